This is an optimization exercise on Yosys and OpenROAD, whose aim is small area, a short achievable clock period and few clock cycles, not a production implementation.
Where RTL was checked, it was by simulation tests only, not by an equivalence proof against the original.
The runs stand in the order in which they began. Some may have run side by side, so a run need not build on the results above it, and the first need not be the original design.
Some runs may be left out. An edit can pass the tests and still lose a function that they never use.
Function not checked in runs 2 and 3: the RTL went through the layout flow alone.
No activity file was given, so power comes from the tool's default toggle rates.

==> design/flow/design.v <==
module ALU(
	input [31:0] dataa,
	input [31:0] datab,
	input [3:0]  ALUctr,
	output reg less,
	output reg zero,
	output reg [31:0] aluresult
);
    reg [31:0] reverse;
    reg [31:0] temp;
    reg carry;
    reg of;
    wire [4:0] offset;
    assign offset = datab[4:0];
    always @(*)
    begin
        less = 1'b0;
        zero = 1'b0;
        aluresult = 32'b0;
        reverse = 32'b0;
        temp = 32'b0;
        carry = 1'b0;
        of = 1'b0;
        case(ALUctr[2:0])
        3'b000:
            begin
                if(ALUctr[3] == 1'b0)
                begin
                    {carry, aluresult} = dataa + datab;
                    zero = (!aluresult);
                end
                else 
                begin
                    {carry, aluresult} = dataa + ~datab + 1;
                    zero = (!aluresult);
                end
            end
        3'b001:
            begin
                aluresult = dataa << datab[4:0];
                zero = (!aluresult);
            end
        3'b010:
            begin
                if(ALUctr[3] == 1'b0)
                begin
                    reverse = ~datab;
                    {carry, aluresult} = dataa + reverse + 1;
                    of = (dataa[31] == reverse[31]) && (aluresult [31] != dataa[31]);
                    less = (aluresult[31] ^ of) ? 1'b1 : 1'b0;
                    aluresult = less;
                end
                else
                begin
                    reverse = ~datab;
                    {carry, aluresult} = dataa + reverse + 1;
                    less = (carry ^ 1) ? 1'b1 : 1'b0;
                    aluresult = less;
                end
                zero = (dataa == datab);
            end
        3'b011:
            begin 
                aluresult = datab;
                zero = (!aluresult);
            end
        3'b100:
            begin 
                aluresult = dataa ^ datab;
                zero = (!aluresult);
            end
        3'b101:
            begin 
                if(ALUctr[3] == 1'b0)
                begin
                    temp = offset[0] ? {32'b0, dataa[31:1]} : dataa;
                    temp = offset[1] ? {32'b0, temp[31:2]} : temp;
                    temp = offset[2] ? {32'b0, temp[31:4]} : temp;
                    temp = offset[3] ? {32'b0, temp[31:8]} : temp;
                    temp = offset[4] ? {32'b0, temp[31:16]} : temp;
                end
                else
                begin
                    temp = offset[0] ? {dataa[31], dataa[31:1]} : dataa;
                    temp = offset[1] ? {{2{temp[31]}}, temp[31:2]} : temp;
                    temp = offset[2] ? {{4{temp[31]}}, temp[31:4]} : temp;
                    temp = offset[3] ? {{8{temp[31]}}, temp[31:8]} : temp;
                    temp = offset[4] ? {{16{temp[31]}}, temp[31:16]} : temp;
                end
                aluresult = temp;
                zero = (!aluresult);
            end
        3'b110:
            begin 
                aluresult = dataa | datab;
                zero = (!aluresult);
            end
        3'b111:
            begin 
                aluresult = dataa & datab;
                zero = (!aluresult);
            end
        endcase 
    end
endmodule
module control_signal_generator (
    input  wire [31:0] instr,
    output wire [2:0]  ExtOp,
    output wire        RegWr,
    output wire        ALUAsrc,
    output wire [1:0]  ALUBsrc,
    output wire [3:0]  ALUctr,
    output wire [2:0]  Branch,
    output wire        MemtoReg,
    output wire        MemWr,
    output wire [2:0]  MemOp,
    output wire [(5)-1:0] rd,
    output wire [(5)-1:0] rs1,
    output wire [(5)-1:0] rs2
);
    wire [6:0] op    = instr[6:0];
    assign  rs1   = instr[19:15];
    assign  rs2   = instr[24:20];
    assign  rd    = instr[11:7];
    wire [2:0] func3 = instr[14:12];
    wire [6:0] func7 = instr[31:25];
    reg [18:0] control_signal;
    assign {ExtOp, RegWr, Branch, MemtoReg, MemWr, MemOp, ALUAsrc, ALUBsrc, ALUctr} = control_signal;
    always @(*) begin
        casex ({op[6:2], func3, func7[5]})
            9'b01101xxxx: control_signal = 19'b001_1_000_0_0_000_0_01_0011;
            9'b00101xxxx: control_signal = 19'b001_1_000_0_0_000_1_01_0000;
            9'b00100000x: control_signal = 19'b000_1_000_0_0_000_0_01_0000;
            9'b00100010x: control_signal = 19'b000_1_000_0_0_000_0_01_0010;
            9'b00100011x: control_signal = 19'b000_1_000_0_0_000_0_01_1010;
            9'b00100100x: control_signal = 19'b000_1_000_0_0_000_0_01_0100;
            9'b00100110x: control_signal = 19'b000_1_000_0_0_000_0_01_0110;
            9'b00100111x: control_signal = 19'b000_1_000_0_0_000_0_01_0111;
            9'b001000010: control_signal = 19'b000_1_000_0_0_000_0_01_0001;
            9'b001001010: control_signal = 19'b000_1_000_0_0_000_0_01_0101;
            9'b001001011: control_signal = 19'b000_1_000_0_0_000_0_01_1101;
            9'b011000000: control_signal = 19'b000_1_000_0_0_000_0_00_0000;
            9'b011000001: control_signal = 19'b000_1_000_0_0_000_0_00_1000;
            9'b011000010: control_signal = 19'b000_1_000_0_0_000_0_00_0001;
            9'b011000100: control_signal = 19'b000_1_000_0_0_000_0_00_0010;
            9'b011000110: control_signal = 19'b000_1_000_0_0_000_0_00_1010;
            9'b011001000: control_signal = 19'b000_1_000_0_0_000_0_00_0100;
            9'b011001010: control_signal = 19'b000_1_000_0_0_000_0_00_0101;
            9'b011001011: control_signal = 19'b000_1_000_0_0_000_0_00_1101;
            9'b011001100: control_signal = 19'b000_1_000_0_0_000_0_00_0110;
            9'b011001110: control_signal = 19'b000_1_000_0_0_000_0_00_0111;
            9'b11011xxxx: control_signal = 19'b100_1_001_0_0_000_1_10_0000;
            9'b11001000x: control_signal = 19'b000_1_010_0_0_000_1_10_0000;
            9'b11000000x: control_signal = 19'b011_0_100_0_0_000_0_00_0010;
            9'b11000001x: control_signal = 19'b011_0_101_0_0_000_0_00_0010;
            9'b11000100x: control_signal = 19'b011_0_110_0_0_000_0_00_0010;
            9'b11000101x: control_signal = 19'b011_0_111_0_0_000_0_00_0010;
            9'b11000110x: control_signal = 19'b011_0_110_0_0_000_0_00_1010;
            9'b11000111x: control_signal = 19'b011_0_111_0_0_000_0_00_1010;
            9'b00000000x: control_signal = 19'b000_1_000_1_0_000_0_01_0000;
            9'b00000001x: control_signal = 19'b000_1_000_1_0_001_0_01_0000;
            9'b00000010x: control_signal = 19'b000_1_000_1_0_010_0_01_0000;
            9'b00000100x: control_signal = 19'b000_1_000_1_0_100_0_01_0000;
            9'b00000101x: control_signal = 19'b000_1_000_1_0_101_0_01_0000;
            9'b01000000x: control_signal = 19'b010_0_000_0_1_000_0_01_0000;
            9'b01000001x: control_signal = 19'b010_0_000_0_1_001_0_01_0000;
            9'b01000010x: control_signal = 19'b010_0_000_0_1_010_0_01_0000;
            default: begin control_signal = 19'b010_0_000_0_1_010_0_01_0000; end
        endcase 
    end
endmodule
module imm_generator (
    input  wire [31:0] instr,
    input  wire [2:0]  ExtOp,
    output reg  [31:0] imm
);
    always @(*) 
    case (ExtOp)
        3'b000: imm = {{20{instr[31]}}, instr[31:20]};  
        3'b001: imm = {instr[31:12], 12'b0};  
        3'b010: imm = {{20{instr[31]}}, instr[31:25], instr[11:7]};  
        3'b011: imm = {{20{instr[31]}}, instr[7], instr[30:25], instr[11:8], 1'b0};  
        3'b100: imm = {{12{instr[31]}}, instr[19:12], instr[20], instr[30:21], 1'b0};  
        default: imm = 32'b0;
    endcase    
endmodule
module jump_control(
    input   wire    [2:0]   branch,
    input   wire            zero,
    input   wire            less, 
    output  wire            pc_source_sel,
    output  wire            pc_offset_sel
);
    reg [1:0] pc_sel;
    assign {pc_source_sel, pc_offset_sel} = pc_sel;
    always @(*)
        casex ({branch, zero, less})
            5'b000xx: pc_sel = 2'b00;
            5'b001xx: pc_sel = 2'b01;
            5'b010xx: pc_sel = 2'b11;
            5'b1000x: pc_sel = 2'b00;
            5'b1001x: pc_sel = 2'b01;
            5'b1010x: pc_sel = 2'b01;
            5'b1011x: pc_sel = 2'b00;
            5'b110x0: pc_sel = 2'b00;
            5'b110x1: pc_sel = 2'b01;
            5'b111x0: pc_sel = 2'b01;
            5'b111x1: pc_sel = 2'b00;
            default: pc_sel = 2'b00;
        endcase
endmodule
module pc_generator(
    input   wire    [(32)-1:0]    pc,              
    input   wire                    pc_source_sel,   
    input   wire                    pc_offset_sel,
    input   wire    [(32)-1:0]    jalr_reg,
    input   wire    [(32)-1:0]    offset,
    output  wire    [(32)-1:0]    next_pc
);
    wire [(32)-1:0] pc_source = pc_source_sel ? jalr_reg : pc;
    wire [(32)-1:0] pc_offset = pc_offset_sel ? offset : 4;
    assign next_pc = pc_source + pc_offset;
endmodule
module regheap (
    input  wire WrClk,
    input  wire [4:0] Ra,
    input  wire [4:0] Rb,
    input  wire [4:0] Rw,
    input  wire        RegWr,
    input  wire [31:0] busW,
    output wire [31:0] busA,
    output wire [31:0] busB
);
    integer i;
    reg [31:0] regs [31:0];
    assign busA = (Ra == 5'd0) ? 32'b0 : regs[Ra];
    assign busB = (Rb == 5'd0) ? 32'b0 : regs[Rb];
    always @(posedge WrClk) 
    begin
        if(RegWr && Rw)
            regs[Rw] <= busW;
    end
endmodule
module rv32is(
    input 	clock,
	input 	reset,
	output [31:0] imemaddr,
	input  [31:0] imemdataout,
	output [31:0] dmemaddr,
	input  [31:0] dmemdataout,
	output [31:0] dmemdatain,
	output [2:0] dmemop,
	output	dmemwe
);
    wire clk = clock;
    wire rst = reset;
    wire [31:0] inst_read_data = imemdataout, data_read_data = dmemdataout;
    wire [31:0] inst_read_addr, data_write_addr, data_write_data;
    reg [31:0] pc;
    wire data_write_en;
    wire [2:0] data_mode;
    wire [(32)-1:0] wire_next_pc, jalr_reg, offset;
    wire pc_offset_sel, pc_source_sel;
    wire [(32)-1:0] inst = inst_read_data;
    wire RegWr, ALUAsrc, MemtoReg, MemWr;
    wire [2:0] Branch, MemOp, ExtOp;
    wire [1:0] ALUBsrc;
    wire [3:0] ALUctr;
    wire [(5)-1:0] Ranum, Rbnum, Rwnum;
    wire [(32)-1:0] Ra, Rb;
    wire [(32)-1:0] imm;
    wire [(32)-1:0] next_pc;
    pc_generator PG (
        .next_pc(wire_next_pc),
        .pc_offset_sel(pc_offset_sel),
        .pc_source_sel(pc_source_sel),
        .pc(pc),
        .jalr_reg(Ra),
        .offset(imm)
    );
    assign next_pc = rst ? 0 : wire_next_pc; 
    always @(posedge clk, posedge rst)
        if (rst) pc <= 0;
        else pc <= next_pc;
    assign inst_read_addr = next_pc;
    control_signal_generator CSG(
        .instr(inst),
        .ALUAsrc(ALUAsrc),
        .ALUBsrc(ALUBsrc),
        .ALUctr(ALUctr),
        .Branch(Branch),
        .MemtoReg(MemtoReg),
        .MemWr(MemWr),
        .MemOp(MemOp),
        .ExtOp(ExtOp),
        .RegWr(RegWr),
        .rs1(Ranum),
        .rs2(Rbnum),
        .rd(Rwnum)
    );
    imm_generator IG(
        .instr(inst),
        .ExtOp(ExtOp),
        .imm(imm)
    );
    wire [(32)-1:0] aluresult;
    wire [(32)-1:0] dataa = ALUAsrc ? pc : Ra;
    reg [(32)-1:0] datab;
    regheap myregfile(
        .WrClk(clk),
        .RegWr(RegWr),
        .Ra(Ranum),
        .Rb(Rbnum),
        .Rw(Rwnum),
        .busW(MemtoReg ? data_read_data : aluresult),
        .busA(Ra),
        .busB(Rb)
    );
    always @(*)
        case (ALUBsrc)
            2'b01: datab = imm;
            2'b10: datab = 4;
            2'b00: datab = Rb;
            default: datab = 32'b0;
        endcase
    wire less, zero;
    ALU alu(
        .dataa(dataa),
        .datab(datab),
        .ALUctr(ALUctr),
        .less(less),
        .zero(zero),
        .aluresult(aluresult)
    );
    jump_control JC(
        .branch(Branch),
        .less(less),
        .zero(zero),
        .pc_offset_sel(pc_offset_sel),
        .pc_source_sel(pc_source_sel)
    );
    assign data_write_en = MemWr;
    assign data_mode = MemOp;
    assign data_write_addr = aluresult;
    assign data_write_data = Rb;
    assign dmemwe = data_write_en;
    assign dmemop = data_mode;
    assign imemaddr = inst_read_addr;
    assign dmemaddr = aluresult;
    assign dmemdatain = data_write_data;
endmodule
==> design/flow/run.sh <==
#!/bin/bash
# synth_recipe.tcl (not shown) runs the flow's synth.tcl, then flattens the netlist and writes it again
# the make line also repeats each setting of config.mk as NAME=value (left out here)
make -C /OpenROAD-flow-scripts/flow DESIGN_CONFIG=/design/flow/config.mk WORK_HOME=/design/flow/orfs CLKGATE_MAP_FILE= SYNTH_SCRIPT=/design/flow/synth_recipe.tcl finish
==> design/flow/config.mk <==
export PLATFORM = sky130hd
export DESIGN_NAME = rv32is
export DESIGN_NICKNAME = rv32is
export VERILOG_FILES = /design/flow/design.v
export SDC_FILE = /design/flow/constraint.sdc
export NUM_CORES = 4
export LEC_CHECK = 0
export CAP_MARGIN = 20
export CORE_MARGIN = 2
export CORE_UTILIZATION = 40
export SLEW_MARGIN = 20
==> design/flow/constraint.sdc <==
create_clock -name core_clock -period 22.0 [get_ports {clock}]
set_input_delay 4.4000 -clock core_clock [delete_from_list [all_inputs] [get_ports {clock}]]
set_output_delay 4.4000 -clock core_clock [all_outputs]
set_load 0.01 [all_outputs]
==> notes.md, run 1 <==
- DP Area: approximately 0.066 mm^2
- FF+latch count, synth: 1056
- Initial drt markers: 6933
- Area growth, synth to finish: 13.5%
- DP HPWL: 166000 um
- Final Hold Viols: 0
- Post_cts resized: 0
- Die width: around 400 um
- RSZ-0062 raised after global routing: no
- Period minus WS final: ~22 ns
- Setup crit start: imemdataout[4]
- CORE AREA: about 0.15 mm^2
- Fmax: approximately 46 MHz
- Vias in the first global route: about 44000
- Grt ovf: 0
- Distinct cells, synth: a little over 100
- Total wire length: ~250000 um
- P per Cell Area: around 86 mW/mm^2
- DIE AREA: 0.157 mm^2
- Placement Rows: ~140
- Clk_skew: between 0.05 and 0.06 ns
- Worst Hold Class: reg2reg
- First-pass GRT wire length: between 300000 and 400000 um
- Later-pin clock latency in the skew report: ~0.76 ns
- Seq/Total Area, Yosys: ~51%
- Synthesized area per cell: around 14 um^2
- Routed length per instance: around 38 um
- Post-CTS Setup Inserts: 0
- Pleak: approximately 23 nW
- DRC violations left: 0
- Total GRT Usage: approximately 31%
- Nets: ~4700
- Critical path class: in2out
- Clk pin slew, worst setup/hold paths: approximately 0.070 ns
- Final Cycle Share: between 90% and 100%
- Max_cap viols: 0
- PnR worst setup slack: 0.361 ns
- FF-to-FF path depth: 42
- Design Area, Final: 0.0696 mm^2
- Crit-path max FO: 16
- Cell depth of the worst hold path: 5
- Fraction of layout cells with a size suffix above 1: around a quarter
- Initial core utilization: about two fifths
- Setup tns final: 0 ns
- Max-slew violations: 0
- Largest net degree at the start of global routing: 87
- Routed vias: roughly 46000
- Finished Layout Cells: between 6000 and 7000
- CP startpoint kind: input port
- CP endpoint kind: output port
- Slowest stage delay, CP: between 0.8 and 0.9 ns
- Ys flop type: edfxtp_1
- Final total power: 5.98 mW
- DRT Pass-1 Iters: 6
- CP max stage cell: clkdlybuf4s50_1
- Initial antenna violation count: 25
- Drt via density: between 6 and 7
- Most used cell, CP: o21ai_0
- Max Root-Sink Buffers: 3
- TritonCTS clock tree: built
- Clock Tree Root: clkbuf_16
- Port Buffers: approximately 160
- CTS buffer count: about 110
- Num Clock Sinks: ~1100
- Ys Warns: 6
- Reg2reg start: myregfile.regs[13][2]
- Syn Std Cell Area: around 0.06 mm^2
- Inst Count DP: between 6000 and 7000
- Slew at the pin closest to its max-slew limit: between 1 and 1.5 ns
- Slew margin rel.: 11.0%
- Peak VDD IR: around 0.07 mV
- IO Count: approximately 170
- Final Wtd Congestion: roughly 1.1
- Post-synth EDFFs: a little over 1000
- Cell count after synthesis: around 4300
- H-tree Lvls: 3
- Endpoints failing setup: 0
- Post-DRT Antenna Nets: 0
- WP data arrival: ~17 ns
- Hold_sp: pc[1]
- Pre-CTS setup slack: 0.589 ns
- Outcome: finished clean
- Required @ worst endpoint: about 18 ns
- Cts hold-fix bufs: 0
- Post-synth ARST share: 3.03%
- Die Y: 396 um
-- final cells by class --
| cell class | instances | area (um^2) |
|---|---|---|
| fillers | 13400 | 82400 |
| clock buffers | 127 | 2800 |
| flip-flops and latches | 1056 | 31600 |
| repair buffers | 365 | 3320 |
| multi-input cells | 2861 | 28200 |
| clock inverters | 71 | 803 |
| diodes | 10 | 25.0 |
| well taps | 2030 | 2540 |
| inverters | 112 | 423 |
-- stage by stage --
stage / utilization [%] / hold slack (ns)
finish: 45.8 / 0.958
CTS: 45.8 / 0.960
detailed placement: 43.4 / 0.947
floorplan: - / 0.848
global route: 45.8 / 0.991
global placement: 43.4 / 0.952
-- final timing paths --
| kind | endpoint | slack (ns) |
|---|---|---|
| max | imemaddr[30] | 0.36 |
| min | pc[1] | 0.96 |
| max reg2reg | pc[30] | 10.30 |
| min reg2reg | pc[1] | 0.96 |
| max in group asynchronous | pc[16] | 17.32 |
| min in group asynchronous | pc[3] | 4.27 |
-- power breakdown --
group | switching, mW | total (mW) | leakage (nW) | internal [mW]
clock | 0.805 | 1.88 | 1.74 | 1.07
combinational | 1.10 | 1.58 | 11.9 | 0.484
sequential | 0.0131 | 2.51 | 9.70 | 2.50
-- synth_stat cells, drive strengths merged (97+ instances only) --
cell type / number / area (um^2)
clkbuf: 182 / 683
a21oi: 256 / 1380
ha: 131 / 1640
nor4: 97 / 644
nor2: 274 / 1030
mux2: 118 / 1330
nand2: 175 / 657
buf: 169 / 1030
mux4: 498 / 11200
mux2i: 212 / 2130
inv: 111 / 417
o21ai: 150 / 751
nor3: 112 / 572
edfxtp: 1024 / 30700
-- registers in the layout, summed over array words and instances (netlist names) --
signal / flops
pc: 32
myregfile.regs: 1024
-- routing by layer --
metal  GRT usage (%)  vias to the layer above  wire length [um]
li1                -                    18200                 -
met1            41.4                    23600             93500
met2            47.6                     3207            112000
met3            8.70                      663             30700
met4            14.6                       14             13800
met5               0                        -                88
-- worst max-delay path: cells and delay by family --
kind                     cells  cell delay [ns]
AO/OA/AOI/OAI               25             6.46
AND/OR/NAND/NOR             10             2.83
adder cells (fa/ha/maj)      4             1.26
buffers and inverters        6             1.95
XOR/XNOR                     2             0.28
-- cells by family after synthesis --
kind of cell	share of synthesized area, %
flip-flops	51.4
XOR/XNOR	0.771
other	0.00611
adder cells (fa/ha/maj)	2.77
AO/OA/AOI/OAI	10.9
multiplexers	23.9
AND/OR/NAND/NOR	6.74
buffers and inverters	3.48
-- layout by cell type (no fill, tap or decap), drive strengths merged, types with 19 or more instances in the layout --
cell	netlist	layout
inv	111	111
o21ai	150	150
clkdlybuf4s50	0	153
mux2	118	118
clkinv	1	53
a211oi	54	54
o22ai	62	62
mux2i	212	212
ha	131	131
buf	169	212
nand2	175	175
edfxtp	1024	1024
xor2	19	19
a21o	27	27
o211ai	23	23
nand3	39	39
nor2b	23	23
dfrtp	32	32
mux4	498	498
a22o	45	45
nor3	112	112
a31oi	50	50
clkbuf	182	127
a2111oi	34	34
nand4	32	32
a21oi	256	256
nor4	97	97
xnor2	35	35
nor2	274	274
conb	1	32
o221ai	54	54
a221oi	50	50
a22oi	25	25
Testbench counts, summed over its fixed seeds: cycles 158,921.
==> run 2, diff against run 1 <==
==> design/flow/design.v (replaced) <==
module rv32is(
    input 	clock,
	input 	reset,
	output [31:0] imemaddr,
	input  [31:0] imemdataout,
	output [31:0] dmemaddr,
	input  [31:0] dmemdataout,
	output [31:0] dmemdatain,
	output [2:0] dmemop,
	output	dmemwe
);
    reg  [31:0] pcF;
    reg         vI;
    reg  [31:0] pcI;
    reg         ptI;
    localparam NB = 2;
    reg  [NB-1:0] bv;
    reg  [9:0]    btag [0:NB-1];
    reg  [9:0]    btgt [0:NB-1];
    reg           bptr;
    reg  [31:0] ir;
    reg  [31:0] pcX;
    reg         vX;
    reg         ptX;
    reg  [31:1] s1;    
    reg  [31:1] s2;
    reg  isLUI, isAUIPC, isJAL, isJALR, isBR, isLD, isST, isOPI, isOP;
    reg  uses1, uses2, wrd, bimm, sub, scmp;
    reg  [31:0] m_res;
    reg  [31:0] m_sd;
    reg  [2:0]  m_op;
    reg         m_st;
    reg         m_we;
    reg         m_ld;
    reg  [4:0]  m_rd;
    reg  [31:0] regs [1:31];
    wire [6:0] op  = ir[6:0];
    wire [4:0] rd  = ir[11:7];
    wire [2:0] f3  = ir[14:12];
    wire [4:0] rs1 = ir[19:15];
    wire [4:0] rs2 = ir[24:20];
    wire       f7b = ir[30];
    wire [6:0] iop = imemdataout[6:0];
    wire [2:0] if3 = imemdataout[14:12];
    wire iLUI   = (iop[6:2] == 5'b01101);
    wire iAUIPC = (iop[6:2] == 5'b00101);
    wire iJAL   = (iop[6:2] == 5'b11011);
    wire iJALR  = (iop[6:2] == 5'b11001);
    wire iBR    = (iop[6:2] == 5'b11000);
    wire iLD    = (iop[6:2] == 5'b00000);
    wire iST    = (iop[6:2] == 5'b01000);
    wire iOPI   = (iop[6:2] == 5'b00100);
    wire iOP    = (iop[6:2] == 5'b01100);
    wire [31:0] immI = {{20{ir[31]}}, ir[31:20]};
    wire [31:0] immS = {{20{ir[31]}}, ir[31:25], ir[11:7]};
    wire [31:0] immB = {{20{ir[31]}}, ir[7], ir[30:25], ir[11:8], 1'b0};
    wire [31:0] immU = {ir[31:12], 12'b0};
    wire [31:0] immJ = {{12{ir[31]}}, ir[19:12], ir[20], ir[30:21], 1'b0};
    reg  [31:0] rf1, rf2;
    integer k;
    always @(*) begin
        rf1 = 32'b0;
        rf2 = 32'b0;
        for (k = 1; k < 32; k = k + 1) begin
            rf1 = rf1 | ({32{s1[k]}} & regs[k]);
            rf2 = rf2 | ({32{s2[k]}} & regs[k]);
        end
    end
    wire fw1 = m_we && (m_rd == rs1);
    wire fw2 = m_we && (m_rd == rs2);
    wire [31:0] a  = fw1 ? m_res : rf1;
    wire [31:0] r2 = fw2 ? m_res : rf2;
    wire hz = m_ld && ((uses1 && (rs1 == m_rd)) || (uses2 && (rs2 == m_rd)));
    wire [31:0] b = bimm ? (isST ? immS : immI) : r2;
    wire [31:0] bx = sub ? ~b : b;
    wire [31:0] sum = a + bx + {31'b0, sub};
    wire lt  = ({a[31] ^ scmp, a[30:0]} < {b[31] ^ scmp, b[30:0]});
    wire eq  = (a == b);
    wire        shl = !f3[2];
    wire [4:0]  sh  = b[4:0];
    wire [31:0] arev;
    wire [31:0] srev;
    genvar gi;
    generate for (gi = 0; gi < 32; gi = gi + 1) begin : g_rev
        assign arev[gi] = a[31 - gi];
    end endgenerate
    wire [31:0] sin  = shl ? arev : a;
    wire        fill = f7b & a[31] & !shl;
    wire [31:0] sout = $signed({fill, sin}) >>> sh;
    generate for (gi = 0; gi < 32; gi = gi + 1) begin : g_rev2
        assign srev[gi] = sout[31 - gi];
    end endgenerate
    wire [31:0] shres = shl ? srev : sout;
    reg [31:0] alu;
    always @(*) begin
        case (f3)
            3'b000: alu = sum;
            3'b001: alu = shres;
            3'b010: alu = {31'b0, lt};
            3'b011: alu = {31'b0, lt};
            3'b100: alu = a ^ b;
            3'b101: alu = shres;
            3'b110: alu = a | b;
            default: alu = a & b;
        endcase
    end
    wire [31:0] pcoff = isBR ? immB : (isJAL ? immJ : immU);
    wire [31:0] pcadd = pcX + pcoff;
    wire [31:0] link  = pcX + 32'd4;
    reg [31:0] res;
    always @(*) begin
        if (isOP | isOPI)      res = alu;
        else if (isLUI)        res = immU;
        else if (isAUIPC)      res = pcadd;
        else if (isJAL|isJALR) res = link;
        else                   res = sum;
    end
    reg cond;
    always @(*) begin
        case (f3)
            3'b000: cond = eq;
            3'b001: cond = !eq;
            3'b100: cond = lt;
            3'b101: cond = !lt;
            3'b110: cond = lt;
            3'b111: cond = !lt;
            default: cond = 1'b0;
        endcase
    end
    wire take = isJAL | isJALR | (isBR & cond);
    wire pok  = ptX & (pcadd == pcI);
    wire miss = isJALR | (take ? !pok : ptX);
    wire redirect = vX & (hz | miss);
    wire [31:0] target = hz ? pcX : (isJALR ? sum : (take ? pcadd : link));
    wire go = vX & !hz;
    wire binst = go & !ptX & (isJAL | (isBR & ir[31]));
    reg        pred;
    reg [9:0]  ptgt;
    integer e;
    always @(*) begin
        pred = 1'b0;
        ptgt = 10'b0;
        for (e = 0; e < NB; e = e + 1)
            if (bv[e] && btag[e] == pcF[11:2]) begin
                pred = 1'b1;
                ptgt = btgt[e];
            end
    end
    wire [31:0] fnext = pred ? {pcF[31:12], ptgt, 2'b00} : pcF + 32'd4;
    always @(posedge clock or posedge reset) begin
        if (reset) begin
            pcF  <= 32'b0;
            vI   <= 1'b0;
            vX   <= 1'b0;
            m_st <= 1'b0;
            m_we <= 1'b0;
            m_ld <= 1'b0;
            bv   <= {NB{1'b0}};
            bptr <= 1'b0;
        end else begin
            if (binst) begin
                bv[bptr] <= 1'b1;
                bptr <= bptr + 1'b1;
            end
            pcF  <= redirect ? target : fnext;
            vI   <= !redirect;
            vX   <= vI & !redirect;
            m_st <= go & isST;
            m_we <= go & wrd;
            m_ld <= go & isLD & wrd;
        end
    end
    always @(posedge clock) begin
        pcI   <= pcF;
        ptI   <= pred;
        ptX   <= ptI;
        if (binst) begin
            btag[bptr] <= pcX[11:2];
            btgt[bptr] <= pcadd[11:2];
        end
        ir    <= imemdataout;
        isLUI  <= iLUI;
        isAUIPC<= iAUIPC;
        isJAL  <= iJAL;
        isJALR <= iJALR;
        isBR   <= iBR;
        isLD   <= iLD;
        isST   <= iST;
        isOPI  <= iOPI;
        isOP   <= iOP;
        uses1  <= !(iLUI | iAUIPC | iJAL);
        uses2  <= iOP | iST | iBR;
        wrd    <= !(iBR | iST) && (imemdataout[11:7] != 5'd0);
        bimm   <= !(iOP | iBR);
        sub    <= iOP & imemdataout[30] & (if3 == 3'b000);
        scmp   <= iBR ? !if3[1] : !if3[0];
        for (k = 1; k < 32; k = k + 1) begin
            s1[k] <= (imemdataout[19:15] == k[4:0]);
            s2[k] <= (imemdataout[24:20] == k[4:0]);
        end
        pcX   <= pcI;
        m_res <= res;
        m_sd  <= r2;
        m_op  <= f3;
        m_rd  <= rd;
    end
    wire [31:0] wd = m_ld ? dmemdataout : m_res;
    integer i;
    always @(posedge clock) begin
        for (i = 1; i < 32; i = i + 1)
            if (m_we && m_rd == i[4:0]) regs[i] <= wd;
    end
    assign imemaddr   = pcF;
    assign dmemaddr   = m_res;
    assign dmemdatain = m_sd;
    assign dmemop     = m_op;
    assign dmemwe     = m_st;
endmodule
==> design/flow/flow/run.sh (new file) <==
#!/bin/bash
set -euo pipefail
bash standard.sh SETUP_SLACK_MARGIN=16 finish > standard.log 2>&1
==> design/flow/standard.sh (new file) <==
#!/bin/bash
# synth_recipe.tcl (not shown) runs the flow's synth.tcl, then flattens the netlist and writes it again
# the make line also repeats each setting of config.mk as NAME=value (left out here)
make -C /OpenROAD-flow-scripts/flow DESIGN_CONFIG=/design/flow/config.mk WORK_HOME=/design/flow/orfs CLKGATE_MAP_FILE= SYNTH_SCRIPT=/design/flow/synth_recipe.tcl "${@:-finish}"
removed: design/flow/run.sh
==> notes.md, run 2 <==
- Worst path depth: 21 (-55%)
- Total GRT Usage: 39.0% (+7.8 points)
- P per Cell Area: 105 mW/mm^2 (+22%)
- First-pass GRT wire length: 437000 um (+27%)
- Post-DRT Antenna Nets: 0 (unchanged)
- Count leader, synth: edfxtp_1
- DRT Pass-1 Iters: 13 (+7)
- Initial antenna violation count: 21 (-16%)
- Critical path class: reg2reg
- Crit-path max FO: 18 (+2)
- Reg2reg start: s2[19]
- Fraction of layout cells with a size suffix above 1: 16.7% (-7.5 points)
- Family with the most delay on the worst path: simple AND/OR/NAND/NOR gates
- Area of the multi-input gates: 0.0263 mm^2 (-6.7%)
- CORE AREA: 0.158 mm^2 (+3.8%)
- Placement Rows: 146 (+2.1%)
- Endpoints failing setup: 0 (unchanged)
- Initial core utilization: 40.2% (-0.20 points)
- DIE AREA: 0.162 mm^2 (+3.2%)
- Clk pin slew, worst setup/hold paths: 0.06 ns (about the same)
- H-tree Lvls: 4 (+1)
- Final Cycle Share: 27.8% (-71 points)
- Net Sw Frac: 35.0% (+2.9 points)
- Num Clock Sinks: 1312 (+24%)
- Wire length on met3: 56700 um (+85%)
- CTS buffer count: 143 (+32%)
- M1 WL: 110000 um (+18%)
- Initial drt markers: 13500 (+95%)
- CP max stage cell: or4_4
- Fmax: 164 MHz (+250%)
- DP HPWL: 191000 um (+15%)
- Ordered list of cells on the worst path: buf_6 > a22o_1 > a221oi_1 > nand3_1 > nor3_4 > a21oi_4 > a21oi_4 > ha_4 > nand2_1 > or4_4 > or3_4 > a41o_1 > xnor2_2 > a21oi_4 > a2111oi_4 > nand4_1 > nor3_2 > nor2_4 > buf_12 > inv_12 > mux2_1
- Area growth, synth to finish: 19.6%
- Most frequent cells in the layout: edfxtp_1, a22oi_1, nor2_1, buf_4, nand2_1
- Max Root-Sink Buffers: 3 (unchanged)
- Routed length per instance: 42.5 um (+13%)
- Commonest cells post-synth: edfxtp_1, a22oi_1, nor2_1
- Cts hold-fix bufs: 0 (unchanged)
- Later-pin clock latency in the skew report: 0.82 ns (+0.06 ns)
- FF+latch count, synth: 1312 (+24%)
- Slew at the pin closest to its max-slew limit: 1.37 ns (+0.0400 ns)
- Switching pwr: 2.78 mW (+45%)
- Syn Std Cell Area: 0.0634 mm^2 (+3.3%)
- Worst Hold Class: reg2reg
- Seq pwr share: 43.2% (+1.1 points)
- IO Count: 166 (unchanged)
- Required @ worst endpoint: 22.69 ns (+5.09 ns)
- Max-slew violations: 0 (unchanged)
- Yosys top cell area share: 48.9% (-1.2 points)
- Ys Warns: 2 (-4)
- Die width: 402 um (+1.6%)
- Ys flop type: edfxtp_1
- Pleak: 26.1 nW (+12%)
- Final Wtd Congestion: 1.02 (-10%)
- Distinct cells, synth: 102 (unchanged)
- Final Hold Viols: 0 (unchanged)
- Max reg flops: 992 (-3.1%)
- Seq/Total Area, Yosys: 58.1% (+6.7 points)
- Peak VDD IR: 0.0863 mV (+27%)
- Max_cap viols: 0 (unchanged)
- Register area: 0.0371 mm^2 (+18%)
- Period minus WS final: 6.11 ns (-15.53 ns)
- Total wire length: 330000 um (+32%)
- Slew margin rel.: 7.73% (-3.3 points)
- Post-synth ARST share: 3.05% (+0.018 points)
- Area leader, netlist: edfxtp_1
- Largest net degree at the start of global routing: 50 (-43%)
- Cell count after synthesis: 5292 (+22%)
- Clk_skew: 0.0645 ns (+0.0131 ns)
- Clock Tree Root: clkbuf_16
- Int Pwr: 5.16 mW (+27%)
- DRC violations left: 0 (unchanged)
- CP startpoint kind: flop
- WP data arrival: 6.80 ns (-10.44 ns)
- Design Area, Final: 0.0758 mm^2 (+8.8%)
- Post-synth EDFFs: 1032 (+0.78%)
- RSZ-0062 raised after global routing: yes
- Combinational Power Share: 26.5% (about the same)
- WL met2: 133000 um (+18%)
- FF-to-FF path depth: 21 (-50%)
- Clock power share: 30.3% (-1.1 points)
- Leading cell type in the layout, fill and taps excluded: edfxtp_1
- Slowest stage delay, CP: 0.55 ns (-0.29 ns)
- Drt via density: 7.36 (+6.9%)
- Synthesized area per cell: 12.0 um^2 (-15%)
- Grt ovf: 0 (unchanged)
- Outcome: finished clean
- Die Y: 402 um (+1.6%)
- RR Endpoint: pcF[29]
- Biggest register: regs
- DP Area: 0.0681 mm^2 (+3.2%)
- CP endpoint kind: flop
- Fill cells: 14200 (+5.7%)
- TritonCTS clock tree: built
- Routed vias: 57300 (+25%)
- Port Buffers: 163 (unchanged)
- Buf/Inv on CP: 3 (-3)
- Most used cell, CP: a21oi_4
- Nets: 5808 (+23%)
- Top Metal Used: met5
- Setup crit start: s2[19]
- Top cells by area, synth: edfxtp_1, a22oi_1, dfxtp_1
- CP endpoint: pcF[29]
- R2R setup slack: 15.89 ns (+5.59 ns)
- Setup tns final: 0 ns (unchanged)
- Vias in the first global route: 52900 (+21%)
run 2: cell count changes in the layout (fill, tap and decap cells not counted), moves of 90 or more:
cell,before,now
nand4_1,32,186
a22oi_1,25,642
xnor2_1,35,138
nand3_1,38,128
mux4_2,498,2
dfxtp_1,0,133
clkdlybuf4s50_1,153,63
a221oi_1,49,139
a22o_1,45,143
dlygate4sd2_1,0,99
run 2: timing repair:
item,CTS,global route
endpoints found under the setup margin,158,52
pin swaps,32,67
setup buffers,48,73
gates resized for setup,413,139
cloned,4,8
run 2: worst min path at each step:
stage                     from  endpoint  slack (ns)  depth (start not counted)
final                      ptI       ptX        0.33                          0
after global routing       ptI       ptX        0.34                          0
after CTS                  ptI       ptX        0.33                          0
after detailed placement   ptI       ptX        0.33                          0
after global placement     ptI       ptX        0.31                          0
after floorplan            ptI       ptX        0.31                          0
run 2: through the flow:
step	setup slack (ns)	util, %	instances	hold WS (ns)	total power [mW]
2_1_floorplan	16.68	-	5292	0.310	4.35
3_3_place_gp	13.98	43.2	7375	0.313	5.32
3_5_place_dp	14.04	43.2	7375	0.326	5.33
4_1_cts	15.84	47.0	7690	0.335	7.75
5_1_grt	15.84	48.0	7773	0.339	8.11
6_report	15.89	48.0	7780	0.332	7.95
run 2: final cells by class:
| class | instances | share of cell area, % |
|---|---|---|
| diodes | 8 | 0.0264 |
| clock buffers | 184 | 5.15 |
| clock inverters | 79 | 1.00 |
| inverters | 112 | 0.571 |
| multi-input cells | 3520 | 34.7 |
| flip-flops and latches | 1312 | 48.9 |
| well taps | 2072 | 3.42 |
| repair buffers | 493 | 6.23 |
run 2: logic make-up (layout without fill, tap and decap cells):
kind of cell               after synthesis  in the layout  share of synthesized area (%)
AOI/OAI and AO/OA                     1722           1722                           19.9
DFF                                   1312           1312                           58.1
and+or+nand+nor                       1205           1209                           9.32
buffers and inverters                  464            868                           2.87
muxes                                  227            227                           3.75
xor gates and xnor gates               202            202                           2.89
adders and majority gates              160            160                           3.18
other                                    0              8                              0
run 2: layer usage:
layer | vias to the layer above | GRT usage (%)
met4 | 18 | 27.2
li1 | 21800 | -
met3 | 1767 | 17.2
met5 | - | 0
met2 | 6015 | 55.1
met1 | 27700 | 47.5
run 2: power by group through the flow:
stage | Combinational, mW | Sequential (mW) | Clock, mW
2_1_floorplan | 1.03 | 3.32 | 0
3_3_place_gp | 1.85 | 3.47 | 0
3_5_place_dp | 1.87 | 3.47 | 0
4_1_cts | 1.95 | 3.40 | 2.40
5_1_grt | 2.18 | 3.43 | 2.50
6_report | 2.11 | 3.43 | 2.41
==> run 3, diff against run 2 <==
--- a/design/flow/design.v
+++ b/design/flow/design.v
@@ -27,3 +27,5 @@
     reg  isLUI, isAUIPC, isJAL, isJALR, isBR, isLD, isST, isOPI, isOP;
-    reg  uses1, uses2, wrd, bimm, sub, scmp;
+    reg  wrd, bimm, sub, scmp, sk1;
+    reg  fw1, fw2;     
+    reg  hz;           
     reg  [31:0] m_res;
@@ -68,7 +70,4 @@
     end
-    wire fw1 = m_we && (m_rd == rs1);
-    wire fw2 = m_we && (m_rd == rs2);
-    wire [31:0] a  = fw1 ? m_res : rf1;
-    wire [31:0] r2 = fw2 ? m_res : rf2;
-    wire hz = m_ld && ((uses1 && (rs1 == m_rd)) || (uses2 && (rs2 == m_rd)));
+    wire [31:0] a  = rf1 | ({32{fw1}} & m_res);
+    wire [31:0] r2 = rf2 | ({32{fw2}} & m_res);
     wire [31:0] b = bimm ? (isST ? immS : immI) : r2;
@@ -88,3 +87,7 @@
     wire        fill = f7b & a[31] & !shl;
-    wire [31:0] sout = $signed({fill, sin}) >>> sh;
+    wire [31:0] t0 = sh[0] ? {fill, sin[31:1]} : sin;
+    wire [31:0] t1 = sh[1] ? {{2{fill}}, t0[31:2]} : t0;
+    wire [31:0] t2 = sh[2] ? {{4{fill}}, t1[31:4]} : t1;
+    wire [31:0] t3 = sh[3] ? {{8{fill}}, t2[31:8]} : t2;
+    wire [31:0] sout = sh[4] ? {{16{fill}}, t3[31:16]} : t3;
     generate for (gi = 0; gi < 32; gi = gi + 1) begin : g_rev2
@@ -131,6 +134,15 @@
     wire pok  = ptX & (pcadd == pcI);
-    wire miss = isJALR | (take ? !pok : ptX);
-    wire redirect = vX & (hz | miss);
-    wire [31:0] target = hz ? pcX : (isJALR ? sum : (take ? pcadd : link));
+    wire skip = sk1 & !ptX & !ptI;
+    wire redT = vX & (hz | isJALR | !(pok | skip));
+    wire redN = vX & (hz | ptX);
+    wire [31:0] nextT = redT ? (hz ? pcX : (isJALR ? sum : pcadd)) : fnext;
+    wire [31:0] nextN = redN ? (hz ? pcX : link) : fnext;
+    wire vXT = vI & !redT & !(vX & !hz & skip);
+    wire vXN = vI & !redN;
     wire go = vX & !hz;
+    wire xw = go & wrd;      
+    wire iuses1 = !(iLUI | iAUIPC | iJAL);
+    wire iuses2 = iOP | iST | iBR;
+    wire f1n = xw & (rd == imemdataout[19:15]);
+    wire f2n = xw & (rd == imemdataout[24:20]);
     wire binst = go & !ptX & (isJAL | (isBR & ir[31]));
@@ -164,5 +176,5 @@
             end
-            pcF  <= redirect ? target : fnext;
-            vI   <= !redirect;
-            vX   <= vI & !redirect;
+            pcF  <= take ? nextT : nextN;
+            vI   <= !(take ? redT : redN);
+            vX   <= take ? vXT : vXN;
             m_st <= go & isST;
@@ -190,4 +202,2 @@
         isOP   <= iOP;
-        uses1  <= !(iLUI | iAUIPC | iJAL);
-        uses2  <= iOP | iST | iBR;
         wrd    <= !(iBR | iST) && (imemdataout[11:7] != 5'd0);
@@ -196,5 +206,10 @@
         scmp   <= iBR ? !if3[1] : !if3[0];
+        sk1    <= (iBR & ({imemdataout[31:25], imemdataout[11:7]} == 12'b0000000_01000))
+                | (iJAL & (imemdataout[31:12] == 20'b0_0000000100_0_00000000));
+        fw1   <= f1n;
+        fw2   <= f2n;
+        hz    <= xw & isLD & ((iuses1 & (rd == imemdataout[19:15])) | (iuses2 & (rd == imemdataout[24:20])));
         for (k = 1; k < 32; k = k + 1) begin
-            s1[k] <= (imemdataout[19:15] == k[4:0]);
-            s2[k] <= (imemdataout[24:20] == k[4:0]);
+            s1[k] <= (imemdataout[19:15] == k[4:0]) & !f1n;
+            s2[k] <= (imemdataout[24:20] == k[4:0]) & !f2n;
         end
==> design/flow/flow/run.sh (replaced) <==
#!/bin/bash
# Standard ORFS layout with two changes to how it is made (the constraints
# are unchanged):
#  - repair_timing aims for 16 ns of setup slack at the 22 ns clock;
#  - ports are buffered with buf_4 rather than the default delay buffer.
set -euo pipefail
bash standard.sh SETUP_SLACK_MARGIN=16 \
  "BUFFER_PORTS_ARGS=-buffer_cell sky130_fd_sc_hd__buf_4" finish > standard.log 2>&1
==> notes.md, run 3 <==
- Outcome: finished clean
- Clk_skew: 0.0938 ns (+0.0293 ns)
- Min Hold Slack: 0.361 ns (+0.0297 ns)
- Total GRT Usage: 38.8% (-0.19 points)
- DIE AREA: 0.165 mm^2 (+2.2%)
- Met1 Usage GRT: 47.8% (+0.30 points)
- Crit-path max FO: 20 (+2)
- Initial antenna violation count: 21 (unchanged)
- CP startpoint kind: flop
- H-tree Lvls: 4 (unchanged)
- Die Y: 406 um (+1.1%)
- Worst Hold Class: reg2reg
- Post-synthesis compound-gate area fraction: 20.1% (+0.13 points)
- First-pass GRT wire length: 442000 um (+1.1%)
- CP endpoint kind: flop
- Largest family of logic cells by synthesized area: compound AO/OA/AOI/OAI gates
- Biggest register: regs
- Max_cap viols: 0 (unchanged)
- Synthesized area per cell: 11.8 um^2 (-1.2%)
- Total wire length: 330000 um (-0.15%)
- Post-synth ARST share: 3.04% (-0.0046 points)
- Nets: 5850 (+0.72%)
- DRT Pass-1 Iters: 9 (-4)
- Pleak: 25.7 nW (-1.5%)
- Routed length per instance: 41.7 um (-1.9%)
- Max-slew violations: 0 (unchanged)
- Distinct cells, synth: 96 (-5.9%)
- Period minus WS final: 6.21 ns (+0.0997 ns)
- Commonest cells post-synth: edfxtp_1, a22oi_1, nor2_1
- Port Buffers: 163 (unchanged)
- Grt ovf: 0 (unchanged)
- Simple-gate area share of the yosys netlist: 9.95% (+0.63 points)
- Max Root-Sink Buffers: 3 (unchanged)
- Peak VDD IR: 0.0871 mV (+0.94%)
- Top cells by area, synth: edfxtp_1, a22oi_1, dfxtp_1
- R2R setup slack: 15.79 ns (-0.10 ns)
- Leading cell type in the layout, fill and taps excluded: edfxtp_1
- TritonCTS clock tree: built
- Xor and xnor area share after synthesis: 3.04% (+0.15 points)
- Slew margin rel.: 12.1% (+4.4 points)
- FF+latch count, synth: 1314 (+0.15%)
- Final Wtd Congestion: 1.03 (+1.7%)
- Placement Rows: 147 (+0.68%)
- Ys Warns: 2 (unchanged)
- DRC violations left: 0 (unchanged)
- CTS buffer count: 143 (unchanged)
- Setup tns final: 0 ns (unchanged)
- Drt via density: 7.31 (-0.72%)
- Critical path class: reg2reg
- Max reg flops: 992 (unchanged)
- Vias in the first global route: 53500 (+1.1%)
- WP data arrival: 6.81 ns (about the same)
- Count leader, synth: edfxtp_1
- Area leader, netlist: edfxtp_1
- Met2 Usage GRT: 54.8% (-0.27 points)
- Post-synth EDFFs: 1032 (unchanged)
- Clock Tree Root: clkbuf_16
- Cell count after synthesis: 5473 (+3.4%)
- Clk pin slew, worst setup/hold paths: 0.06 ns (about the same)
- Final Cycle Share: 28.2% (+0.45 points)
- Largest net degree at the start of global routing: 69 (+38%)
- Post-DRT Antenna Nets: 0 (unchanged)
- Multiplexer area fraction after synthesis: 3.63% (-0.11 points)
- Required @ worst endpoint: 22.60 ns (-0.09 ns)
- Num Clock Sinks: 1314 (+0.15%)
- Layer with the highest usage: met2
- Seq/Total Area, Yosys: 56.9% (-1.2 points)
- Later-pin clock latency in the skew report: 0.83 ns (about the same)
- Syn Std Cell Area: 0.0648 mm^2 (+2.2%)
- DP HPWL: 193000 um (+1.0%)
- CORE AREA: 0.161 mm^2 (+1.9%)
- Initial core utilization: 40.3% (+0.14 points)
- Routed vias: 57900 (+1.0%)
- Fmax: 161 MHz (-1.6%)
- Die width: 406 um (+1.1%)
- Final Hold Viols: 0 (unchanged)
- Post-synthesis adder-cell area fraction: 3.11% (-0.069 points)
- Slew at the pin closest to its max-slew limit: 1.32 ns (-0.0560 ns)
- Initial drt markers: 12700 (-6.1%)
- Ys flop type: edfxtp_1
- Most frequent cells in the layout: edfxtp_1, a22oi_1, buf_4, nor2_1, nand2_1
- Cts hold-fix bufs: 0 (unchanged)
- Yosys top cell area share: 47.8% (-1.1 points)
- Endpoints failing setup: 0 (unchanged)
- Met3 Use GR: 17.5% (+0.26 points)
- Area growth, synth to finish: 15.7%
- RSZ-0062 raised after global routing: no
- P per Cell Area: 113 mW/mm^2 (+8.0%)
- Fraction of layout cells with a size suffix above 1: 16.3% (-0.37 points)
- IO Count: 166 (unchanged)
==> run 3: changes by cell type after synthesis, moves of 58 or more <==
cell	change
a222oi_1	-63
a22o_1	-74
a22oi_1	+279
a221oi_1	-78
clkbuf_1	-77
mux2i_1	-58
buf_2	+59
==> run 3: repair_timing <==
action | 4_1_cts | 5_1_grt
pin swaps | 4 | 10
gates cloned | 1 | 1
gates resized for setup | 108 | 92
endpoints found under the hold margin | 0 | 0
endpoints found under the setup margin | 84 | 56
buffers inserted | 5 | 12
==> run 3: cells by family after synthesis <==
| group | after synthesis |
|---|---|
| AO/OA/AOI/OAI | 1811 |
| XOR/XNOR | 222 |
| adder cells (fa/ha/maj) | 160 |
| buffers and inverters | 491 |
| flip-flops | 1314 |
| multiplexers | 191 |
| AND/OR/NAND/NOR | 1284 |
==> run 3: area by class of cell <==
class | count | area, um^2
Fill cell | 14600 | 85800
Sequential cell | 1314 | 37000
Multi-Input combinational cell | 3669 | 26600
Clock buffer | 180 | 3800
Timing Repair Buffer | 371 | 3030
Tap cell | 2160 | 2700
Clock inverter | 85 | 1280
Inverter | 125 | 479
Antenna cell | 13 | 32.5
==> run 3: stage by stage <==
step / cells / setup slack, ns / instance area [um^2] / util, % / power [mW]
finish: 7917 / 15.79 / 75000 / 46.6 / 8.49
global route: 7908 / 16.00 / 74900 / 46.6 / 8.69
CTS: 7891 / 16.00 / 74400 / 46.3 / 8.32
detailed placement: 7620 / 14.62 / 68900 / 42.9 / 5.72
global placement: 7620 / 14.60 / 68900 / 42.9 / 5.71
floorplan: 5473 / 16.37 / 64800 / - / 4.63
==> run 3: metal layers <==
layer / part of all wire, % / vias to the layer above
met3: 17 / 1582
met4: 8.4 / 22
met2: 40 / 6057
li1: - / 22200
met5: 0.054 / -
met1: 34 / 28100
==> run 3: where the power goes <==
| part | total [mW] | internal [mW] | switching (mW) |
|---|---|---|---|
| clock network | 2.60 | 1.50 | 1.10 |
| logic | 2.38 | 0.787 | 1.59 |
| registers | 3.51 | 3.15 | 0.358 |
==> run 3: path summary, 6_finish.rpt <==
kind,cells after the start,startpoint,endpoint
min,0,ptI,ptX
max reg2reg,13,s1[27],m_res[5]
max in group asynchronous,2,reset,m_ld
min reg2reg,0,ptI,ptX
min in group asynchronous,2,reset,pcF[10]
max,13,s1[27],m_res[5]
==> run 3: critical path: stages (launching register included) <==
cell,delay [ns]
dfxtp_2,0.88
buf_4,0.62
a22oi_1,0.14
nand4_1,0.15
or4_1,0.66
inv_1,0.41
mux4_2,0.59
mux2i_1,0.73
o22ai_1,0.22
a211oi_2,0.48
nand2_1,0.14
o211ai_1,0.18
a222oi_1,0.22
o21ai_2,0.49
==> run 4, diff against run 3 <==
--- a/design/flow/design.v
+++ b/design/flow/design.v
@@ -28,2 +28,3 @@
     reg  wrd, bimm, sub, scmp, sk1;
+    reg  rsSum, rsSh, rsSlt, rsXor, rsOr, rsAnd, rsLink;
     reg  fw1, fw2;     
@@ -96,15 +97,2 @@
     wire [31:0] shres = shl ? srev : sout;
-    reg [31:0] alu;
-    always @(*) begin
-        case (f3)
-            3'b000: alu = sum;
-            3'b001: alu = shres;
-            3'b010: alu = {31'b0, lt};
-            3'b011: alu = {31'b0, lt};
-            3'b100: alu = a ^ b;
-            3'b101: alu = shres;
-            3'b110: alu = a | b;
-            default: alu = a & b;
-        endcase
-    end
     wire [31:0] pcoff = isBR ? immB : (isJAL ? immJ : immU);
@@ -112,10 +100,11 @@
     wire [31:0] link  = pcX + 32'd4;
-    reg [31:0] res;
-    always @(*) begin
-        if (isOP | isOPI)      res = alu;
-        else if (isLUI)        res = immU;
-        else if (isAUIPC)      res = pcadd;
-        else if (isJAL|isJALR) res = link;
-        else                   res = sum;
-    end
+    wire [31:0] res = ({32{rsSum}}  & sum)
+                    | ({32{rsSh}}   & shres)
+                    | ({32{rsSlt}}  & {31'b0, lt})
+                    | ({32{rsXor}}  & (a ^ b))
+                    | ({32{rsOr}}   & (a | b))
+                    | ({32{rsAnd}}  & (a & b))
+                    | ({32{isLUI}}  & immU)
+                    | ({32{isAUIPC}} & pcadd)
+                    | ({32{rsLink}} & link);
     reg cond;
@@ -206,2 +195,9 @@
         scmp   <= iBR ? !if3[1] : !if3[0];
+        rsSh   <= (iOP | iOPI) & (if3[1:0] == 2'b01);
+        rsSlt  <= (iOP | iOPI) & (if3[2:1] == 2'b01);
+        rsXor  <= (iOP | iOPI) & (if3 == 3'b100);
+        rsOr   <= (iOP | iOPI) & (if3 == 3'b110);
+        rsAnd  <= (iOP | iOPI) & (if3 == 3'b111);
+        rsLink <= iJAL | iJALR;
+        rsSum  <= !(iLUI | iAUIPC | iJAL | iJALR | ((iOP | iOPI) & (if3 != 3'b000)));
         sk1    <= (iBR & ({imemdataout[31:25], imemdataout[11:7]} == 12'b0000000_01000))
==> design/flow/flow/run.sh (replaced) <==
#!/bin/bash
# Standard ORFS layout (standard.sh, its synthesis unchanged) with
# these changes to how the layout is made; the constraints are unchanged:
#  - repair_timing aims for 16 ns of setup slack at the 22 ns clock;
#  - ports are buffered with buf_4 rather than the default delay buffer;
#  - clock tree sinks are clustered 20 to a leaf buffer.
# If a step after global routing fails (for example the final extraction
# refuses a detailed-routing connection), detailed routing is run again
# with another seed.
set -uo pipefail
ARGS=(SETUP_SLACK_MARGIN=16
      "BUFFER_PORTS_ARGS=-buffer_cell sky130_fd_sc_hd__buf_4"
      CTS_CLUSTER_SIZE=20 CTS_CLUSTER_DIAMETER=100)
if [ -f flow/extra.args ]; then
  while read -r a; do [ -n "$a" ] && ARGS+=("$a"); done < flow/extra.args
fi
B=orfs/results/sky130hd/rv32is/base
L=orfs/logs/sky130hd/rv32is/base
bash standard.sh "${ARGS[@]}" finish > standard.log 2>&1 && exit 0
for seed in 11 23; do
  [ -f $B/5_1_grt.odb ] || exit 1
  rm -f $B/5_2_route.odb $B/5_3_fillcell.odb $B/5_route.odb $B/5_route.sdc \
        $B/6_* $L/5_2_route* $L/5_3_fillcell* $L/6_*
  bash standard.sh "${ARGS[@]}" OR_SEED=$seed finish > standard_retry_$seed.log 2>&1 && exit 0
done
exit 1
==> notes.md, run 4 <==
- Outcome: finished clean
- Max-slew violations: 0 (unchanged)
- Initial antenna violation count: 13 (-38%)
- Critical path class: reg2out
- FF+latch count, synth: 1319 (+0.38%)
- Count leader, synth: edfxtp_1
- Commonest cells post-synth: edfxtp_1, a22oi_1, clkbuf_1
- Final Hold Viols: 0 (unchanged)
- Period minus WS final: 6.00 ns (-0.206 ns)
- Inst Count DP: 7235 (-5.1%)
- DRC violations left: 0 (unchanged)
- Synthesized area per cell: 12.2 um^2 (+3.3%)
- Worst Hold Class: reg2reg
- Final total power: 7.18 mW (-15%)
- CP startpoint kind: flop
- Die width: 402 um (-1.1%)
- Finished Layout Cells: 7390 (-6.7%)
- DP Area: 0.0677 mm^2 (-1.8%)
- Family with the most delay on the worst path: flip-flops
- First-pass GRT wire length: 417000 um (-5.8%)
- Largest net degree at the start of global routing: 67 (-2.9%)
- Area leader, netlist: edfxtp_1
- Most frequent cells in the layout: edfxtp_1, a22oi_1, buf_4, nor2_1, nand4_1
- Fmax: 167 MHz (+3.4%)
- Pleak: 23.9 nW (-7.2%)
- H-tree Lvls: 3 (-1)
- Slew at the pin closest to its max-slew limit: 1.19 ns (-0.133 ns)
- Die Y: 402 um (-1.1%)
- Final Wtd Congestion: 1.00 (-2.8%)
- CP endpoint kind: output port
- RSZ-0062 raised after global routing: yes
- Distinct cells, synth: 100 (+4.2%)
- Design Area, Final: 0.0705 mm^2 (-5.9%)
- Ordered list of cells on the worst path: buf_4
- Min Hold Slack: 0.379 ns (+0.0172 ns)
- Slew margin rel.: 21.0% (+8.9 points)
- Biggest register: regs
- P per Cell Area: 102 mW/mm^2 (-10%)
- DP HPWL: 185000 um (-4.2%)
- R2R setup slack: 16.04 ns (+0.25 ns)
- TritonCTS clock tree: built
- Ys flop type: edfxtp_1
- DIE AREA: 0.161 mm^2 (-2.2%)
- CTS buffer count: 79 (-45%)
- Initial drt markers: 11500 (-9.4%)
- Clk pin slew, worst setup/hold paths: 0.09 ns (+0.03 ns)
- Area growth, synth to finish: 11.4%
- Syn Std Cell Area: 0.0633 mm^2 (-2.3%)
- Vias in the first global route: 50800 (-5.0%)
- Cell count after synthesis: 5180 (-5.4%)
- Peak VDD IR: 0.108 mV (+24%)
- Max_cap viols: 0 (unchanged)
- Post-synth EDFFs: 1032 (unchanged)
- Num Clock Sinks: 1319 (+0.38%)
- Fill cells: 14200 (-2.7%)
- Routed vias: 54900 (-5.1%)
- Post-synth ARST share: 3.03% (-0.012 points)
- Max Root-Sink Buffers: 3 (unchanged)
- CP max stage cell: dfxtp_1
- Cts hold-fix bufs: 0 (unchanged)
- Post-DRT Antenna Nets: 0 (unchanged)
- DRT Pass-1 Iters: 8 (-1)
- Required @ worst endpoint: 17.60 ns (-5.00 ns)
- Clk_skew: 0.0737 ns (-0.0200 ns)
- Nets: 5494 (-6.1%)
- Fraction of layout cells with a size suffix above 1: 14.6% (-1.8 points)
- Ys Warns: 2 (unchanged)
- Slowest stage delay, CP: 0.65 ns (-0.23 ns)
- Port Buffers: 163 (unchanged)
- Initial core utilization: 40.4% (+0.092 points)
- Grt ovf: 0 (unchanged)
- CORE AREA: 0.157 mm^2 (-2.5%)
- Setup tns final: 0 ns (unchanged)
- Clock Tree Root: clkbuf_16
- Crit-path max FO: 4 (-80%)
- Total wire length: 310000 um (-5.9%)
- Top cells by area, synth: edfxtp_1, a22oi_1, dfxtp_1
- Placement Rows: 145 (-1.4%)
- WP data arrival: 1.60 ns (-5.21 ns)
- Final Cycle Share: 27.3% (-0.94 points)
- Leading cell type in the layout, fill and taps excluded: edfxtp_1
- Max reg flops: 992 (unchanged)
- Buf/Inv on CP: 1 (-1)
- IO Count: 166 (unchanged)
- Seq/Total Area, Yosys: 58.3% (+1.5 points)
- Total GRT Usage: 36.9% (-1.9 points)
- Routed length per instance: 42.0 um (+0.84%)
- Endpoints failing setup: 0 (unchanged)
- Yosys top cell area share: 48.9% (+1.1 points)
- Drt via density: 7.43 (+1.6%)
- Later-pin clock latency in the skew report: 0.76 ns (-0.07 ns)
[run 4: cell types whose count changed after synthesis, sizes merged, moves of 19 or more]
cell,change
xnor2,-29
clkbuf,+86
xor2,+30
o21ai,-47
nor3,-35
nor2,-75
nor4,+19
mux2i,-29
a21oi,-92
buf,-106
[run 4: layer usage]
layer / vias up / routed length, um / global-route usage [%]
li1: 20900 / - / -
met1: 26600 / 106000 / 45.6
met2: 5754 / 128000 / 53.7
met3: 1579 / 49900 / 15.2
met4: 14 / 25700 / 22.8
met5: - / 279 / 0.178
[run 4: final cells by class]
| type | count | area, um^2 | share of cell area (%) |
|---|---|---|---|
| diodes | 19 | 47.5 | 0.0674 |
| clock buffers | 112 | 2110 | 2.99 |
| clock inverters | 14 | 231 | 0.328 |
| inverters | 122 | 468 | 0.664 |
| multi-input cells | 3393 | 25300 | 35.8 |
| flip-flops and latches | 1319 | 37000 | 52.5 |
| well taps | 2058 | 2570 | 3.65 |
| repair buffers | 353 | 2780 | 3.95 |
[run 4: power breakdown]
group | internal, mW | switching [mW]
sequential | 3.15 | 0.352
combinational | 0.723 | 1.39
clock | 0.689 | 0.884
total | 4.56 | 2.62
[run 4: worst paths after layout]
check                           startpoint  depth (start not counted)      endpoint
min in group asynchronous            reset                          2          m_we
worst min-delay path                pcI[0]                          0        pcX[0]
worst min register to register      pcI[0]                          0        pcX[0]
worst max-delay path             m_res[23]                          1  dmemaddr[23]
worst max register to register       s2[4]                         20       pcF[17]
max in group asynchronous            reset                          2        pcF[4]
[run 4: metrics by stage]
stage	util, %	setup slack [ns]
3_3_place_gp	43.1	14.52
2_1_floorplan	-	16.29
6_report	45.0	16.00
4_1_cts	44.8	15.95
5_1_grt	45.0	15.94
3_5_place_dp	43.2	14.70
[run 4: cells by family after synthesis]
| kind of cell | synth area share [%] |
|---|---|
| DFF | 58.3 |
| adders and majority gates | 3.19 |
| and+or+nand+nor | 9.41 |
| buffers and inverters | 2.85 |
| muxes | 3.24 |
| xor gates and xnor gates | 3.39 |
| AOI/OAI and AO/OA | 19.6 |
[run 4: timing repair]
action | 4_1_cts | 5_1_grt
endpoints found under the hold margin | 0 | 0
setup endpoints to repair | 56 | 55
gates resized for setup | 29 | 64
pin swaps | 2 | 7
buffers inserted | 6 | 4
Testbench counts for the RTL of run 4, summed over its fixed seeds: cycles 182,386.
==> run 5, diff against run 4 <==
==> design/flow/flow/extra.args (new file) <==
CORE_UTILIZATION=35
==> notes.md, run 5 <==
- Initial drt markers: 11300 (-1.2%)
- Crit-path max FO: 4 (unchanged)
- CORE AREA: 0.180 mm^2 (+15%)
- Fin util: 39.3% (-5.7 points)
- Post-synth EDFFs: 1032 (unchanged)
- Peak VDD IR: 0.0819 mV (-24%)
- Slowest stage delay, CP: 0.67 ns (+0.02 ns)
- Later-pin clock latency in the skew report: 0.77 ns (about the same)
- Leading cell type in the layout, fill and taps excluded: edfxtp_1
- Count leader, synth: edfxtp_1
- CTS buffer count: 79 (unchanged)
- Clock power share: 22.0% (about the same)
- Required @ worst endpoint: 17.60 ns (about the same)
- Switching pwr: 2.65 mW (+1.1%)
- Final Wtd Congestion: 0.981 (-2.3%)
- TritonCTS clock tree: built
- Final total power: 7.22 mW (+0.47%)
- Cell count after synthesis: 5180 (unchanged)
- Buf/Inv on CP: 1 (unchanged)
- Die width: 429 um (+6.8%)
- Top cells by area, synth: edfxtp_1, a22oi_1, dfxtp_1
- Max reg flops: 992 (unchanged)
- FF+latch count, synth: 1319 (unchanged)
- CP endpoint kind: output port
- Routed length per instance: 40.8 um (-2.9%)
- Port Buffers: 163 (unchanged)
- Outcome: finished clean
- Grt ovf: 0 (unchanged)
- Vias in the first global route: 50600 (-0.33%)
- RSZ-0062 raised after global routing: yes
- Area growth, synth to finish: 11.7%
- Drt via density: 7.07 (-4.8%)
- Family with the most delay on the worst path: flip-flops
- Post-synth ARST share: 3.03% (unchanged)
- Final Cycle Share: 27.6% (+0.29 points)
- Combinational Power Share: 29.4% (about the same)
- DRT Pass-1 Iters: 9 (+1)
- Setup crit start: m_res[23]
- FF-to-FF path depth: 16 (-20%)
- Finished Layout Cells: 7678 (+3.9%)
- Initial core utilization: 35.1% (-5.2 points)
- Total GRT Usage: 32.5% (-4.4 points)
- Initial antenna violation count: 10 (-3)
- Nets: 5481 (-0.24%)
- Commonest cells post-synth: edfxtp_1, a22oi_1, clkbuf_1
- P per Cell Area: 102 mW/mm^2 (+0.19%)
- WP data arrival: 1.67 ns (+0.07 ns)
- Most frequent cells in the layout: edfxtp_1, a22oi_1, buf_4, nor2_1, nand4_1
- Die Y: 429 um (+6.8%)
- Routed vias: 54300 (-1.1%)
- Cts hold-fix bufs: 0 (unchanged)
- Biggest register: regs
- RR Endpoint: m_res[9]
- Int Pwr: 4.56 mW (about the same)
- Max-slew violations: 0 (unchanged)
- Worst Hold Class: reg2reg
- Fraction of layout cells with a size suffix above 1: 14.5% (-0.056 points)
- Inst Count DP: 7535 (+4.1%)
- Clk_skew: 0.0772 ns (+0.00349 ns)
- Final Hold Viols: 0 (unchanged)
- Area leader, netlist: edfxtp_1
- Seq/Total Area, Yosys: 58.3% (unchanged)
- First-pass GRT wire length: 419000 um (+0.60%)
- Max Root-Sink Buffers: 3 (unchanged)
- Ordered list of cells on the worst path: buf_4
- Pleak: 23.8 nW (-0.36%)
- Placement Rows: 156 (+7.6%)
- Synthesized area per cell: 12.2 um^2 (unchanged)
- Period minus WS final: 6.07 ns (+0.0642 ns)
- Total wire length: 313000 um (+0.86%)
- H-tree Lvls: 3 (unchanged)
- Setup tns final: 0 ns (unchanged)
- PnR worst setup slack: 15.93 ns (-0.0642 ns)
- CP endpoint: dmemaddr[23]
- DIE AREA: 0.184 mm^2 (+14%)
- Clk pin slew, worst setup/hold paths: 0.09 ns (about the same)
- Worst path depth: 1 (unchanged)
- Pre-CTS setup slack: 14.50 ns (-0.196 ns)
- IO Count: 166 (unchanged)
- CP max stage cell: dfxtp_1
- Yosys top cell area share: 48.9% (unchanged)
- R2R setup slack: 15.96 ns (-0.08 ns)
- Critical path class: reg2out
- Fmax: 165 MHz (-1.1%)
- Syn Std Cell Area: 0.0633 mm^2 (unchanged)
- Net Sw Frac: 36.8% (+0.24 points)
- Largest net degree at the start of global routing: 67 (unchanged)
- Ys Warns: 2 (unchanged)
- Seq pwr share: 48.6% (about the same)
- Ys flop type: edfxtp_1
- CP startpoint kind: flop
- Post-DRT Antenna Nets: 0 (unchanged)
- Num Clock Sinks: 1319 (unchanged)
- Reg2reg start: s2[9]
- Slew margin rel.: 12.6% (-8.4 points)
- Max_cap viols: 0 (unchanged)
- Slew at the pin closest to its max-slew limit: 1.30 ns (+0.113 ns)
- Distinct cells, synth: 100 (unchanged)
- Clock Tree Root: clkbuf_16
- DP HPWL: 182000 um (-1.5%)
- Endpoints failing setup: 0 (unchanged)
- DRC violations left: 0 (unchanged)
run 5: cells by family (layout without fill, tap and decap cells):
| family | count (synthesis) | count (layout) | synth area share (%) |
|---|---|---|---|
| buffers and inverters | 468 | 587 | 2.85 |
| other | 0 | 9 | 0 |
| AO/OA/AOI/OAI | 1676 | 1676 | 19.6 |
| XOR/XNOR | 230 | 230 | 3.39 |
| multiplexers | 163 | 163 | 3.24 |
| flip-flops | 1319 | 1319 | 58.3 |
| adder cells (fa/ha/maj) | 160 | 160 | 3.19 |
| AND/OR/NAND/NOR | 1164 | 1164 | 9.41 |
run 5: worst min path at each step:
stage	from	slack [ns]	cells after the start	end
after global routing	pcI[8]	0.38	0	pcX[8]
after floorplan	ptI	0.32	0	ptX
after CTS	pcI[8]	0.37	0	pcX[8]
final	pcI[0]	0.37	0	pcX[0]
after detailed placement	pcI[0]	0.36	0	pcX[0]
after global placement	pcI[1]	0.35	0	pcX[1]
run 5: cell type report:
class	count	area, um^2
Clock inverter	12	216
Clock buffer	113	2130
Multi-Input combinational cell	3393	25200
Timing Repair Buffer	340	2640
Tap cell	2370	2970
Sequential cell	1319	37100
Antenna cell	9	22.5
Inverter	122	468
Fill cell	17100	109000
run 5: per-stage QoR:
step / hold slack, ns / cell area [um^2]
3_5_place_dp: 0.357 / 67900
4_1_cts: 0.375 / 70500
2_1_floorplan: 0.323 / 63300
3_3_place_gp: 0.355 / 67900
6_report: 0.373 / 70700
5_1_grt: 0.380 / 70700
run 5: what timing repair did:
item,in CTS,in global routing
pin swaps,2,9
buffers inserted,5,3
cloned,0,1
gates resized for setup,57,48
endpoints found under the setup margin,77,42
run 5: power groups by stage:
stage	Combinational (mW)	Clock [mW]	Sequential [mW]
after floorplan	1.22	0	3.36
after global placement	1.99	0	3.53
after detailed placement	2.00	0	3.52
after CTS	2.03	1.59	3.48
after global routing	2.22	1.67	3.51
final	2.12	1.59	3.51
run 5: per-layer routing:
metal | up-vias | global-route usage, % | share of wire, %
met4 | 18 | 20.0 | 8.0
met2 | 5589 | 46.3 | 41
met5 | - | 0.651 | 0.072
met3 | 1531 | 14.2 | 17
li1 | 20900 | - | -
met1 | 26300 | 40.3 | 35
==> run 6, diff against run 5 <==
==> design/flow/flow/extra.args (replaced) <==
CORE_UTILIZATION=35
SETUP_SLACK_MARGIN=16.4
==> notes.md, run 6 <==
- RR Endpoint: pcF[23]
- Top cells by area, synth: edfxtp_1, a22oi_1, dfxtp_1
- DP HPWL: 189000 um (+4.1%)
- Family with the most delay on the worst path: flip-flops
- Leading cell type in the layout, fill and taps excluded: edfxtp_1
- Total wire length: 320000 um (+2.3%)
- Initial drt markers: 11900 (+4.9%)
- DRT Pass-1 Iters: 10 (+1)
- Cell count after synthesis: 5180 (unchanged)
- DRC violations left: 0 (unchanged)
- Clk pin slew, worst setup/hold paths: 0.09 ns (about the same)
- RSZ-0062 raised after global routing: yes
- Max_cap viols: 0 (unchanged)
- Commonest cells post-synth: edfxtp_1, a22oi_1, clkbuf_1
- Num Clock Sinks: 1319 (unchanged)
- WP data arrival: 1.42 ns (-0.25 ns)
- Slowest stage delay, CP: 0.48 ns (-0.19 ns)
- Total GRT Usage: 33.4% (+0.85 points)
- Syn Std Cell Area: 0.0633 mm^2 (unchanged)
- Final Cycle Share: 26.5% (-1.1 points)
- Hold_sp: pcI[27]
- Nets: 5633 (+2.8%)
- CP endpoint kind: output port
- TritonCTS clock tree: built
- DIE AREA: 0.184 mm^2 (unchanged)
- Max Root-Sink Buffers: 3 (unchanged)
- DP Area: 0.0681 mm^2 (+0.18%)
- Die Y: 429 um (unchanged)
- Final Hold Viols: 0 (unchanged)
- IO Count: 166 (unchanged)
- Vias in the first global route: 51700 (+2.0%)
- Placement Rows: 156 (unchanged)
- Routed length per instance: 40.9 um (+0.20%)
- Die width: 429 um (unchanged)
- Cts hold-fix bufs: 0 (unchanged)
- Period minus WS final: 5.82 ns (-0.246 ns)
- CORE AREA: 0.180 mm^2 (unchanged)
- FF+latch count, synth: 1319 (unchanged)
- Buf/Inv on CP: 1 (unchanged)
- Worst Hold Class: reg2reg
- Slew margin rel.: 17.8% (+5.2 points)
- Post-DRT Antenna Nets: 0 (unchanged)
- Fmax: 172 MHz (+4.2%)
- Fraction of layout cells with a size suffix above 1: 18.7% (+4.2 points)
- Crit-path max FO: 4 (unchanged)
- Setup tns final: 0 ns (unchanged)
- Hold EP: pcX[27]
- Clock Tree Root: clkbuf_16
- Ys flop type: edfxtp_1
- Most frequent cells in the layout: edfxtp_1, a22oi_1, buf_4, nor2_1, nand4_1
- Outcome: finished clean
- Distinct cells, synth: 100 (unchanged)
- Peak VDD IR: 0.0739 mV (-9.7%)
- Later-pin clock latency in the skew report: 0.80 ns (+0.03 ns)
- Area leader, netlist: edfxtp_1
- Ys Warns: 2 (unchanged)
- Initial core utilization: 35.1% (unchanged)
- Post-synth EDFFs: 1032 (unchanged)
- Seq/Total Area, Yosys: 58.3% (unchanged)
- Cell depth of the worst hold path: 0 (unchanged)
- Max reg flops: 992 (unchanged)
- R2R setup slack: 16.34 ns (+0.38 ns)
- Synthesized area per cell: 12.2 um^2 (unchanged)
- CP startpoint kind: flop
- H-tree Lvls: 3 (unchanged)
- Reg2reg start: s2[20]
- Port Buffers: 163 (unchanged)
- Final Wtd Congestion: 1.03 (+4.7%)
- CP max stage cell: dfxtp_4
- CTS buffer count: 80 (+1.3%)
- FF-to-FF path depth: 20 (+4)
- Grt ovf: 0 (unchanged)
- Largest net degree at the start of global routing: 67 (unchanged)
- Endpoints failing setup: 0 (unchanged)
- Pleak: 24.8 nW (+4.4%)
- Drt via density: 7.09 (+0.27%)
- Critical path class: reg2out
- Clk_skew: 0.0909 ns (+0.0137 ns)
- First-pass GRT wire length: 428000 um (+2.1%)
- Biggest register: regs
- Count leader, synth: edfxtp_1
- Ordered list of cells on the worst path: buf_6
- Area growth, synth to finish: 15.6%
- P per Cell Area: 103 mW/mm^2 (+0.48%)
- Initial antenna violation count: 18 (+8)
- Fill cells: 16900 (-1.3%)
- Routed vias: 55600 (+2.4%)
- Design Area, Final: 0.0732 mm^2 (+3.4%)
- Slew at the pin closest to its max-slew limit: 1.22 ns (-0.0773 ns)
- Max-slew violations: 0 (unchanged)
- Yosys top cell area share: 48.9% (unchanged)
- Required @ worst endpoint: 17.60 ns (about the same)
- Post-synth ARST share: 3.03% (unchanged)
[run 6: cell counts after synthesis]
No cell type changed its count.
[run 6: power breakdown]
part / leakage, nW / internal, mW / switching [mW]
Sequential: 11.9 / 3.17 / 0.307
Combinational: 11.8 / 0.885 / 1.53
Clock: 1.15 / 0.700 / 0.908
[run 6: how the worst max path moves through the flow]
stage / end / cells after the start / startpoint / slack, ns
2_1_floorplan: sk1 / 5 / imemdataout[24] / 16.41
3_3_place_gp: m_res[23] / 21 / fw2 / 14.75
3_5_place_dp: m_res[23] / 21 / fw2 / 14.75
4_1_cts: dmemaddr[3] / 1 / m_res[3] / 16.16
5_1_grt: dmemaddr[3] / 1 / m_res[3] / 16.14
6_report: dmemaddr[3] / 1 / m_res[3] / 16.18
[run 6: metal layers]
| metal | share of wire, % | global-route usage [%] |
|---|---|---|
| met1 | 34 | 40.6 |
| met2 | 40 | 47.0 |
| met5 | 0.075 | 0 |
| met4 | 9.0 | 22.8 |
| met3 | 17 | 15.0 |
[run 6: cell type report]
class | count | area, um^2 | share of cell area, %
Timing Repair Buffer | 491 | 4490 | 6.14
Antenna cell | 15 | 37.5 | 0.0513
Tap cell | 2370 | 2970 | 4.05
Multi-Input combinational cell | 3393 | 25500 | 34.9
Sequential cell | 1319 | 37300 | 50.9
Clock inverter | 15 | 268 | 0.366
Inverter | 122 | 482 | 0.658
Clock buffer | 116 | 2140 | 2.92
[run 6: per-stage QoR]
step                setup WS, ns  std cells  hold slack [ns]  utilization, %  total power, mW
floorplan                  16.41       5180            0.323               -             4.58
global placement           14.75       7550            0.340            37.8             5.52
detailed placement         14.75       7550            0.343            37.8             5.53
CTS                        16.16       7762            0.358            40.0             7.30
global route               16.14       7827            0.376            40.6             7.69
finish                     16.18       7841            0.357            40.6             7.50
[run 6: timing repair]
item,CTS,global route
gates resized for setup,313,115
gates cloned,1,3
pin swaps,8,32
buffers inserted,80,61
setup endpoints to repair,163,148
[run 6: logic make-up (layout without fill, tap and decap cells)]
| logic type | after synthesis | in the layout | share of synthesized area (%) |
|---|---|---|---|
| adder cells (fa/ha/maj) | 160 | 160 | 3.19 |
| buffers and inverters | 468 | 744 | 2.85 |
| other | 0 | 15 | 0 |
| XOR/XNOR | 230 | 230 | 3.39 |
| AND/OR/NAND/NOR | 1164 | 1164 | 9.41 |
| flip-flops | 1319 | 1319 | 58.3 |
| multiplexers | 163 | 163 | 3.24 |
| AO/OA/AOI/OAI | 1676 | 1676 | 19.6 |
==> run 7, diff against run 6 <==
==> design/flow/flow/extra.args (replaced) <==
SETUP_SLACK_MARGIN=16.4
==> notes.md, run 7 <==
- Final Hold Viols: 0 (unchanged)
- Cell depth of the worst hold path: 0 (unchanged)
- Top cells by area, synth: edfxtp_1, a22oi_1, dfxtp_1
- Post-synth EDFFs: 1032 (unchanged)
- Final Wtd Congestion: 1.02 (-1.1%)
- Pleak: 24.4 nW (-1.6%)
- Post-synth ARST share: 3.03% (unchanged)
- RSZ-0062 raised after global routing: yes
- Synthesized area per cell: 12.2 um^2 (unchanged)
- Die width: 402 um (-6.4%)
- Drt via density: 7.38 (+4.1%)
- Initial drt markers: 11700 (-1.8%)
- H-tree Lvls: 3 (unchanged)
- Final Cycle Share: 26.1% (-0.31 points)
- Met2 Usage GRT: 53.1% (+6.1 points)
- Fmax: 174 MHz (+1.2%)
- Count leader, synth: edfxtp_1
- DP HPWL: 182000 um (-4.1%)
- Critical path class: reg2out
- Cts hold-fix bufs: 0 (unchanged)
- Buf/Inv on CP: 1 (unchanged)
- Max reg flops: 992 (unchanged)
- Area leader, netlist: edfxtp_1
- Outcome: finished clean
- Period minus WS final: 5.75 ns (-0.0683 ns)
- Yosys top cell area share: 48.9% (unchanged)
- Fraction of layout cells with a size suffix above 1: 17.6% (-1.1 points)
- Routed vias: 55100 (-0.92%)
- Min Hold Slack: 0.358 ns (+0.00184 ns)
- Syn Std Cell Area: 0.0633 mm^2 (unchanged)
- Area growth, synth to finish: 13.8%
- FF-to-FF path depth: 19 (-5.0%)
- Nets: 5571 (-1.1%)
- Total GRT Usage: 37.2% (+3.8 points)
- Slowest stage delay, CP: 0.47 ns (about the same)
- Die Y: 402 um (-6.4%)
- Initial antenna violation count: 16 (-2)
- Ordered list of cells on the worst path: buf_6
- Met3 Use GR: 16.4% (+1.4 points)
- TritonCTS clock tree: built
- FF+latch count, synth: 1319 (unchanged)
- DIE AREA: 0.161 mm^2 (-12%)
- Pre-CTS setup slack: 14.68 ns (-0.0681 ns)
- Clock Tree Root: clkbuf_16
- Commonest cells post-synth: edfxtp_1, a22oi_1, clkbuf_1
- Endpoints failing setup: 0 (unchanged)
- Max Root-Sink Buffers: 3 (unchanged)
- CTS buffer count: 78 (-2.5%)
- Layer with the highest usage: met2
- Slew at the pin closest to its max-slew limit: 1.24 ns (+0.0236 ns)
- First-pass GRT wire length: 419000 um (-2.2%)
- WP data arrival: 1.35 ns (-0.07 ns)
- Leading cell type in the layout, fill and taps excluded: edfxtp_1
- Port Buffers: 163 (unchanged)
- CP startpoint kind: flop
- Max_cap viols: 0 (unchanged)
- Fin util: 46.0% (+5.4 points)
- Ys flop type: edfxtp_1
- Setup tns final: 0 ns (unchanged)
- Distinct cells, synth: 100 (unchanged)
- DRC violations left: 0 (unchanged)
- Total wire length: 312000 um (-2.5%)
- Post-DRT Antenna Nets: 0 (unchanged)
- Num Clock Sinks: 1319 (unchanged)
- CP max stage cell: dfxtp_4
- CP endpoint kind: output port
- Peak VDD IR: 0.0828 mV (+12%)
- Met1 Usage GRT: 45.6% (+5.0 points)
- IO Count: 166 (unchanged)
- DP Area: 0.0676 mm^2 (-0.75%)
- Family with the most delay on the worst path: flip-flops
- Seq/Total Area, Yosys: 58.3% (unchanged)
- DRT Pass-1 Iters: 12 (+2)
- Design Area, Final: 0.0721 mm^2 (-1.5%)
- PnR worst setup slack: 16.25 ns (+0.0683 ns)
- Max-slew violations: 0 (unchanged)
- Fill cells: 14100 (-16%)
- Worst path depth: 1 (unchanged)
- Initial core utilization: 40.4% (+5.2 points)
- Worst Hold Class: reg2reg
- Ys Warns: 2 (unchanged)
- Biggest register: regs
- Most frequent cells in the layout: edfxtp_1, a22oi_1, buf_4, nor2_1, nand4_1
- CORE AREA: 0.157 mm^2 (-13%)
- Routed length per instance: 41.9 um (+2.4%)
- Cell count after synthesis: 5180 (unchanged)
- P per Cell Area: 103 mW/mm^2 (+0.48%)
- Required @ worst endpoint: 17.60 ns (about the same)
- Clk_skew: 0.0794 ns (-0.0115 ns)
- Later-pin clock latency in the skew report: 0.77 ns (-0.03 ns)
- Placement Rows: 145 (-7.1%)
- Crit-path max FO: 4 (unchanged)
- Grt ovf: 0 (unchanged)
- Slew margin rel.: 17.1% (-0.71 points)
- Largest net degree at the start of global routing: 67 (unchanged)
- Clk pin slew, worst setup/hold paths: 0.09 ns (about the same)
- Vias in the first global route: 51500 (-0.36%)
run 7: report_power, final:
part           switching (mW)  internal (mW)
sequential              0.300           3.17
combinational            1.51          0.858
clock                   0.881          0.711
run 7: timing repair:
item                                    CTS  global route
endpoints found under the setup margin  145           139
pin swaps                                 8            23
cloned                                    1             3
setup buffers                            77            18
resized for setup                       269           130
run 7: layer usage:
metal	up-vias	wire, um
met3	1567	51500
met1	26700	106000
met5	-	395
met2	5718	128000
met4	22	26100
li1	21100	-
run 7: through the flow:
step	instances	total power, mW
after floorplan	5180	4.58
after global placement	7224	5.50
after detailed placement	7224	5.51
after CTS	7427	7.25
after global routing	7451	7.61
final	7461	7.42
run 7: kinds of logic (layout without fill, tap and decap cells):
kind of cell | count (synthesis) | count (layout) | share of synthesized area (%)
compound gates | 1676 | 1676 | 19.6
mux | 163 | 163 | 3.24
flops | 1319 | 1319 | 58.3
other cells | 0 | 13 | 0
xor+xnor | 230 | 230 | 3.39
buf+inv | 468 | 678 | 2.85
fa+ha+maj | 160 | 160 | 3.19
simple gates | 1164 | 1164 | 9.41
run 7: final timing paths:
path / from / to / slack [ns]
setup reg to reg: s2[8] / m_res[11] / 16.36
max in group asynchronous: reset / pcF[28] / 17.54
hold / removal: pcI[27] / pcX[27] / 0.36
min in group asynchronous: reset / pcF[2] / 3.83
setup / recovery: m_res[10] / dmemaddr[10] / 16.25
hold reg to reg: pcI[27] / pcX[27] / 0.36
run 7: area by class of cell:
cell class	instances	area, um^2	area share, %
sequential	1319	37200	51.7
multi-input combinational	3393	25500	35.3
timing repair buffer	431	3930	5.46
tap	2058	2570	3.57
clock buffer	113	2130	2.95
inverter	122	468	0.649
clock inverter	12	248	0.344
antenna	13	32.5	0.0451
==> run 8, diff against run 7 <==
==> design/flow/flow/extra.args (replaced) <==
SETUP_SLACK_MARGIN=16.4
CORE_UTILIZATION=45
==> notes.md, run 8 <==
- Outcome: finished clean
- Max_cap viols: 0 (unchanged)
- Worst Hold Class: reg2reg
- Slowest stage delay, CP: 0.47 ns (about the same)
- DRT Pass-1 Iters: 19 (+7)
- Peak VDD IR: 0.0860 mV (+3.8%)
- Count leader, synth: edfxtp_1
- Initial core utilization: 45.4% (+5.0 points)
- Leading cell type in the layout, fill and taps excluded: edfxtp_1
- Period minus WS final: 5.75 ns (-0.00340 ns)
- Fin util: 51.7% (+5.7 points)
- Initial antenna violation count: 7 (-9)
- CORE AREA: 0.140 mm^2 (-11%)
- First-pass GRT wire length: 416000 um (-0.59%)
- Top cells by area, synth: edfxtp_1, a22oi_1, dfxtp_1
- Max Root-Sink Buffers: 3 (unchanged)
- Biggest register: regs
- Area leader, netlist: edfxtp_1
- Max reg flops: 992 (unchanged)
- Nets: 5601 (+0.54%)
- Clock Tree Root: clkbuf_16
- CP max stage cell: dfxtp_4
- Final Cycle Share: 26.1% (about the same)
- Inst Count DP: 7069 (-2.1%)
- Area growth, synth to finish: 14.0%
- DIE AREA: 0.144 mm^2 (-11%)
- Min Hold Slack: 0.363 ns (+0.00482 ns)
- Finished Layout Cells: 7326 (-1.8%)
- DP HPWL: 185000 um (+1.9%)
- Slew margin rel.: 17.5% (+0.41 points)
- Placement Rows: 137 (-5.5%)
- Drt via density: 7.53 (+2.0%)
- Final Hold Viols: 0 (unchanged)
- H-tree Lvls: 3 (unchanged)
- DRC violations left: 0 (unchanged)
- Num Clock Sinks: 1319 (unchanged)
- Syn Std Cell Area: 0.0633 mm^2 (unchanged)
- Pre-CTS setup slack: 15.14 ns (+0.457 ns)
- Family with the most delay on the worst path: flip-flops
- Post-DRT Antenna Nets: 0 (unchanged)
- Pleak: 24.6 nW (+0.85%)
- Ys flop type: edfxtp_1
- Die width: 379 um (-5.7%)
- Clk pin slew, worst setup/hold paths: 0.09 ns (about the same)
- Routed length per instance: 42.5 um (+1.5%)
- Critical path class: reg2out
- CP startpoint kind: flop
- Fmax: 174 MHz (about the same)
- Design Area, Final: 0.0722 mm^2 (+0.13%)
- Die Y: 379 um (-5.7%)
- Port Buffers: 163 (unchanged)
- Crit-path max FO: 2 (-2)
- Ordered list of cells on the worst path: buf_6
- Setup tns final: 0 ns (unchanged)
- Required @ worst endpoint: 17.60 ns (about the same)
- RSZ-0062 raised after global routing: yes
- Seq/Total Area, Yosys: 58.3% (unchanged)
- Total GRT Usage: 42.1% (+4.9 points)
- Buf/Inv on CP: 1 (unchanged)
- WP data arrival: 1.35 ns (about the same)
- PnR worst setup slack: 16.25 ns (+0.00340 ns)
- Synthesized area per cell: 12.2 um^2 (unchanged)
- Grt ovf: 0 (unchanged)
- Slew at the pin closest to its max-slew limit: 1.22 ns (-0.0192 ns)
- Clk_skew: 0.0839 ns (+0.00451 ns)
- FF+latch count, synth: 1319 (unchanged)
- Cell count after synthesis: 5180 (unchanged)
- Final total power: 7.42 mW (about the same)
- Vias in the first global route: 51200 (-0.53%)
- Largest net degree at the start of global routing: 67 (unchanged)
- Post-synth ARST share: 3.03% (unchanged)
- Ys Warns: 2 (unchanged)
- P per Cell Area: 103 mW/mm^2 (-0.18%)
- TritonCTS clock tree: built
- Initial drt markers: 11800 (+0.53%)
- Cts hold-fix bufs: 0 (unchanged)
- Final Wtd Congestion: 1.01 (-0.33%)
- Later-pin clock latency in the skew report: 0.78 ns (about the same)
- IO Count: 166 (unchanged)
- Commonest cells post-synth: edfxtp_1, a22oi_1, clkbuf_1
- DP Area: 0.0676 mm^2 (unchanged)
- Fraction of layout cells with a size suffix above 1: 18.1% (+0.45 points)
- Most frequent cells in the layout: edfxtp_1, a22oi_1, buf_4, nor2_1, nand4_1
- Distinct cells, synth: 100 (unchanged)
- CP endpoint kind: output port
- Post-synth EDFFs: 1032 (unchanged)
- Max-slew violations: 0 (unchanged)
- Endpoints failing setup: 0 (unchanged)
- CTS buffer count: 80 (+2.6%)
- Total wire length: 311000 um (-0.36%)
- Routed vias: 55200 (+0.13%)
- Yosys top cell area share: 48.9% (unchanged)
==> run 8: cell count changes in the layout (fill, tap and decap cells not counted), moves of 4 or more <==
cell	delta
clkbuf_1	+17
or4_4	+4
buf_6	+6
buf_4	+21
buf_8	+4
o21ai_0	+4
or4_1	-4
==> run 8: logic make-up (layout without fill, tap and decap cells) <==
group,Yosys count,count (layout),synth area share [%]
other,0,11,0
AO/OA/AOI/OAI,1676,1676,19.6
buffers and inverters,468,727,2.85
multiplexers,163,163,3.24
AND/OR/NAND/NOR,1164,1164,9.41
flip-flops,1319,1319,58.3
XOR/XNOR,230,230,3.39
adder cells (fa/ha/maj),160,160,3.19
==> run 8: worst paths after layout <==
kind / start / end / slack (ns) / depth (start not counted)
min in group asynchronous: reset / m_ld / 3.75 / 2
max in group asynchronous: reset / pcF[23] / 17.72 / 2
hold / removal: ptI / ptX / 0.36 / 0
setup / recovery: m_res[10] / dmemaddr[10] / 16.25 / 1
hold reg to reg: ptI / ptX / 0.36 / 0
setup reg to reg: s2[4] / m_res[23] / 16.35 / 21
==> run 8: report_power, final <==
group / switching (mW) / internal [mW]
combinational: 1.48 / 0.861
clock: 0.897 / 0.724
sequential: 0.289 / 3.17
==> run 8: layer usage <==
layer	part of all wire, %	GRT usage, %	wire length, um	up-vias
li1	-	-	-	21200
met1	33	50.4	103000	26600
met2	41	60.4	127000	5725
met3	16	18.1	50400	1676
met4	9.7	30.2	30100	14
met5	0.14	1.13	448	-
==> run 8: layout make-up <==
class	count	area, um^2
Tap cell	1876	2350
Timing Repair Buffer	459	4140
Multi-Input combinational cell	3393	25400
Fill cell	12100	67400
Antenna cell	11	27.5
Sequential cell	1319	37200
Clock inverter	13	234
Clock buffer	133	2250
Inverter	122	487
==> run 8: timing repair <==
action | CTS | global route
setup endpoints to repair | 142 | 131
endpoints found under the hold margin | 0 | 0
gates cloned | 0 | 2
setup buffers | 73 | 25
pin swaps | 7 | 19
resized for setup | 278 | 123
==> run 9, diff against run 8 <==
==> design/flow/flow/extra.args (replaced) <==
SETUP_SLACK_MARGIN=16.4
PLACE_DENSITY=0.7
==> notes.md, run 9 <==
- Buf/Inv on CP: 1 (unchanged)
- Design Area, Final: 0.0722 mm^2 (+0.13%)
- Fraction of layout cells with a size suffix above 1: 17.9% (-0.18 points)
- Worst Hold Class: reg2reg
- Leading cell type in the layout, fill and taps excluded: edfxtp_1
- CP endpoint kind: output port
- Cts hold-fix bufs: 0 (unchanged)
- Seq/Total Area, Yosys: 58.3% (unchanged)
- DRC violations left: 0 (unchanged)
- Final Cycle Share: 26.2% (+0.048 points)
- WP data arrival: 1.36 ns (about the same)
- Count leader, synth: edfxtp_1
- Outcome: finished clean
- Post-synth ARST share: 3.03% (unchanged)
- Area of the multi-input gates: 0.0254 mm^2 (about the same)
- Met1 Usage GRT: 43.7% (-6.8 points)
- R2R setup slack: 16.26 ns (-0.09 ns)
- Slew at the pin closest to its max-slew limit: 1.42 ns (+0.192 ns)
- Final Wtd Congestion: 0.987 (-2.6%)
- P per Cell Area: 103 mW/mm^2 (+0.20%)
- Hold EP: pcX[0]
- RR Endpoint: pcF[29]
- Met2 Usage GRT: 50.1% (-10 points)
- Placement Rows: 145 (+5.8%)
- Biggest register: regs
- Syn Std Cell Area: 0.0633 mm^2 (unchanged)
- CORE AREA: 0.157 mm^2 (+12%)
- TritonCTS clock tree: built
- Period minus WS final: 5.76 ns (+0.0106 ns)
- DP Area: 0.0675 mm^2 (about the same)
- Initial antenna violation count: 14 (+7)
- Layer with the highest usage: met2
- Initial core utilization: 40.4% (-5.0 points)
- Vias in the first global route: 52000 (+1.5%)
- Routed vias: 56800 (+3.1%)
- FF+latch count, synth: 1319 (unchanged)
- Largest net degree at the start of global routing: 65 (-3.0%)
- Nets: 5598 (-0.054%)
- First-pass GRT wire length: 408000 um (-1.9%)
- Die Y: 402 um (+6.0%)
- CP startpoint kind: flop
- Slowest stage delay, CP: 0.47 ns (about the same)
- Initial drt markers: 14000 (+19%)
- Total wire length: 306000 um (-1.6%)
- Clock Tree Root: clkbuf_16
- Top cells by area, synth: edfxtp_1, a22oi_1, dfxtp_1
- Cell depth of the worst hold path: 0 (unchanged)
- Total GRT Usage: 35.9% (-6.2 points)
- Critical path class: reg2out
- DP HPWL: 172000 um (-7.1%)
- Family with the most delay on the worst path: flip-flops
- Port Buffers: 163 (unchanged)
- RSZ-0062 raised after global routing: yes
- Peak VDD IR: 0.108 mV (+25%)
- Min Hold Slack: 0.377 ns (+0.0135 ns)
- Most frequent cells in the layout: edfxtp_1, a22oi_1, buf_4, nor2_1, nand4_1
- Pleak: 24.6 nW (-0.29%)
- Final total power: 7.44 mW (+0.33%)
- Fmax: 174 MHz (-0.18%)
- Fill cells: 14000 (+15%)
- Grt ovf: 0 (unchanged)
- DRT Pass-1 Iters: 12 (-7)
- CTS buffer count: 78 (-2.5%)
- Crit-path max FO: 2 (unchanged)
- Later-pin clock latency in the skew report: 0.76 ns (-0.02 ns)
- Clk pin slew, worst setup/hold paths: 0.09 ns (about the same)
- Max reg flops: 992 (unchanged)
- Num Clock Sinks: 1319 (unchanged)
- Ys flop type: edfxtp_1
- Drt via density: 7.57 (+0.61%)
- Clk_skew: 0.0701 ns (-0.0138 ns)
- Synthesized area per cell: 12.2 um^2 (unchanged)
- Setup tns final: 0 ns (unchanged)
- Area growth, synth to finish: 14.1%
- Endpoints failing setup: 0 (unchanged)
- FF-to-FF path depth: 20 (-4.8%)
- Reg2reg start: s1[12]
- Yosys top cell area share: 48.9% (unchanged)
- Cell count after synthesis: 5180 (unchanged)
- Die width: 402 um (+6.0%)
- Max Root-Sink Buffers: 3 (unchanged)
- Required @ worst endpoint: 17.60 ns (about the same)
- Commonest cells post-synth: edfxtp_1, a22oi_1, clkbuf_1
- Ys Warns: 2 (unchanged)
- IO Count: 166 (unchanged)
- Max_cap viols: 0 (unchanged)
- Distinct cells, synth: 100 (unchanged)
- CP max stage cell: dfxtp_4
- Met3 Use GR: 18.5% (+0.46 points)
- Slew margin rel.: 5.53% (-12 points)
- Final Hold Viols: 0 (unchanged)
- DIE AREA: 0.161 mm^2 (+12%)
- Register area: 0.0372 mm^2 (about the same)
- Routed length per instance: 40.8 um (-4.0%)
- Hold_sp: pcI[0]
- Ordered list of cells on the worst path: buf_6
- Post-synth EDFFs: 1032 (unchanged)
- Post-DRT Antenna Nets: 0 (unchanged)
- Area leader, netlist: edfxtp_1
- H-tree Lvls: 3 (unchanged)
- Max-slew violations: 0 (unchanged)
## run 9: cell counts after synthesis
Identical to the previous run, type by type.
## run 9: routing by layer
metal  vias up  wire length, um  share of wire [%]
met5         -              523               0.17
met4        22            28300                9.3
met3      2019            57600                 19
met2      6631           120000                 39
met1     27000            99900                 33
li1      21100                -                  -
## run 9: final cells by class
| type | count | area share [%] |
|---|---|---|
| Sequential cell | 1319 | 51.5 |
| Multi-Input combinational cell | 3393 | 35.2 |
| Timing Repair Buffer | 458 | 5.68 |
| Tap cell | 2058 | 3.56 |
| Clock buffer | 123 | 2.94 |
| Inverter | 122 | 0.670 |
| Clock inverter | 12 | 0.338 |
| Antenna cell | 19 | 0.0658 |
## run 9: kinds of logic (layout without fill, tap and decap cells)
group                      after synthesis  count (layout)  synth area share, %
AOI/OAI and AO/OA                     1676            1676                 19.6
DFF                                   1319            1319                 58.3
and+or+nand+nor                       1164            1164                 9.41
buffers and inverters                  468             715                 2.85
xor gates and xnor gates               230             230                 3.39
muxes                                  163             163                 3.24
adders and majority gates              160             160                 3.19
other                                    0              19                    0
## run 9: worst max path at each step
| stage | startpoint | endpoint | slack [ns] | depth (start not counted) |
|---|---|---|---|---|
| 6_report | m_res[27] | dmemaddr[27] | 16.24 | 1 |
| 3_5_place_dp | s2[26] | m_res[23] | 14.74 | 21 |
| 4_1_cts | pcF[8] | imemaddr[8] | 16.23 | 1 |
| 2_1_floorplan | imemdataout[24] | sk1 | 16.41 | 5 |
| 5_1_grt | pcF[1] | imemaddr[1] | 16.24 | 1 |
| 3_3_place_gp | s2[26] | m_res[23] | 14.71 | 21 |
## run 9: report_power, final
group | internal [mW] | leakage, nW | switching [mW] | total, mW
clock network | 0.687 | 1.12 | 0.891 | 1.58
logic | 0.873 | 11.6 | 1.52 | 2.39
registers | 3.17 | 11.9 | 0.310 | 3.48
total | 4.73 | 24.6 | 2.72 | 7.44
## run 9: what timing repair did
action,4_1_cts,5_1_grt
setup buffers,72,50
cloned,0,3
pin swaps,6,29
setup endpoints to repair,144,131
resized for setup,259,129
## run 9: metrics by stage
step | setup WS [ns] | instances | util (%)
after floorplan | 16.41 | 5180 | -
after global placement | 14.71 | 7225 | 43.1
after detailed placement | 14.74 | 7225 | 43.1
after CTS | 16.23 | 7432 | 45.4
after global routing | 16.24 | 7486 | 46.1
final | 16.24 | 7504 | 46.1

==> separate check: timing with driven ports <==
The results above use ideal ports. As a check the final layouts listed here were re-extracted and re-timed, cells and wires unchanged. Step 1 sets driving cells, clkbuf_16 on the clock port and buf_2 on the other inputs (assumed; they add their load-dependent delay and slew). Step 2 also shifts input and output timing later by t, the mid clock arrival at the registers, as if the neighbouring blocks saw the same clock. Three values: ideal ports, drivers, drivers and shift; two values: the first two.
run	shift t [ns]	setup WS [ns]	slew at the worst register clock pin (ns)	cell pins on the clock port's net
run 1	0.821	0.361 / 0.252 / 0.252	0.07 / 0.07	1
run 2	0.863	15.892 / 15.892 / 15.419	0.07 / 0.07	1
run 3	0.867	15.792 / 15.792 / 15.792	0.07 / 0.07	1
run 4	0.804	15.998 / 15.914 / 15.616	0.09 / 0.09	1
run 5	0.817	15.934 / 15.853 / 15.653	0.09 / 0.09	1
run 6	0.842	16.180 / 16.093 / 15.796	0.09 / 0.09	1
run 7	0.813	16.249 / 16.168 / 15.781	0.10 / 0.10	1
run 8	0.818	16.252 / 16.172 / 15.790	0.10 / 0.10	1
run 9	0.809	16.241 / 16.161 / 15.821	0.10 / 0.10	1
After both steps every run listed still meets setup and hold. For run 2, which loses most, drivers alone change the setup slack by 0.000 ns; drivers and shift together by -0.473 ns.
